What follows belongs to an exercise in optimizing a design on an open flow for small area; a production flow would make more cautious choices.
Where RTL was checked, it was by simulation tests only, not by an equivalence proof against the original.
Runs are listed by start time; runs that overlapped did not see each other's results, and the first one shown may already differ from the original design.
The series may have gaps, and a smaller design here may also do less where the tests do not look.
No functional check of the RTL was part of run 3.

==> flow/config.mk <==
export PLATFORM = sky130hd
export DESIGN_NAME = AluTop
export DESIGN_NICKNAME = AluTop
export VERILOG_FILES = /design/flow/design.v
export SDC_FILE = /design/flow/constraint.sdc
export NUM_CORES = 4
export LEC_CHECK = 0
export CAP_MARGIN = 20
export CORE_MARGIN = 2
export CORE_UTILIZATION = 40
export SLEW_MARGIN = 20
==> flow/constraint.sdc <==
create_clock -name core_clock -period 34.0 [get_ports {Clock}]
set_input_delay 6.8000 -clock core_clock [delete_from_list [all_inputs] [get_ports {Clock}]]
set_output_delay 6.8000 -clock core_clock [all_outputs]
set_load 0.01 [all_outputs]
==> flow/design.v <==
package InstructionSetPkg;
	parameter DataWidth          = 16;
	parameter ImmediateWidth     = 6;
	parameter ImmediateHighStart = 11;
	typedef enum logic [3:0] {
		NAND = 4'd0,
		ROL  = 4'd1,
		MOVE = 4'd2,
		NOR  = 4'd3,
		ROR  = 4'd4,
		LIL  = 4'd5,
		LIU  = 4'd6,
		ADC  = 4'd7,
		SUB  = 4'd8,
		DIV  = 4'd9,
		MOD  = 4'd10,
		MUL  = 4'd11,
		MUH  = 4'd12,
		NOP13 = 4'd13,
		NOP14 = 4'd14,
		NOP15 = 4'd15
	} eOperation;
	typedef struct packed {
		logic Overflow;
		logic Parity;
		logic Negative;
		logic Zero;
		logic Carry;
	} sFlags;
endpackage
module CondNeg (input logic [15:0] X, input logic Neg, output logic [15:0] Y);
	logic [16:0] t;
	assign t[0] = 1'b0;
	genvar k;
	generate for (k = 0; k < 16; k++) begin : g
		assign Y[k]   = X[k] ^ t[k];
		assign t[k+1] = t[k] | (Neg & X[k]);
	end endgenerate
endmodule
module UMul16 (input logic [15:0] A, input logic [15:0] B, output logic [31:0] P);
	logic [15:0] acc [0:15];
	logic        top [0:15];
	genvar i, k;
	generate
		assign acc[0] = A & {16{B[0]}};
		assign top[0] = 1'b0;
		assign P[0] = acc[0][0];
		for (i = 1; i < 16; i++) begin : row
			logic [15:0] in, pp;
			logic [16:0] cy;
			assign in = {top[i-1], acc[i-1][15:1]};
			assign pp = A & {16{B[i]}};
			assign cy[0] = 1'b0;
			for (k = 0; k < 16; k++) begin : b
				assign acc[i][k] = in[k] ^ pp[k] ^ cy[k];
				assign cy[k+1]   = (in[k] & pp[k]) | (in[k] & cy[k]) | (pp[k] & cy[k]);
			end
			assign top[i] = cy[16];
			assign P[i] = acc[i][0];
		end
		assign P[31:16] = {top[15], acc[15][15:1]};
	endgenerate
endmodule
module DivSteps #(parameter int JHI = 15, parameter int JLO = 0)
(
	input  logic [15:0]      WordIn,
	input  logic [15:0]      D,
	input  logic             En,
	output logic [15:0]      WordOut,
	output logic [JHI:JLO]   Q
);
	logic [15:0] nD;
	logic [16:0] dHigh;    
	logic [15:0] word [JLO:JHI+1];
	assign nD = ~D;
	assign dHigh[16] = 1'b0;
	assign word[JHI+1] = WordIn;
	genvar j, k;
	generate
		for (k = 15; k >= 0; k--) begin : dh
			assign dHigh[k] = dHigh[k+1] | D[k];
		end
		for (j = JHI; j >= JLO; j--) begin : step
			localparam int W = 16 - j;
			logic [W-1:0] rp, diff;
			logic [W:0]   cy;
			assign rp = word[j+1][15:j];
			assign cy[0] = 1'b1;
			for (k = 0; k < W; k++) begin : b
				assign diff[k] = rp[k] ^ nD[k] ^ cy[k];
				assign cy[k+1] = (rp[k] & nD[k]) | (rp[k] & cy[k]) | (nD[k] & cy[k]);
			end
			assign Q[j] = En & cy[W] & ~dHigh[W];
			if (j == 0) begin : last
				assign word[j] = Q[j] ? diff : rp;
			end else begin : mid
				assign word[j] = {Q[j] ? diff : rp, word[j+1][j-1:0]};
			end
		end
	endgenerate
	assign WordOut = word[JLO];
endmodule
module AluTop
(
	input  logic        Clock,
	input  logic [3:0]  Operation,
	input  logic [4:0]  InFlags,
	input  logic [5:0]  InImm,
	input  logic [15:0] InSrc,
	input  logic [15:0] InDest,
	output logic [15:0] OutDest,
	output logic [4:0]  OutFlags
);
	localparam logic [1:0] CL_WORD = 2'd0, CL_QUO = 2'd1, CL_REM = 2'd2, CL_ZERO = 2'd3;
	logic        sN, sS;
	logic [15:0] aN, aS;
	assign sN = InDest[15];
	assign sS = InSrc[15];
	CondNeg absN (.X(InDest), .Neg(sN), .Y(aN));
	CondNeg absS (.X(InSrc),  .Neg(sS), .Y(aS));
	logic [31:0] prod;
	UMul16 mul (.A(aN), .B(aS), .P(prod));
	logic        isDivMod;
	logic [15:0] wordA;
	logic [15:8] qA;
	assign isDivMod = (Operation == 4'd9) || (Operation == 4'd10);
	DivSteps #(.JHI(15), .JLO(8)) divA (.WordIn(aN), .D(aS), .En(isDivMod), .WordOut(wordA), .Q(qA));
	logic        isSub, c;
	logic [15:0] addB, sum;
	logic [16:0] cy;
	assign c     = InFlags[0];
	assign isSub = (Operation == 4'd8);
	assign addB  = InSrc ^ {16{isSub}};
	assign cy[0] = c ^ isSub;
	genvar k;
	generate for (k = 0; k < 16; k++) begin : g_add
		assign sum[k]  = InDest[k] ^ addB[k] ^ cy[k];
		assign cy[k+1] = (InDest[k] & addB[k]) | (InDest[k] & cy[k]) | (addB[k] & cy[k]);
	end endgenerate
	logic [15:0] valA;
	logic [4:0]  flagsA;
	logic [1:0]  clsA;
	logic        negA, updA;
	always_comb begin
		flagsA = InFlags;
		clsA   = CL_WORD;
		negA   = 1'b0;
		updA   = 1'b0;
		case (Operation)
			4'd0:  valA = ~(InSrc & InDest);
			4'd1:  valA = {InSrc[14:0], c};
			4'd2:  valA = InSrc;
			4'd3:  valA = ~(InSrc | InDest);
			4'd4:  valA = {c, InSrc[15:1]};
			4'd5:  valA = {{10{InImm[5]}}, InImm};
			4'd6:  valA = InImm[5] ? {InImm[4:0], InDest[10:0]} : {{4{InImm[5]}}, InImm, InDest[5:0]};
			4'd7, 4'd8: valA = sum;
			4'd11: valA = prod[15:0];
			4'd12: valA = prod[31:16];
			4'd9, 4'd10: valA = wordA;
			default: valA = 16'd0;
		endcase
		if (Operation == 4'd1) flagsA[0] = InSrc[15];
		if (Operation == 4'd4) flagsA[0] = InSrc[0];
		if (Operation == 4'd7 || Operation == 4'd8) begin
			flagsA[0] = cy[16] ^ isSub;
			flagsA[4] = (InDest[15] ^ sum[15]) & ~(InDest[15] ^ addB[15]);
		end
		if (Operation >= 4'd7 && Operation <= 4'd12) updA = 1'b1;
		if (Operation == 4'd11 || Operation == 4'd12 || Operation == 4'd9) negA = sN ^ sS;
		if (Operation == 4'd10) negA = sN;
		if (Operation == 4'd9)  clsA = (InSrc == 16'd0) ? CL_ZERO : CL_QUO;
		if (Operation == 4'd10) clsA = (InSrc == 16'd0) ? CL_ZERO : CL_REM;
	end
	logic [15:0] valB, dB;
	logic [15:8] qB;
	logic [4:0]  flagsB;
	logic [1:0]  clsB;
	logic        negB, updB;
	always_ff @(posedge Clock) begin
		valB   <= valA;
		dB     <= aS;
		qB     <= qA;
		flagsB <= flagsA;
		clsB   <= clsA;
		negB   <= negA;
		updB   <= updA;
	end
	logic [15:0] wordB;
	logic [7:2]  qBn;
	DivSteps #(.JHI(7), .JLO(2)) divB (.WordIn(valB), .D(dB), .En(clsB == CL_QUO || clsB == CL_REM), .WordOut(wordB), .Q(qBn));
	logic [15:0] valC, dC;
	logic [15:2] qC;
	logic [4:0]  flagsC;
	logic [1:0]  clsC;
	logic        negC, updC;
	always_ff @(posedge Clock) begin
		valC   <= wordB;
		dC     <= dB;
		qC     <= {qB, qBn};
		flagsC <= flagsB;
		clsC   <= clsB;
		negC   <= negB;
		updC   <= updB;
	end
	logic [15:0] wordC, mag;
	logic [1:0]  qCn;
	DivSteps #(.JHI(1), .JLO(0)) divC (.WordIn(valC), .D(dC), .En(clsC == CL_QUO || clsC == CL_REM), .WordOut(wordC), .Q(qCn));
	always_comb begin
		case (clsC)
			CL_QUO:  mag = {qC, qCn};
			CL_ZERO: mag = 16'd0;
			default: mag = wordC;
		endcase
	end
	CondNeg negR (.X(mag), .Neg(negC), .Y(OutDest));
	always_comb begin
		OutFlags = flagsC;
		if (updC) begin
			OutFlags[1] = ~|OutDest;
			OutFlags[2] = OutDest[15];
			OutFlags[3] = ~^OutDest;
		end
	end
endmodule
==> flow/run.sh <==
#!/bin/bash
# synth_recipe.tcl (not shown) runs the flow's synth.tcl, then flattens the netlist and writes it again
# the make line also repeats each setting of config.mk as NAME=value (left out here)
make -C /OpenROAD-flow-scripts/flow DESIGN_CONFIG=/design/flow/config.mk WORK_HOME=/design/flow/orfs CLKGATE_MAP_FILE= SYNTH_SCRIPT=/design/flow/synth_recipe.tcl finish
==> summary.txt, run 1 <==
Clock tree
  – CTS tree: done
  – CTS root buf: clkbuf_16
  – Postcts setup bufs: 0
  – CTS Buffer Depth: 2
  – Hold_buf cts: 0
  – Clock Sinks: 104
  – Post-CTS Resized: 0
  – Inserted Clock Buffers: 9
  – Clock slew at reported path FFs: around 0.07 ns
  – Htree depth: 3
  – Worst skew pair latency: around 0.34 ns

Route
  – Routed via count: between 10000 and 15000
  – Via-to-Cell Ratio: approximately 5.6
  – TritonRoute pass-1 iters: 5
  – 1st-iter DRT viols: ~960
  – Drt drc: 0
  – Routed len/inst: 20.3 um
  – DRT Wirelength: 47800 um
  – DRT antenna net count: 0

Floorplan
  – Full die area: 44100 sq um
  – Site Rows: 75
  – IO Pins: ~70
  – Initial Util: 0.405
  – Die X: about 210 um
  – Die Span Y: around 210 um
  – Area of the core: approximately 42000 sq um

Layout
  – Nets: approximately 2300
  – Fillers: a little over 4000
  – Multi-input logic area: approximately 14000 sq um
  – Register area: between 2000 and 2500 sq um
  – P&R area growth vs syn: 9.72%
  – Non-filler cells, final: between 2000 and 2500
  – Share of layout cells above drive strength 1: 0.0794

Setup path
  – Critical Path Source Type: register
  – Crit end category: register
  – Worst reg-to-reg setup slack: about 2.3 ns
  – Slowest-stage cell, CP: nand3_1
  – WP data required: 34.22 ns
  – Worst EP arrival: 31.93 ns
  – Worst path most repeated cell: fa_1
  – Largest stage delay on the critical path: 0.48 ns
  – Crit Path Class: reg2reg
  – Critical Path Fanout Max: 15

Yosys
  – Dominant cells by area after synthesis: fa_1 42%, dfxtp_1 12%, nor2_1 6.2%
  – Area of the mapped netlist: around 17000 sq um
  – Syn nets: about 2200
  – Netlist cell types: 85
  – Post-synthesis xor/xnor area fraction: 0.0401
  – Flop and latch count out of synthesis: 104
  – Post-Synthesis Cells: ~1800
  – Multiplexer share of the synthesized area: 0.0555
  – Yosys warnings: 10
  – Largest family of logic cells by synthesized area: adder cells
  – Post-synth EDFFs: 0
  – Top_reg_cell synth: dfxtp_1
  – Post-synthesis sequential area ratio: 0.123
  – Syn_area_per_cell: ~9.5 sq um
  – Async SR Flop Fraction: 0
  – Simple-Gate Fraction of Synth Area: 0.149
  – Yosys top cell area share: 0.422
  – Synth Area in Compound Gates: 0.111
  – Adder-Cell Fraction of Synth Area: 0.456
  – Synth area leader: fa_1

STA
  – Final hold vios: 0
  – Skew final: ~0.0075 ns
  – Maximum clock rate: approximately 0.032 GHz
  – Slew @ Worst Pin: between 1 and 1.5 ns
  – Period utilization: 0.933
  – Endpoints failing setup: 0
  – Rel. slew slack: 0.281
  – RSZ-0062 raised after global routing: no
  – Slew Limit Fails: 0
  – Post-layout min period: roughly 32 ns
  – Setup TNS: 0 ns
  – Final hold slack: ~0.33 ns

GRT
  – Vias in the first global route: roughly 14000
  – Initial antenna violation count: 6
  – First-pass GRT wire length: ~80000 um
  – GRT overflow: 0
  – Largest net degree at the start of global routing: 35
  – Total global-route track usage: 0.229

Place
  – DP Cell Count: 2339
  – Hpwl dp: around 40000 um
  – RePlAce Congestion: 0.921
  – # port buffers: 68

Worst hold path
  – HP Class: reg2reg

Run
  – Max-Cap Viols: 0

Status
  – Status: timing/DRC/antenna clean
-- flip-flops by register name (all words and copies together), names as in the netlist --
signal,flops
dB,16
valB,16
dC,16
negB,1
flagsB,5
updB,1
qC,14
updC,1
valC,16
qB,8
negC,1
clsC,2
clsB,2
flagsC,5
-- path summary, 6_finish.rpt --
path | end | cells after the start | start
worst max register to register | valC[12]$_DFF_P_ | 85 | dB[0]$_DFF_P_
worst max-delay path | valC[12]$_DFF_P_ | 85 | dB[0]$_DFF_P_
worst min register to register | flagsC[1]$_DFF_P_ | 0 | flagsB[1]$_DFF_P_
worst min-delay path | flagsC[1]$_DFF_P_ | 0 | flagsB[1]$_DFF_P_
-- cells in the final DEF (no fill, tap or decap), types with 9 or more instances in the layout --
master           instances
buf_4                   49
xnor2_1                 32
a211oi_1                17
nor4bb_1                10
nand2_1                110
and3_1                  11
inv_1                  179
a21o_1                  10
nor2_1                 279
a222oi_1                 9
mux2_2                  50
o31ai_1                 13
nor4_1                  12
mux2i_1                 38
nand4_1                 13
a21oi_1                 71
fa_1                   358
or3_1                   10
nand3_1                 26
a22oi_1                 11
ha_1                    47
clkbuf_16                9
xor2_1                  35
o21a_1                   9
clkdlybuf4s50_1         68
nand2b_1                14
o21ai_0                 56
nor3_1                  19
dfxtp_1                104
-- critical path: cells and delay by family, from the launching register on --
family          cells  cell delay, ns
flops               1            0.47
mux                 2            0.79
simple gates        8            2.08
buf+inv             7            1.10
fa+ha+maj          64           26.37
compound gates      4            0.72
-- metrics by stage --
step           area, sq um   util  setup slack, ns
2_1_floorplan        17000      -             1.96
3_3_place_gp         18400  0.438             2.75
3_5_place_dp         18400  0.438             2.13
4_1_cts              18600  0.444             2.06
5_1_grt              18600  0.444            0.564
6_report             18600  0.444             2.29
-- synthesized netlist by cell type (all sizes together), types with 38 or more instances --
master  count
fa        358
nor2      280
inv       179
nand2     110
dfxtp     104
clkbuf     90
a21oi      71
o21ai      64
mux2       50
ha         47
xor2       39
mux2i      38
-- cells by family (layout without fill, tap and decap cells) --
kind of cell / Yosys count / count (layout)
xor gates and xnor gates: 74 / 74
adders and majority gates: 405 / 405
other: 0 / 1
buffers and inverters: 289 / 310
muxes: 88 / 88
and+or+nand+nor: 555 / 555
DFF: 104 / 104
AOI/OAI and AO/OA: 277 / 277
-- per-layer routing --
layer | track usage | part of all wire | up-vias
li1 | - | - | 5908
met1 | 0.293 | 0.40 | 6651
met2 | 0.380 | 0.48 | 420
met3 | 0.0331 | 0.062 | 92
met4 | 0.118 | 0.056 | 4
met5 | 0 | 0.00048 | -
-- area by class of cell --
cell class	instances	share of cell area
Multi-Input combinational cell	1399	0.744
Tap cell	539	0.0362
Timing Repair Buffer	117	0.0562
Inverter	180	0.0362
Antenna cell	1	0.000134
Sequential cell	104	0.112
Clock buffer	10	0.0128
Clock inverter	3	0.00235
Power of run 1 is not shown: default switching activity piles up to over one toggle a cycle in this logic, so the estimate is an artifact.
==> run 2: changes to the inputs <==
--- a/flow/config.mk
+++ b/flow/config.mk
@@ -6,4 +6,5 @@
 export NUM_CORES = 4
 export LEC_CHECK = 0
+export ABC_AREA = 1
 export CAP_MARGIN = 20
 export CORE_MARGIN = 2
==> summary.txt, run 2 <==
STA
  – RSZ-0062 raised after global routing: no
  – Period utilization: 0.954
  – Post-layout min period: approximately 32 ns
  – Endpoints failing setup: 0
  – Final hold slack: 0.330 ns
  – Final hold vios: 0
  – Slew Limit Fails: 0
  – Maximum clock rate: between 0.03 and 0.04 GHz
  – Rel. slew slack: 0.327
  – Skew final: 0.00621 ns
  – Setup TNS: 0 ns
  – Slew @ Worst Pin: just under 1 ns

Yosys
  – Top_reg_cell synth: dfxtp_1
  – Area of the mapped netlist: around 17000 sq um
  – Commonest cells post-synth: 358 x fa_1, 346 x nand2_1, 298 x nor2_1
  – Dominant cells by area after synthesis: fa_1 43%, dfxtp_1 13%, nand2_1 7.8%
  – Most common cell in the netlist: fa_1
  – Flop and latch count out of synthesis: 104
  – Yosys top cell area share: 0.433
  – Async SR Flop Fraction: 0
  – Syn_area_per_cell: 8.52 sq um
  – Syn nets: ~2400
  – Netlist cell types: 63
  – Post-synthesis sequential area ratio: 0.126
  – Post-synth EDFFs: 0
  – Post-Synthesis Cells: 1941
  – Synth area leader: fa_1
  – Yosys warnings: 10

Setup path
  – Worst reg-to-reg setup slack: between 1.5 and 2 ns
  – Worst setup endpoint: valC[4]$_DFF_P_
  – Critical R2R Launch: dB[0]$_DFF_P_
  – Crit Path Class: reg2reg
  – Cell count along the critical path: 92
  – WP data required: roughly 34 ns
  – Slowest-stage cell, CP: dfxtp_1
  – Buf+Inv Stages, Crit Path: 9
  – CP startpoint: dB[0]$_DFF_P_
  – Crit end category: register
  – CP delay by family, top: adder cells
  – Worst r2r path cells: between 90 and 100
  – Largest stage delay on the critical path: about 0.5 ns
  – Worst EP arrival: roughly 33 ns
  – Worst path most repeated cell: fa_1
  – Reg2reg end: valC[4]$_DFF_P_
  – Critical Path Fanout Max: 16
  – Critical Path Source Type: register

Route
  – DR WL met2: about 24000 um
  – DRT antenna net count: 0
  – Met3 WL: about 2500 um
  – Met1 wire length: roughly 21000 um
  – 1st-iter DRT viols: 1065
  – Via-to-Cell Ratio: 5.30
  – TritonRoute pass-1 iters: 5
  – DRT Wirelength: 49600 um
  – Routed via count: roughly 13000
  – Routed len/inst: 19.7 um
  – Drt drc: 0
  – Top layer used by detailed routing: met5

GRT
  – GRT overflow: 0
  – Initial antenna violation count: 4
  – First-pass GRT wire length: ~79000 um
  – Largest net degree at the start of global routing: 31
  – Vias in the first global route: between 10000 and 15000
  – Total global-route track usage: 0.238

Clock tree
  – CTS root buf: clkbuf_16
  – CTS tree: done
  – Inserted Clock Buffers: 9
  – Worst skew pair latency: approximately 0.35 ns
  – Clock Sinks: approximately 100
  – Clock slew at reported path FFs: approximately 0.08 ns
  – CTS Buffer Depth: 2
  – Htree depth: 3

Floorplan
  – Die Span Y: 207 um
  – Area of the core: around 41000 sq um
  – Site Rows: 74
  – Initial Util: 0.405
  – Die X: about 210 um
  – IO Pins: 69
  – Full die area: 43000 sq um

Status
  – Status: timing/DRC/antenna clean

Run
  – Max-Cap Viols: 0

Layout
  – Share of layout cells above drive strength 1: 0.0550
  – Nets: between 2000 and 2500
  – Most frequent cells in the layout: 358 x fa_1, 345 x nand2_1, 296 x nor2_1
  – P&R area growth vs syn: 9.60%
  – Design Area, Final: approximately 18000 sq um
  – Final Util: 0.444
  – Commonest non-fill, non-tap cell in the layout: fa_1

Worst hold path
  – HP Class: reg2reg

Place
  – Hpwl dp: about 41000 um
  – RePlAce Congestion: slightly below 1
  – # port buffers: 68
  – Placed Area: between 15000 and 20000 sq um
run 2: cell count changes in the layout (fill, tap and decap cells not counted), moves of 14 or more:
cell | previous run | this run
nand2_1 | 110 | 345
inv_1 | 179 | 286
mux2_2 | 50 | 0
a21oi_1 | 71 | 24
nand3_1 | 26 | 69
xnor2_1 | 32 | 10
buf_4 | 49 | 28
mux2i_1 | 38 | 20
nor2_1 | 279 | 296
nand2b_1 | 14 | 0
run 2: repair_timing:
item                                    4_1_cts  5_1_grt
endpoints found under the setup margin        0       15
resized for setup                             0        8
hold buffers                                  0        0
setup buffers                                 0        1
endpoints found under the hold margin         0        0
run 2: logic make-up after synthesis:
logic type | synth area share
compound gates | 0.0724
xor+xnor | 0.0253
fa+ha+maj | 0.469
buf+inv | 0.0874
flops | 0.126
mux | 0.0121
simple gates | 0.208
run 2: how the worst min path moves through the flow:
stage | startpoint | end | slack [ns] | depth (start not counted)
2_1_floorplan | flagsB[0]$_DFF_P_ | flagsC[0]$_DFF_P_ | 0.31 | 0
3_3_place_gp | flagsB[4]$_DFF_P_ | flagsC[4]$_DFF_P_ | 0.31 | 0
3_5_place_dp | flagsB[2]$_DFF_P_ | flagsC[2]$_DFF_P_ | 0.31 | 0
4_1_cts | flagsB[2]$_DFF_P_ | flagsC[2]$_DFF_P_ | 0.33 | 0
5_1_grt | negB$_DFF_P_ | negC$_DFF_P_ | 0.34 | 0
6_report | flagsB[2]$_DFF_P_ | flagsC[2]$_DFF_P_ | 0.33 | 0
run 2: routing by layer:
metal  global-route usage  vias to the layer above
met5                    0                        -
met4               0.0874                        4
met3               0.0242                       99
met2                0.406                      401
met1                0.315                     6747
li1                     -                     6068
run 2: worst reg2reg max path: cells and delay by family (launching register included):
family	cells	cell delay, ns
buffers and inverters	9	1.53
AOI/OAI and AO/OA	8	1.23
and+or+nand+nor	11	2.23
adders and majority gates	64	26.82
DFF	1	0.51
run 2: layout make-up:
| type | instances | area [sq um] |
|---|---|---|
| sequential | 104 | 2080 |
| tap | 532 | 666 |
| timing repair inverter | 1 | 5.00 |
| fill | 4060 | 22700 |
| timing repair buffer | 96 | 891 |
| multi-input combinational | 1464 | 13100 |
| antenna | 1 | 2.50 |
| inverter | 301 | 1140 |
| clock inverter | 7 | 62.6 |
| clock buffer | 9 | 225 |
run 2: metrics by stage:
step           setup slack, ns  instances
2_1_floorplan             3.65       1941
3_3_place_gp             0.733       2496
3_5_place_dp             0.152       2496
4_1_cts                  0.109       2512
5_1_grt                 0.0954       2514
6_report                  1.56       2515
Power of run 2 is left out for the same reason.
==> run 3: changes to the inputs <==
--- a/flow/design.v
+++ b/flow/design.v
@@ -39,25 +39,25 @@
 endmodule
 module UMul16 (input logic [15:0] A, input logic [15:0] B, output logic [31:0] P);
-	logic [15:0] acc [0:15];
-	logic        top [0:15];
+	logic [15:0] accn [0:15];
+	logic        topn [0:15];
 	genvar i, k;
 	generate
-		assign acc[0] = A & {16{B[0]}};
-		assign top[0] = 1'b0;
-		assign P[0] = acc[0][0];
+		assign accn[0] = ~(A & {16{B[0]}});
+		assign topn[0] = 1'b1;
+		assign P[0] = ~accn[0][0];
 		for (i = 1; i < 16; i++) begin : row
-			logic [15:0] in, pp;
-			logic [16:0] cy;
-			assign in = {top[i-1], acc[i-1][15:1]};
-			assign pp = A & {16{B[i]}};
-			assign cy[0] = 1'b0;
+			logic [15:0] inn, ppn;
+			logic [16:0] cyn;
+			assign inn = {topn[i-1], accn[i-1][15:1]};
+			assign ppn = ~(A & {16{B[i]}});
+			assign cyn[0] = 1'b1;
 			for (k = 0; k < 16; k++) begin : b
-				assign acc[i][k] = in[k] ^ pp[k] ^ cy[k];
-				assign cy[k+1]   = (in[k] & pp[k]) | (in[k] & cy[k]) | (pp[k] & cy[k]);
+				assign accn[i][k] = inn[k] ^ ppn[k] ^ cyn[k];
+				assign cyn[k+1]   = (inn[k] & ppn[k]) | (inn[k] & cyn[k]) | (ppn[k] & cyn[k]);
 			end
-			assign top[i] = cy[16];
-			assign P[i] = acc[i][0];
-		end
-		assign P[31:16] = {top[15], acc[15][15:1]};
+			assign topn[i] = cyn[16];
+			assign P[i] = ~accn[i][0];
+		end
+		assign P[31:16] = ~{topn[15], accn[15][15:1]};
 	endgenerate
 endmodule
@@ -175,12 +175,12 @@
 	logic [15:0] valB, dB;
 	logic [15:8] qB;
-	logic [4:0]  flagsB;
+	logic [1:0]  flagsB;    
 	logic [1:0]  clsB;
 	logic        negB, updB;
 	always_ff @(posedge Clock) begin
 		valB   <= valA;
-		dB     <= aS;
+		dB     <= updA ? aS : {aS[15:3], flagsA[3:1]};
 		qB     <= qA;
-		flagsB <= flagsA;
+		flagsB <= {flagsA[4], flagsA[0]};
 		clsB   <= clsA;
 		negB   <= negA;
@@ -188,9 +188,9 @@
 	end
 	logic [15:0] wordB;
-	logic [7:2]  qBn;
-	DivSteps #(.JHI(7), .JLO(2)) divB (.WordIn(valB), .D(dB), .En(clsB == CL_QUO || clsB == CL_REM), .WordOut(wordB), .Q(qBn));
+	logic [7:3]  qBn;
+	DivSteps #(.JHI(7), .JLO(3)) divB (.WordIn(valB), .D(dB), .En(clsB == CL_QUO || clsB == CL_REM), .WordOut(wordB), .Q(qBn));
 	logic [15:0] valC, dC;
-	logic [15:2] qC;
-	logic [4:0]  flagsC;
+	logic [15:3] qC;
+	logic [1:0]  flagsC;
 	logic [1:0]  clsC;
 	logic        negC, updC;
@@ -205,6 +205,6 @@
 	end
 	logic [15:0] wordC, mag;
-	logic [1:0]  qCn;
-	DivSteps #(.JHI(1), .JLO(0)) divC (.WordIn(valC), .D(dC), .En(clsC == CL_QUO || clsC == CL_REM), .WordOut(wordC), .Q(qCn));
+	logic [2:0]  qCn;
+	DivSteps #(.JHI(2), .JLO(0)) divC (.WordIn(valC), .D(dC), .En(clsC == CL_QUO || clsC == CL_REM), .WordOut(wordC), .Q(qCn));
 	always_comb begin
 		case (clsC)
@@ -216,5 +216,5 @@
 	CondNeg negR (.X(mag), .Neg(negC), .Y(OutDest));
 	always_comb begin
-		OutFlags = flagsC;
+		OutFlags = {flagsC[1], dC[2:0], flagsC[0]};
 		if (updC) begin
 			OutFlags[1] = ~|OutDest;
==> flow/flow/run.sh (new file) <==
#!/bin/bash
# Layout flow: the standard layout (standard.sh) with an area-oriented
# synthesis in front of it.
#  2. the same ORFS synthesis run with flow/my_synth.tcl: Yosys's synth
#     without its quick ABC pass, so that the full adders written in the RTL
#     are extracted as written, and the final ABC mapping with
#     flow/abc_area.script (area-oriented standard-cell mapping).
#  3. flow/regnames.py gives that netlist's flip-flops the standard names
#     (paired by the net on their Q pin); if anything does not pair one to
#     one, the standard netlist is kept.
#  4. standard.sh finish on the chosen netlist.
# Each tool's output goes to a log file of its own in the work folder.
set -uo pipefail
W=$(pwd)
F=$W/flow
R=$W/orfs/results/$FLOW_PLATFORM/AluTop/base
A=$W/area/results/$FLOW_PLATFORM/AluTop/base

bash standard.sh synth > "$W/log_1_standard_synth.txt" 2>&1 || exit 1
cp "$R/1_2_yosys.v" "$W/standard_1_2_yosys.v"

MY_ABC_SCRIPT=$F/abc_area.script bash standard.sh SYNTH_SCRIPT=$F/my_synth.tcl WORK_HOME=$W/area synth \
	> "$W/log_2_area_synth.txt" 2>&1
if [[ -f $A/1_2_yosys.v ]] && python3 "$F/regnames.py" "$W/standard_1_2_yosys.v" "$A/1_2_yosys.v" \
	"$W/area_1_2_yosys.v" > "$W/log_3_regnames.txt" 2>&1; then
	cp "$W/area_1_2_yosys.v" "$R/1_2_yosys.v"
	touch "$R/1_2_yosys.v"
	echo "using the area synthesis" >> "$W/log_3_regnames.txt"
else
	echo "using the standard synthesis" >> "$W/log_3_regnames.txt"
fi

bash standard.sh > "$W/log_4_layout.txt" 2>&1
==> flow/flow/abc_area.script (new file) <==
strash
dch
amap
topo
stime -c
==> flow/flow/my_synth.tcl (new file) <==
# The standard flow's synthesis script with three changes: Yosys's synth runs without its
# quick ABC pass (so that full adders are found in the logic as written), the
# flip-flops are frozen once they carry their register names, and the final
# ABC mapping uses the script named by MY_ABC_SCRIPT.
proc synth {args} { yosys synth -nofsm -noshare -noabc {*}$args }
proc renames {args} {
  yosys rename {*}$args
  yosys setattr -set keep 1 t:*DFF* t:*dff*
}
proc abc {args} {
  set i [lsearch -exact $args -script]
  if { $i >= 0 && [info exists ::env(MY_ABC_SCRIPT)] } {
    set args [lreplace $args [expr {$i + 1}] [expr {$i + 1}] $::env(MY_ABC_SCRIPT)]
  }
  yosys abc {*}$args
}
source $::env(SCRIPTS_DIR)/synth.tcl
# left out here: clear keep_hierarchy
setattr -unset keep
# left out here: flatten, clean up, hide names made inside functions, write 1_2_yosys.v
==> flow/flow/regnames.py (new file) <==
#!/usr/bin/env python3
"""Give the flip-flops of a netlist the names the standard synthesis gave them.

usage: regnames.py STANDARD.v CUSTOM.v OUT.v
Flip-flops are paired by the net on their Q pin. Exits non-zero, writing
nothing, unless every flip-flop pairs one to one with the same cell type."""
import re
import sys

INST = re.compile(r'^(\s*)(sky130_fd_sc_hd__\w+)\s+(\\\S+|\S+)\s*\(', re.M)


def flops(text):
    out = {}
    for m in INST.finditer(text):
        cell, name = m.group(2), m.group(3)
        if not re.match(r'sky130_fd_sc_hd__(df|sdf|edf|dl)', cell):
            continue
        body = text[m.end():text.index(');', m.end())]
        q = re.search(r'\.Q\(\s*(\\\S+|[^\s)]+)\s*\)', body)
        if not q:
            sys.exit('flop without Q: ' + name)
        out[name] = (cell, q.group(1), m)
    return out


std = open(sys.argv[1]).read()
cus = open(sys.argv[2]).read()
fs, fc = flops(std), flops(cus)
by_q = {}
for name, (cell, q, _) in fs.items():
    if q in by_q:
        sys.exit('two standard flops on one net ' + q)
    by_q[q] = (name, cell)
if len(fs) != len(fc):
    sys.exit('flop counts differ: %d standard, %d custom' % (len(fs), len(fc)))
ren = {}
for name, (cell, q, m) in fc.items():
    if q not in by_q:
        sys.exit('no standard flop drives ' + q)
    sname, scell = by_q.pop(q)
    if re.sub(r'_\d+$', '', scell) != re.sub(r'_\d+$', '', cell):
        sys.exit('cell types differ on ' + q)
    ren[name] = sname
names_in_use = set(m.group(3) for m in INST.finditer(cus))
for name, sname in ren.items():
    if sname != name and sname in names_in_use and sname not in ren:
        sys.exit('name clash ' + sname)
# rewrite instance names (positions from the end so offsets stay valid)
edits = sorted(((m.start(3), m.end(3), ren[n]) for n, (c, q, m) in fc.items()), reverse=True)
for a, b, new in edits:
    if new.startswith('\\') and not new.endswith(' '):
        new = new + ' '
    cus = cus[:a] + new + cus[b:]
open(sys.argv[3], 'w').write(cus)
print('renamed %d of %d flops' % (sum(1 for n in ren if ren[n] != n), len(ren)))
==> flow/standard.sh (new file) <==
#!/bin/bash
# synth_recipe.tcl (not shown) runs the flow's synth.tcl, then flattens the netlist and writes it again
# the make line also repeats each setting of config.mk as NAME=value (left out here)
make -C /OpenROAD-flow-scripts/flow DESIGN_CONFIG=/design/flow/config.mk WORK_HOME=/design/flow/orfs CLKGATE_MAP_FILE= SYNTH_SCRIPT=/design/flow/synth_recipe.tcl "${@:-finish}"
--- a/flow/config.mk
+++ b/flow/config.mk
@@ -6,5 +6,4 @@
 export NUM_CORES = 4
 export LEC_CHECK = 0
-export ABC_AREA = 1
 export CAP_MARGIN = 20
 export CORE_MARGIN = 2
removed: flow/run.sh
==> summary.txt, run 3 <==
Route
  – Via-to-Cell Ratio: ~5.5
  – Routed len/inst: between 20 and 25 um
  – DRT antenna net count: 0
  – Routed via count: ~12000
  – TritonRoute pass-1 iters: 7
  – 1st-iter DRT viols: between 700 and 800
  – Drt drc: 0
  – DRT Wirelength: between 40000 and 50000 um

Setup path
  – Worst path most repeated cell: fa_1
  – Slowest-stage cell, CP: or4b_1
  – Critical Path Source Type: register
  – Buf+Inv Stages, Crit Path: 6
  – WP data required: between 20 and 30 ns
  – Crit end category: output pin
  – CP delay by family, top: adder cells
  – Crit Path Class: reg2out
  – Worst EP arrival: around 26 ns
  – Critical Path Fanout Max: 29
  – Largest stage delay on the critical path: roughly 0.54 ns

Layout
  – Multi-input logic area: between 10000 and 15000 sq um
  – Design Area, Final: 17200 sq um
  – Nets: ~2200
  – P&R area growth vs syn: 13.0%
  – Commonest non-fill, non-tap cell in the layout: nor2_1
  – Most frequent cells in the layout: 363 x nor2_1, 360 x fa_1, 176 x clkinv_1
  – Fillers: 3707
  – Share of layout cells above drive strength 1: 0.0375
  – Register area: about 1900 sq um
  – # diodes: 0

STA
  – Endpoints failing setup: 0
  – Final hold vios: 0
  – Post-layout min period: about 32 ns
  – Skew final: about 0.0079 ns
  – Rel. slew slack: 0.262
  – RSZ-0062 raised after global routing: no
  – Period utilization: 0.951
  – Slew @ Worst Pin: between 1 and 1.5 ns
  – Slew Limit Fails: 0
  – Maximum clock rate: 0.0309 GHz
  – Final hold slack: about 0.32 ns
  – Setup TNS: 0 ns
  – Final Worst Setup Slack: between 1.5 and 2 ns

GRT
  – Largest net degree at the start of global routing: 30
  – Initial antenna violation count: 2
  – Total global-route track usage: 0.243
  – GRT overflow: 0
  – Vias in the first global route: about 13000
  – First-pass GRT wire length: around 73000 um

Floorplan
  – Die Span Y: approximately 200 um
  – Die X: 199 um
  – Site Rows: slightly above 70
  – Full die area: between 30000 and 40000 sq um
  – Initial Util: 0.405
  – IO Pins: between 60 and 70
  – Area of the core: approximately 37000 sq um

Place
  – Hpwl dp: around 37000 um
  – # port buffers: a little under 70
  – Placed Area: between 15000 and 20000 sq um
  – Pre-CTS setup slack: between 1.5 and 2 ns
  – RePlAce Congestion: 0.969

Yosys
  – Yosys warnings: 10
  – Post-Synthesis Cells: around 1600
  – Syn_area_per_cell: 9.78 sq um
  – Syn nets: roughly 2000
  – Area of the mapped netlist: ~15000 sq um

Clock tree
  – CTS tree: done
  – Htree depth: 3
  – Worst skew pair latency: 0.35 ns
  – Clock Sinks: 97
  – CTS Buffer Depth: 2
  – Postcts setup bufs: 0
  – CTS root buf: clkbuf_16
  – Clock slew at reported path FFs: about 0.07 ns
  – Inserted Clock Buffers: 9

Worst hold path
  – HP Class: reg2reg

Status
  – Status: timing/DRC/antenna clean

Run
  – Max-Cap Viols: 0
==> run 3: final timing paths <==
kind,startpoint,end,slack (ns),depth (start not counted)
worst max-delay path,valC[2]$_DFF_P_,OutFlags[3],1.65,77
worst min-delay path,qB[10]$_DFF_P_,qC[10]$_DFF_P_,0.32,0
worst max register to register,dB[0]$_DFF_P_,valC[3]$_DFF_P_,7.06,74
worst min register to register,qB[10]$_DFF_P_,qC[10]$_DFF_P_,0.32,0
==> run 3: layer usage <==
layer	global-route usage	vias to the layer above	part of all wire
met2	0.429	309	0.51
met5	0	-	0
met1	0.318	6185	0.41
met3	0.0254	76	0.051
met4	0.0683	0	0.028
li1	-	5486	-
==> run 3: stage by stage <==
step,utilization,std cells
6_report,0.458,2189
3_3_place_gp,0.449,2173
3_5_place_dp,0.449,2173
2_1_floorplan,-,1553
4_1_cts,0.458,2189
5_1_grt,0.458,2189
==> run 3: worst register-to-register path: cells and delay by family, from the launching register on <==
kind,cells,cell delay (ns)
adders and majority gates,51,21.41
AOI/OAI and AO/OA,5,0.60
and+or+nand+nor,9,1.79
DFF,1,0.45
buffers and inverters,9,2.61
==> run 3: repair_timing <==
action,in CTS,in global routing
hold buffers,0,0
gates resized for setup,0,1
hold endpoints to repair,0,0
setup endpoints to repair,0,2
==> run 3: area by class of cell <==
cell class	instances	share of cell area
repair buffers	110	0.0580
clock inverters	6	0.00532
well taps	511	0.0372
multi-input cells	1279	0.734
flip-flops and latches	97	0.113
clock buffers	10	0.0133
inverters	176	0.0385
Power of run 3 is left out for the same reason.
==> run 4: changes to the inputs <==
--- a/flow/design.v
+++ b/flow/design.v
@@ -39,25 +39,32 @@
 endmodule
 module UMul16 (input logic [15:0] A, input logic [15:0] B, output logic [31:0] P);
-	logic [15:0] accn [0:15];
-	logic        topn [0:15];
+	logic [29:0] p15;
+	UMul15 core (.A(A[14:0]), .B(B[14:0]), .P(p15));
+	assign P[14:0]  = p15[14:0];
+	assign P[30:15] = {1'b0, p15[29:15]} | (B & {16{A[15]}}) | (A & {16{B[15]}});
+	assign P[31]    = 1'b0;
+endmodule
+module UMul15 (input logic [14:0] A, input logic [14:0] B, output logic [29:0] P);
+	logic [14:0] accn [0:14];
+	logic        topn [0:14];
 	genvar i, k;
 	generate
-		assign accn[0] = ~(A & {16{B[0]}});
+		assign accn[0] = ~(A & {15{B[0]}});
 		assign topn[0] = 1'b1;
 		assign P[0] = ~accn[0][0];
-		for (i = 1; i < 16; i++) begin : row
-			logic [15:0] inn, ppn;
-			logic [16:0] cyn;
-			assign inn = {topn[i-1], accn[i-1][15:1]};
-			assign ppn = ~(A & {16{B[i]}});
+		for (i = 1; i < 15; i++) begin : row
+			logic [14:0] inn, ppn;
+			logic [15:0] cyn;
+			assign inn = {topn[i-1], accn[i-1][14:1]};
+			assign ppn = ~(A & {15{B[i]}});
 			assign cyn[0] = 1'b1;
-			for (k = 0; k < 16; k++) begin : b
+			for (k = 0; k < 15; k++) begin : b
 				assign accn[i][k] = inn[k] ^ ppn[k] ^ cyn[k];
 				assign cyn[k+1]   = (inn[k] & ppn[k]) | (inn[k] & cyn[k]) | (ppn[k] & cyn[k]);
 			end
-			assign topn[i] = cyn[16];
+			assign topn[i] = cyn[15];
 			assign P[i] = ~accn[i][0];
 		end
-		assign P[31:16] = ~{topn[15], accn[15][15:1]};
+		assign P[29:15] = ~{topn[14], accn[14][14:1]};
 	endgenerate
 endmodule
@@ -65,5 +72,5 @@
 (
 	input  logic [15:0]      WordIn,
-	input  logic [15:0]      D,
+	input  logic [15:0]      ND,
 	input  logic             En,
 	output logic [15:0]      WordOut,
@@ -73,5 +80,5 @@
 	logic [16:0] dHigh;    
 	logic [15:0] word [JLO:JHI+1];
-	assign nD = ~D;
+	assign nD = ND;
 	assign dHigh[16] = 1'b0;
 	assign word[JHI+1] = WordIn;
@@ -79,5 +86,5 @@
 	generate
 		for (k = 15; k >= 0; k--) begin : dh
-			assign dHigh[k] = dHigh[k+1] | D[k];
+			assign dHigh[k] = dHigh[k+1] | ~nD[k];
 		end
 		for (j = JHI; j >= JLO; j--) begin : step
@@ -112,5 +119,4 @@
 	output logic [4:0]  OutFlags
 );
-	localparam logic [1:0] CL_WORD = 2'd0, CL_QUO = 2'd1, CL_REM = 2'd2, CL_ZERO = 2'd3;
 	logic        sN, sS;
 	logic [15:0] aN, aS;
@@ -121,9 +127,12 @@
 	logic [31:0] prod;
 	UMul16 mul (.A(aN), .B(aS), .P(prod));
-	logic        isDivMod;
+	logic        isDiv, isMod, srcZero, enA;
 	logic [15:0] wordA;
 	logic [15:8] qA;
-	assign isDivMod = (Operation == 4'd9) || (Operation == 4'd10);
-	DivSteps #(.JHI(15), .JLO(8)) divA (.WordIn(aN), .D(aS), .En(isDivMod), .WordOut(wordA), .Q(qA));
+	assign isDiv   = (Operation == 4'd9);
+	assign isMod   = (Operation == 4'd10);
+	assign srcZero = (InSrc == 16'd0);
+	assign enA     = (isDiv | isMod) & ~srcZero;
+	DivSteps #(.JHI(15), .JLO(8)) divA (.WordIn(aN), .ND(~aS), .En(enA), .WordOut(wordA), .Q(qA));
 	logic        isSub, c;
 	logic [15:0] addB, sum;
@@ -140,11 +149,7 @@
 	logic [15:0] valA;
 	logic [4:0]  flagsA;
-	logic [1:0]  clsA;
-	logic        negA, updA;
+	logic        selA, negA, updA;
 	always_comb begin
 		flagsA = InFlags;
-		clsA   = CL_WORD;
-		negA   = 1'b0;
-		updA   = 1'b0;
 		case (Operation)
 			4'd0:  valA = ~(InSrc & InDest);
@@ -158,5 +163,5 @@
 			4'd11: valA = prod[15:0];
 			4'd12: valA = prod[31:16];
-			4'd9, 4'd10: valA = wordA;
+			4'd9, 4'd10: valA = srcZero ? 16'd0 : wordA;
 			default: valA = 16'd0;
 		endcase
@@ -167,55 +172,47 @@
 			flagsA[4] = (InDest[15] ^ sum[15]) & ~(InDest[15] ^ addB[15]);
 		end
-		if (Operation >= 4'd7 && Operation <= 4'd12) updA = 1'b1;
-		if (Operation == 4'd11 || Operation == 4'd12 || Operation == 4'd9) negA = sN ^ sS;
-		if (Operation == 4'd10) negA = sN;
-		if (Operation == 4'd9)  clsA = (InSrc == 16'd0) ? CL_ZERO : CL_QUO;
-		if (Operation == 4'd10) clsA = (InSrc == 16'd0) ? CL_ZERO : CL_REM;
-	end
-	logic [15:0] valB, dB;
+		updA = (Operation >= 4'd7 && Operation <= 4'd12);
+		selA = enA ? isDiv : updA;
+		negA = 1'b0;
+		if (Operation == 4'd11 || Operation == 4'd12) negA = sN ^ sS;
+		if (enA) negA = isDiv ? (sN ^ sS) : sN;
+	end
+	logic [15:0] valB, ndB;
 	logic [15:8] qB;
 	logic [1:0]  flagsB;    
-	logic [1:0]  clsB;
-	logic        negB, updB;
+	logic        enB, selB, negB;
 	always_ff @(posedge Clock) begin
 		valB   <= valA;
-		dB     <= updA ? aS : {aS[15:3], flagsA[3:1]};
+		ndB    <= updA ? ~aS : {~aS[15:3], flagsA[3:1]};
 		qB     <= qA;
 		flagsB <= {flagsA[4], flagsA[0]};
-		clsB   <= clsA;
+		enB    <= enA;
+		selB   <= selA;
 		negB   <= negA;
-		updB   <= updA;
 	end
 	logic [15:0] wordB;
 	logic [7:3]  qBn;
-	DivSteps #(.JHI(7), .JLO(3)) divB (.WordIn(valB), .D(dB), .En(clsB == CL_QUO || clsB == CL_REM), .WordOut(wordB), .Q(qBn));
-	logic [15:0] valC, dC;
+	DivSteps #(.JHI(7), .JLO(3)) divB (.WordIn(valB), .ND(ndB), .En(enB), .WordOut(wordB), .Q(qBn));
+	logic [15:0] valC, ndC;
 	logic [15:3] qC;
 	logic [1:0]  flagsC;
-	logic [1:0]  clsC;
-	logic        negC, updC;
+	logic        enC, selC, negC;
 	always_ff @(posedge Clock) begin
 		valC   <= wordB;
-		dC     <= dB;
+		ndC    <= ndB;
 		qC     <= {qB, qBn};
 		flagsC <= flagsB;
-		clsC   <= clsB;
+		enC    <= enB;
+		selC   <= selB;
 		negC   <= negB;
-		updC   <= updB;
 	end
 	logic [15:0] wordC, mag;
 	logic [2:0]  qCn;
-	DivSteps #(.JHI(2), .JLO(0)) divC (.WordIn(valC), .D(dC), .En(clsC == CL_QUO || clsC == CL_REM), .WordOut(wordC), .Q(qCn));
-	always_comb begin
-		case (clsC)
-			CL_QUO:  mag = {qC, qCn};
-			CL_ZERO: mag = 16'd0;
-			default: mag = wordC;
-		endcase
-	end
+	DivSteps #(.JHI(2), .JLO(0)) divC (.WordIn(valC), .ND(ndC), .En(enC), .WordOut(wordC), .Q(qCn));
+	assign mag = (enC & selC) ? {qC, qCn} : wordC;
 	CondNeg negR (.X(mag), .Neg(negC), .Y(OutDest));
 	always_comb begin
-		OutFlags = {flagsC[1], dC[2:0], flagsC[0]};
-		if (updC) begin
+		OutFlags = {flagsC[1], ndC[2:0], flagsC[0]};
+		if (enC | selC) begin
 			OutFlags[1] = ~|OutDest;
 			OutFlags[2] = OutDest[15];
--- a/flow/flow/my_synth.tcl
+++ b/flow/flow/my_synth.tcl
@@ -8,4 +8,6 @@
   yosys setattr -set keep 1 t:*DFF* t:*dff*
 }
+# Only full adders: a half adder cell is no smaller than its XOR and AND.
+proc extract_fa {args} { yosys extract_fa -fa }
 proc abc {args} {
   set i [lsearch -exact $args -script]
==> summary.txt, run 4 <==
Status
  – Status: timing/DRC/antenna clean

Worst hold path
  – HP Start: selB$_DFF_P_
  – HP Class: reg2reg

Setup path
  – Critical Path Fanout Max: 16
  – Worst EP arrival: 25.94 ns
  – Critical Path Source Type: register
  – CP startpoint: ndC[0]$_DFF_P_
  – Slowest-stage cell, CP: or4b_1
  – Largest stage delay on the critical path: 0.56 ns
  – WP data required: about 27 ns
  – Crit Path Class: reg2out
  – Worst path most repeated cell: fa_1
  – Critical R2R Launch: ndB[0]$_DFF_P_
  – Crit end category: output pin

Yosys
  – Area of the mapped netlist: 13800 sq um
  – Syn_area_per_cell: about 9.6 sq um
  – Syn nets: roughly 1800
  – Post-Synthesis Cells: 1443
  – Yosys warnings: 10

Clock tree
  – Inserted Clock Buffers: 9
  – Clock Sinks: 95
  – Hold_buf cts: 0
  – Clock slew at reported path FFs: 0.08 ns
  – CTS Buffer Depth: 2
  – CTS root buf: clkbuf_16
  – Htree depth: 3
  – CTS tree: done
  – Worst skew pair latency: between 0.3 and 0.4 ns

Floorplan
  – Initial Util: 0.403
  – Area of the core: between 30000 and 40000 sq um
  – Site Rows: slightly below 70
  – Die Span Y: 190 um
  – Die X: roughly 190 um
  – IO Pins: 69
  – Full die area: ~36000 sq um

Layout
  – Nets: around 2000
  – # diodes: 0
  – Commonest non-fill, non-tap cell in the layout: fa_1
  – P&R area growth vs syn: 14.6%
  – Share of layout cells above drive strength 1: 0.0519
  – Most frequent cells in the layout: 329 x fa_1, 318 x nor2_1, 137 x clkinv_1
  – Non-filler cells, final: approximately 2000

Route
  – TritonRoute pass-1 iters: 8
  – Routed len/inst: about 21 um
  – 1st-iter DRT viols: around 820
  – DRT antenna net count: 0
  – Via-to-Cell Ratio: 5.89
  – DRT Wirelength: between 40000 and 50000 um
  – Routed via count: 11989
  – Drt drc: 0

GRT
  – Initial antenna violation count: 1
  – Vias in the first global route: approximately 13000
  – Largest net degree at the start of global routing: 27
  – First-pass GRT wire length: about 70000 um
  – GRT overflow: 0
  – Total global-route track usage: 0.251

Place
  – RePlAce Congestion: ~1
  – Hpwl dp: 34600 um
  – # port buffers: a little under 70
  – DP Cell Count: approximately 2000

STA
  – Final hold slack: around 0.33 ns
  – Post-layout min period: ~33 ns
  – Period utilization: 0.963
  – Slew @ Worst Pin: between 1 and 1.5 ns
  – Setup TNS: 0 ns
  – Endpoints failing setup: 0
  – RSZ-0062 raised after global routing: no
  – Maximum clock rate: around 0.031 GHz
  – Slew Limit Fails: 0
  – Rel. slew slack: 0.183
  – Final hold vios: 0
  – Skew final: around 0.012 ns

Run
  – Max-Cap Viols: 0
## run 4: what timing repair did
action	4_1_cts	5_1_grt
buffers inserted	0	11
endpoints found under the setup margin	0	5
gates resized for setup	0	13
## run 4: layer usage
metal | vias up | track usage | share of wire
li1 | 5350 | - | -
met4 | 2 | 0.0772 | 0.031
met1 | 6098 | 0.329 | 0.41
met2 | 453 | 0.431 | 0.50
met5 | - | 0 | 0.00031
met3 | 86 | 0.0343 | 0.066
## run 4: worst max-delay path, delay by kind of cell, from the launching register on
family / cells / cell delay [ns]
fa+ha+maj: 42 / 19.25
simple gates: 17 / 3.86
compound gates: 8 / 0.98
buf+inv: 4 / 0.94
flops: 1 / 0.36
xor+xnor: 1 / 0.20
## run 4: final timing paths
path / to / slack [ns] / depth (start not counted)
max: OutFlags[3] / 1.26 / 72
min: selC$_DFF_P_ / 0.33 / 0
max reg2reg: valC[3]$_DFF_P_ / 6.87 / 71
min reg2reg: selC$_DFF_P_ / 0.33 / 0
## run 4: layout make-up
cell class | instances | area [sq um]
Clock buffer | 9 | 225
Clock inverter | 7 | 88.8
Fill cell | 3304 | 18400
Inverter | 138 | 522
Multi-Input combinational cell | 1209 | 11500
Sequential cell | 95 | 1900
Tap cell | 455 | 569
Timing Repair Buffer | 121 | 1080
Timing Repair inverter | 1 | 5.00
## run 4: per-stage QoR
step	worst slack (ns)	utilization	instance area (sq um)
detailed placement	0.460	0.449	15400
CTS	0.0637	0.458	15700
global placement	1.00	0.449	15400
finish	1.26	0.462	15800
floorplan	1.71	-	13800
global route	0.0273	0.462	15800
Power of run 4 is left out for the same reason.
==> run 5: changes to the inputs <==
--- a/flow/flow/run.sh
+++ b/flow/flow/run.sh
@@ -9,5 +9,6 @@
 #     (paired by the net on their Q pin); if anything does not pair one to
 #     one, the standard netlist is kept.
-#  4. standard.sh finish on the chosen netlist.
+#  4. standard.sh finish on the chosen netlist, with a buf_1 as the buffer
+#     that every input and output port gets.
 # Each tool's output goes to a log file of its own in the work folder.
 set -uo pipefail
@@ -31,3 +32,3 @@
 fi
 
-bash standard.sh > "$W/log_4_layout.txt" 2>&1
+bash standard.sh "BUFFER_PORTS_ARGS=-buffer_cell sky130_fd_sc_hd__buf_1" finish > "$W/log_4_layout.txt" 2>&1
==> flow/flow/my_synth.tcl (replaced) <==
# The standard flow's synthesis script with three changes: Yosys's synth runs without its
# quick ABC pass (so that full adders are found in the logic as written),
# only full adders are extracted, and the final ABC mapping uses the script
# named by MY_ABC_SCRIPT.
proc synth {args} { yosys synth -nofsm -noshare -noabc {*}$args }
# Only full adders: a half adder cell is no smaller than its XOR and AND.
proc extract_fa {args} { yosys extract_fa -fa }
proc abc {args} {
  set i [lsearch -exact $args -script]
  if { $i >= 0 && [info exists ::env(MY_ABC_SCRIPT)] } {
    set args [lreplace $args [expr {$i + 1}] [expr {$i + 1}] $::env(MY_ABC_SCRIPT)]
  }
  yosys abc {*}$args
}
source $::env(SCRIPTS_DIR)/synth.tcl
# left out here: clear keep_hierarchy, flatten, clean up, hide names made inside functions, write 1_2_yosys.v
--- a/flow/config.mk
+++ b/flow/config.mk
@@ -8,4 +8,6 @@
 export CAP_MARGIN = 20
 export CORE_MARGIN = 2
-export CORE_UTILIZATION = 40
+export CORE_UTILIZATION = 55
+export CTS_BUF_LIST = sky130_fd_sc_hd__clkbuf_8
+export CTS_CLUSTER_SIZE = 20
 export SLEW_MARGIN = 20
==> summary.txt, run 5 <==
GRT
  – Total global-route track usage: 0.332
  – Vias in the first global route: 12359
  – Largest net degree at the start of global routing: 33
  – Initial antenna violation count: 2
  – First-pass GRT wire length: about 67000 um
  – GRT overflow: 0

STA
  – Period utilization: 0.965
  – Maximum clock rate: a little over 0.03 GHz
  – Skew final: 0.0124 ns
  – Final hold slack: between 0.3 and 0.4 ns
  – Final hold vios: 0
  – Post-layout min period: approximately 33 ns
  – Slew @ Worst Pin: 1.01 ns
  – Rel. slew slack: 0.318
  – Slew Limit Fails: 0
  – Endpoints failing setup: 0

Setup path
  – Crit end category: output pin
  – Crit Path Class: reg2out
  – Worst EP arrival: 26.00 ns
  – Worst path most repeated cell: fa_1
  – Critical Path Source Type: register
  – WP data required: around 27 ns
  – Worst reg-to-reg setup slack: a little under 7 ns
  – Slowest-stage cell, CP: or4b_1
  – Largest stage delay on the critical path: roughly 0.58 ns
  – Critical Path Fanout Max: 18

Route
  – Routed len/inst: about 22 um
  – Routed via count: between 10000 and 15000
  – Via-to-Cell Ratio: 6.28
  – Drt drc: 0
  – 1st-iter DRT viols: approximately 930
  – TritonRoute pass-1 iters: 5
  – DRT Wirelength: roughly 42000 um
  – DRT antenna net count: 0

Clock tree
  – Hold_buf cts: 0
  – CTS tree: done
  – Htree depth: 3
  – Clock slew at reported path FFs: ~0.1 ns
  – Clock Sinks: between 90 and 100
  – CTS Buffer Depth: 2
  – CTS root buf: clkbuf_8
  – Inserted Clock Buffers: 9
  – Worst skew pair latency: 0.37 ns

Floorplan
  – Initial Util: 0.555
  – Die Span Y: 163 um
  – Area of the core: ~25000 sq um
  – Full die area: 26400 sq um
  – Site Rows: 58
  – Die X: 163 um
  – IO Pins: between 60 and 70

Layout
  – Design Area, Final: around 15000 sq um
  – Share of layout cells above drive strength 1: 0.0518
  – Commonest non-fill, non-tap cell in the layout: fa_1
  – Most frequent cells in the layout: 331 x fa_1, 318 x nor2_1, 136 x clkinv_1
  – P&R area growth vs syn: 9.83%
  – Nets: between 1500 and 2000

Status
  – Status: timing/DRC/antenna clean

Place
  – Hpwl dp: roughly 33000 um
  – RePlAce Congestion: roughly 0.98
  – Placed Area: 14800 sq um
  – # port buffers: around 70

Yosys
  – Syn_area_per_cell: approximately 9.6 sq um
  – Area of the mapped netlist: between 10000 and 15000 sq um
  – Post-Synthesis Cells: between 1000 and 1500
  – Syn nets: approximately 1800
  – Yosys warnings: 10

Run
  – Max-Cap Viols: 0

Worst hold path
  – HP Class: reg2reg
-- run 5: critical path: cells and delay by family, from the launching register on --
kind,cells,cell delay [ns]
adders and majority gates,42,19.35
and+or+nand+nor,17,3.90
AOI/OAI and AO/OA,8,1.01
buffers and inverters,5,0.82
DFF,1,0.38
xor gates and xnor gates,1,0.21
-- run 5: final timing paths --
check                 start         endpoint  depth (start not counted)
max          ndC[0]$_DFF_P_      OutFlags[3]                         73
min reg2reg    negB$_DFF_P_     negC$_DFF_P_                          0
max reg2reg  ndB[0]$_DFF_P_  valC[3]$_DFF_P_                         70
min            negB$_DFF_P_     negC$_DFF_P_                          0
-- run 5: what timing repair did --
action                     4_1_cts  5_1_grt
gates resized for setup          0        7
hold endpoints to repair         0        0
setup endpoints to repair        0        6
setup buffers                    0       12
-- run 5: stage by stage --
step,utilization,setup WS (ns),TNS (ns),cells
floorplan,-,1.71,0,1443
global placement,0.596,1.10,0,1884
detailed placement,0.596,0.530,0,1884
CTS,0.605,0.0538,0,1900
global route,0.610,-0.0152,-0.0152,1913
finish,0.610,1.20,0,1914
-- run 5: final cells by class --
type / count / area (sq um)
diodes: 1 / 2.50
well taps: 330 / 413
clock inverters: 6 / 85.1
repair buffers: 124 / 676
fillers: 2207 / 9710
flip-flops and latches: 95 / 1900
clock buffers: 10 / 138
inverters: 138 / 526
repair inverters: 1 / 5.00
multi-input cells: 1209 / 11400
-- run 5: layer usage --
layer / GRT usage / up-vias / wire length [um]
met5: 0 / - / 13
met4: 0.131 / 2 / 1920
met3: 0.0540 / 126 / 2530
met2: 0.595 / 417 / 21300
met1: 0.400 / 6114 / 16000
li1: - / 5356 / -
Power of run 5 is left out for the same reason.
==> run 6: changes to the inputs <==
--- a/flow/config.mk
+++ b/flow/config.mk
@@ -6,8 +6,8 @@
 export NUM_CORES = 4
 export LEC_CHECK = 0
-export CAP_MARGIN = 20
+export CAP_MARGIN = 0
 export CORE_MARGIN = 2
-export CORE_UTILIZATION = 55
+export CORE_UTILIZATION = 65
 export CTS_BUF_LIST = sky130_fd_sc_hd__clkbuf_8
 export CTS_CLUSTER_SIZE = 20
-export SLEW_MARGIN = 20
+export SLEW_MARGIN = 0
==> summary.txt, run 6 <==
Route
  – DRT Wirelength: between 30000 and 40000 um
  – DRT antenna net count: 0
  – Drt drc: 0
  – TritonRoute pass-1 iters: 5
  – Top layer used by detailed routing: met4
  – Via-to-Cell Ratio: 6.59
  – DR WL met2: around 20000 um
  – Met3 WL: 2740 um
  – Routed len/inst: between 20 and 25 um
  – Routed via count: ~12000
  – Met1 wire length: 14900 um
  – 1st-iter DRT viols: ~900

Setup path
  – CP delay by family, top: adder cells
  – WP data required: 27.20 ns
  – Largest stage delay on the critical path: 0.59 ns
  – Critical Path Source Type: register
  – Slowest-stage cell, CP: or4b_1
  – Worst path most repeated cell: fa_1
  – Worst EP arrival: 26.08 ns
  – Crit Path Class: reg2out
  – Crit end category: output pin
  – Critical Path Fanout Max: 18
  – Buf+Inv Stages, Crit Path: 4

Layout
  – Share of layout cells above drive strength 1: 0.0421
  – P&R area growth vs syn: 8.37%
  – Design Area, Final: 15000 sq um
  – Most frequent cells in the layout: 331 x fa_1, 319 x nor2_1, 135 x clkinv_1
  – Nets: ~1900
  – # diodes: 0
  – Register area: 1900 sq um
  – Multi-input logic area: 11400 sq um
  – Fillers: ~1600
  – Commonest non-fill, non-tap cell in the layout: fa_1

GRT
  – Largest net degree at the start of global routing: 36
  – GRT overflow: 0
  – First-pass GRT wire length: between 60000 and 70000 um
  – Vias in the first global route: 12232
  – Initial antenna violation count: 1
  – Total global-route track usage: 0.375

Clock tree
  – Worst skew pair latency: 0.37 ns
  – CTS root buf: clkbuf_8
  – Clock Sinks: 95
  – Htree depth: 3
  – CTS Buffer Depth: 2
  – CTS tree: done
  – Inserted Clock Buffers: 9
  – Hold_buf cts: 0
  – Clock slew at reported path FFs: approximately 0.10 ns

Floorplan
  – Area of the core: roughly 21000 sq um
  – Initial Util: 0.660
  – Full die area: between 20000 and 25000 sq um
  – Site Rows: 53
  – Die X: about 150 um
  – Die Span Y: roughly 150 um
  – IO Pins: 69

Yosys
  – Syn nets: ~1800
  – Yosys warnings: 10
  – Post-Synthesis Cells: 1443
  – Syn_area_per_cell: between 9 and 10 sq um
  – Area of the mapped netlist: 13800 sq um

Place
  – RePlAce Congestion: about 0.98
  – # port buffers: slightly below 70
  – Placed Area: 14700 sq um
  – Hpwl dp: around 32000 um
  – Pre-CTS setup slack: about 0.38 ns

Worst hold path
  – HP Class: reg2reg

STA
  – Period utilization: 0.967
  – Final hold vios: 0
  – Slew Limit Fails: 0
  – Skew final: approximately 0.0094 ns
  – Maximum clock rate: between 0.03 and 0.04 GHz
  – Rel. slew slack: 0.324
  – Final Worst Setup Slack: around 1.1 ns
  – Endpoints failing setup: 0
  – Final hold slack: 0.333 ns
  – Slew @ Worst Pin: between 1 and 1.5 ns
  – Post-layout min period: approximately 33 ns

Run
  – Max-Cap Viols: 0

Status
  – Status: timing/DRC/antenna clean
-- run 6: path summary, 6_finish.rpt --
path                           from                end  slack (ns)  cells past startpoint
setup / recovery     ndC[0]$_DFF_P_        OutFlags[3]        1.12                     72
hold / removal    flagsB[1]$_DFF_P_  flagsC[1]$_DFF_P_        0.33                      0
setup reg to reg     ndB[0]$_DFF_P_    valC[3]$_DFF_P_        6.62                     69
hold reg to reg   flagsB[1]$_DFF_P_  flagsC[1]$_DFF_P_        0.33                      0
-- run 6: per-stage QoR --
stage	util	TNS [ns]	std cells
final	0.715	0	1844
after global routing	0.715	-0.0395	1844
after CTS	0.712	0	1840
after detailed placement	0.702	0	1822
after global placement	0.702	0	1822
after floorplan	-	0	1443
-- run 6: what timing repair did --
action,in CTS,in global routing
setup buffers,2,4
resized for setup,1,9
setup endpoints to repair,1,9
-- run 6: area by class of cell --
| type | count | area share |
|---|---|---|
| multi-input combinational | 1209 | 0.763 |
| clock inverter | 6 | 0.00409 |
| timing repair buffer | 111 | 0.0388 |
| inverter | 138 | 0.0352 |
| sequential | 95 | 0.127 |
| clock buffer | 10 | 0.00919 |
| tap | 275 | 0.0230 |
-- run 6: per-layer routing --
layer	global-route usage	up-vias
met4	0.174	0
met2	0.649	544
met3	0.0418	126
met1	0.478	6144
li1	-	5333
met5	0	-
Power of run 6 is left out for the same reason.
==> run 7: changes to the inputs <==
--- a/flow/design.v
+++ b/flow/design.v
@@ -90,17 +90,35 @@
 		for (j = JHI; j >= JLO; j--) begin : step
 			localparam int W = 16 - j;
-			logic [W-1:0] rp, diff;
-			logic [W:0]   cy;
+			logic [W-1:0] rp;
 			assign rp = word[j+1][15:j];
-			assign cy[0] = 1'b1;
-			for (k = 0; k < W; k++) begin : b
-				assign diff[k] = rp[k] ^ nD[k] ^ cy[k];
-				assign cy[k+1] = (rp[k] & nD[k]) | (rp[k] & cy[k]) | (nD[k] & cy[k]);
-			end
-			assign Q[j] = En & cy[W] & ~dHigh[W];
-			if (j == 0) begin : last
-				assign word[j] = Q[j] ? diff : rp;
-			end else begin : mid
-				assign word[j] = {Q[j] ? diff : rp, word[j+1][j-1:0]};
+			if (((JHI - j) % 2) == 0) begin : pos
+				logic [W-1:0] diff;
+				logic [W:0]   cy;
+				assign cy[0] = 1'b1;
+				for (k = 0; k < W; k++) begin : b
+					assign diff[k] = rp[k] ^ nD[k] ^ cy[k];
+					assign cy[k+1] = (rp[k] & nD[k]) | (rp[k] & cy[k]) | (nD[k] & cy[k]);
+				end
+				assign Q[j] = En & cy[W] & ~dHigh[W];
+				if (j == 0) begin : last
+					assign word[j] = Q[j] ? diff : rp;
+				end else begin : mid
+					assign word[j] = {Q[j] ? diff : rp, word[j+1][j-1:0]};
+				end
+			end else begin : neg
+				logic [W-1:0] rpn, diffn;
+				logic [W:0]   cyn;
+				assign rpn = ~rp;
+				assign cyn[0] = 1'b0;
+				for (k = 0; k < W; k++) begin : b
+					assign diffn[k] = rpn[k] ^ ~nD[k] ^ cyn[k];
+					assign cyn[k+1] = (rpn[k] & ~nD[k]) | (rpn[k] & cyn[k]) | (~nD[k] & cyn[k]);
+				end
+				assign Q[j] = En & ~cyn[W] & ~dHigh[W];
+				if (j == 0) begin : last
+					assign word[j] = Q[j] ? ~diffn : rp;
+				end else begin : mid
+					assign word[j] = {Q[j] ? ~diffn : rp, word[j+1][j-1:0]};
+				end
 			end
 		end
==> summary.txt, run 7 <==
Clock tree
  – Worst skew pair latency: roughly 0.37 ns
  – CTS Buffer Depth: 2
  – Clock slew at reported path FFs: 0.11 ns
  – Inserted Clock Buffers: 9
  – Clock Sinks: 95
  – CTS root buf: clkbuf_8
  – Htree depth: 3
  – Postcts setup bufs: 0
  – CTS tree: done
  – Hold_buf cts: 0
  – Post-CTS Resized: 0

STA
  – Endpoints failing setup: 0
  – Skew final: 0.0213 ns
  – Slew Limit Fails: 0
  – Final hold vios: 0
  – RSZ-0062 raised after global routing: no
  – Slew @ Worst Pin: around 1.4 ns
  – Setup TNS: 0 ns
  – Post-layout min period: between 30 and 40 ns
  – Period utilization: 0.963
  – Maximum clock rate: just over 0.03 GHz
  – Rel. slew slack: 0.0671

Layout
  – Multi-input logic area: approximately 11000 sq um
  – Register area: roughly 1900 sq um
  – Share of layout cells above drive strength 1: 0.0405
  – Most frequent cells in the layout: 331 x fa_1, 306 x nor2_1, 125 x clkinv_1
  – # diodes: 0
  – P&R area growth vs syn: 8.55%
  – Nets: approximately 1900
  – Commonest non-fill, non-tap cell in the layout: fa_1
  – Fillers: 1621

GRT
  – Vias in the first global route: around 12000
  – Total global-route track usage: 0.373
  – First-pass GRT wire length: about 64000 um
  – Initial antenna violation count: 2
  – Largest net degree at the start of global routing: 36
  – GRT overflow: 0

Route
  – Via-to-Cell Ratio: around 6.5
  – 1st-iter DRT viols: about 780
  – DRT Wirelength: between 30000 and 40000 um
  – DRT antenna net count: 0
  – Routed via count: 11944
  – Drt drc: 0
  – TritonRoute pass-1 iters: 5
  – Routed len/inst: 21.3 um

Floorplan
  – Initial Util: 0.658
  – Site Rows: between 50 and 60
  – Full die area: around 22000 sq um
  – Die X: 149 um
  – Area of the core: 20900 sq um
  – IO Pins: between 60 and 70
  – Die Span Y: ~150 um

Status
  – Status: timing/DRC/antenna clean

Setup path
  – CP delay by family, top: adder cells
  – Largest stage delay on the critical path: between 0.6 and 0.7 ns
  – Crit Path Class: reg2out
  – Critical Path Fanout Max: 17
  – WP data required: ~27 ns
  – Critical Path Source Type: register
  – Slowest-stage cell, CP: or4b_1
  – Worst path most repeated cell: fa_1
  – Worst EP arrival: approximately 26 ns
  – Crit end category: output pin
  – Buf+Inv Stages, Crit Path: 4

Yosys
  – Post-Synthesis Cells: 1433
  – Syn_area_per_cell: between 9 and 10 sq um
  – Syn nets: 1812
  – Area of the mapped netlist: roughly 14000 sq um
  – Yosys warnings: 10

Place
  – # port buffers: around 70
  – RePlAce Congestion: ~1.0
  – Hpwl dp: about 31000 um

Worst hold path
  – HP Class: reg2reg

Run
  – Max-Cap Viols: 0
==> run 7: area by class of cell <==
cell class                      count  share of cell area
Clock buffer                       10             0.00922
Clock inverter                      6             0.00771
Inverter                          127              0.0324
Multi-Input combinational cell   1210               0.763
Sequential cell                    95               0.127
Tap cell                          275              0.0230
Timing Repair Buffer              107              0.0367
==> run 7: worst paths after layout <==
check                 start              end  slack, ns  depth (start not counted)
max          ndC[0]$_DFF_P_      OutFlags[3]       1.26                         69
min          qB[13]$_DFF_P_   qC[13]$_DFF_P_       0.32                          0
max reg2reg  ndB[0]$_DFF_P_  valC[3]$_DFF_P_       7.65                         74
min reg2reg  qB[13]$_DFF_P_   qC[13]$_DFF_P_       0.32                          0
==> run 7: through the flow <==
stage	cells	hold WS, ns	utilization	instance area [sq um]	setup WS [ns]
6_report	1830	0.317	0.715	14900	1.26
5_1_grt	1830	0.321	0.715	14900	0.0997
4_1_cts	1830	0.320	0.714	14900	0.656
3_5_place_dp	1814	0.313	0.702	14700	1.13
3_3_place_gp	1814	0.310	0.702	14700	1.95
2_1_floorplan	1433	0.310	-	13800	2.31
==> run 7: per-layer routing <==
layer	up-vias	global-route usage	wire [um]
li1	5269	-	-
met1	6014	0.457	14000
met2	524	0.633	19600
met3	137	0.0686	3060
met4	0	0.196	2280
met5	-	0	0
Power of run 7 is left out for the same reason.
==> run 8: changes to the inputs <==
--- a/flow/config.mk
+++ b/flow/config.mk
@@ -11,3 +11,4 @@
 export CTS_BUF_LIST = sky130_fd_sc_hd__clkbuf_8
 export CTS_CLUSTER_SIZE = 20
+export GPL_TIMING_DRIVEN = 0
 export SLEW_MARGIN = 0
==> summary.txt, run 8 <==
Setup path
  – Worst EP arrival: between 20 and 30 ns
  – WP data required: roughly 27 ns
  – Worst r2r path cells: 70
  – Reg2reg end: valC[3]$_DFF_P_
  – Critical Path Source Type: register
  – Slowest-stage cell, CP: or4b_1
  – Largest stage delay on the critical path: roughly 0.62 ns
  – CP delay by family, top: adder cells
  – Crit Path Class: reg2out
  – Buf+Inv Stages, Crit Path: 4
  – Worst path most repeated cell: fa_1
  – Crit end category: output pin
  – Critical Path Fanout Max: 17
  – Worst reg-to-reg setup slack: 7.28 ns
  – Critical R2R Launch: ndB[0]$_DFF_P_

Run
  – Max-Cap Viols: 1

Place
  – Hpwl dp: roughly 32000 um
  – DP Cell Count: 1789
  – RePlAce Congestion: ~0.99
  – # port buffers: about 70

Layout
  – Commonest non-fill, non-tap cell in the layout: fa_1
  – Share of layout cells above drive strength 1: 0.0352
  – Fillers: 1668
  – Most frequent cells in the layout: 331 x fa_1, 306 x nor2_1, 124 x clkinv_1
  – Non-filler cells, final: about 1800
  – P&R area growth vs syn: 8.06%
  – Nets: ~1900

GRT
  – Vias in the first global route: between 10000 and 15000
  – Initial antenna violation count: 2
  – First-pass GRT wire length: 61900 um
  – Total global-route track usage: 0.364
  – Largest net degree at the start of global routing: 36
  – GRT overflow: 0

Clock tree
  – CTS root buf: clkbuf_8
  – Htree depth: 3
  – Hold_buf cts: 0
  – Worst skew pair latency: ~0.37 ns
  – Clock Sinks: 95
  – CTS Buffer Depth: 2
  – Inserted Clock Buffers: 9
  – Clock slew at reported path FFs: approximately 0.090 ns
  – CTS tree: done

Route
  – 1st-iter DRT viols: 934
  – TritonRoute pass-1 iters: 5
  – DRT antenna net count: 0
  – Drt drc: 0
  – Via-to-Cell Ratio: 6.48
  – Routed len/inst: between 20 and 25 um
  – Routed via count: around 12000
  – DRT Wirelength: a little under 40000 um

STA
  – Rel. slew slack: -0.0126
  – RSZ-0062 raised after global routing: no
  – Final hold vios: 0
  – Maximum clock rate: ~0.031 GHz
  – Post-layout min period: roughly 33 ns
  – Slew Limit Fails: 1
  – Setup TNS: 0 ns
  – Endpoints failing setup: 0
  – Skew final: between 0.01 and 0.015 ns
  – Period utilization: 0.959
  – Slew @ Worst Pin: 1.48 ns

Worst hold path
  – Hold path depth: 0
  – Hold Crit Endpoint: negC$_DFF_P_
  – HP Class: reg2reg
  – HP Start: negB$_DFF_P_

Yosys
  – Yosys warnings: 10
  – Syn_area_per_cell: about 9.6 sq um
  – Post-Synthesis Cells: approximately 1400
  – Syn nets: ~1800
  – Area of the mapped netlist: between 10000 and 15000 sq um

Floorplan
  – Die X: ~150 um
  – Site Rows: between 50 and 60
  – Full die area: between 20000 and 25000 sq um
  – Area of the core: ~21000 sq um
  – Die Span Y: 149 um
  – Initial Util: 0.658
  – IO Pins: slightly below 70

Status
  – Status: finished with violations
  – Violated checks: max-capacitance violations, max-slew violations
run 8: layout make-up:
| type | count | area [sq um] | area share |
|---|---|---|---|
| diodes | 1 | 2.50 | 0.000168 |
| plain buffers | 1 | 7.51 | 0.000505 |
| flip-flops and latches | 95 | 1900 | 0.128 |
| repair buffers | 86 | 447 | 0.0301 |
| well taps | 275 | 344 | 0.0232 |
| inverters | 127 | 485 | 0.0327 |
| clock inverters | 7 | 96.3 | 0.00648 |
| clock buffers | 9 | 124 | 0.00834 |
| multi-input cells | 1210 | 11500 | 0.771 |
run 8: per-stage QoR:
step                      setup slack, ns  utilization  hold WS (ns)  cell area, sq um
after floorplan                      2.31            -         0.310             13800
after global placement              0.854        0.687         0.310             14400
after detailed placement            0.413        0.698         0.313             14600
after CTS                          0.0531        0.708         0.335             14800
after global routing                0.154        0.711         0.341             14900
final                                1.39        0.711         0.332             14900
run 8: how the worst max path moves through the flow:
stage | startpoint | end | slack (ns) | cells after the start
2_1_floorplan | ndC[0]$_DFF_P_ | OutFlags[3] | 2.31 | 67
3_3_place_gp | ndC[0]$_DFF_P_ | OutFlags[3] | 0.85 | 66
3_5_place_dp | ndC[0]$_DFF_P_ | OutFlags[3] | 0.41 | 66
4_1_cts | ndC[0]$_DFF_P_ | OutFlags[3] | 0.05 | 68
5_1_grt | ndC[0]$_DFF_P_ | OutFlags[3] | 0.15 | 70
6_report | ndC[0]$_DFF_P_ | OutFlags[3] | 1.39 | 70
run 8: per-layer routing:
metal	vias to the layer above	GRT usage	wire [um]
met5	-	0	0
met4	0	0.173	1940
met3	112	0.0543	2730
met2	497	0.628	19600
met1	5904	0.453	14200
li1	5229	-	-
run 8: what timing repair did:
| item | in CTS | in global routing |
|---|---|---|
| buffers inserted | 0 | 5 |
| gates resized for setup | 1 | 4 |
| setup endpoints to repair | 1 | 6 |
run 8: worst register-to-register path: cells and delay by family, from the launching register on:
kind                       cells  cell delay [ns]
adders and majority gates     50            22.29
and+or+nand+nor                9             1.75
buffers and inverters          5             1.29
AOI/OAI and AO/OA              6             0.81
DFF                            1             0.50
Power of run 8 is left out for the same reason.
==> run 9: changes to the inputs <==
--- a/flow/config.mk
+++ b/flow/config.mk
@@ -10,5 +10,4 @@
 export CORE_UTILIZATION = 65
 export CTS_BUF_LIST = sky130_fd_sc_hd__clkbuf_8
-export CTS_CLUSTER_SIZE = 20
-export GPL_TIMING_DRIVEN = 0
+export CTS_CLUSTER_SIZE = 40
 export SLEW_MARGIN = 0
==> summary.txt, run 9 <==
Clock tree
  – Inserted Clock Buffers: 9
  – Post-CTS Resized: 0
  – Htree depth: 3
  – Clock slew at reported path FFs: between 0.1 and 0.15 ns
  – CTS tree: done
  – Worst skew pair latency: around 0.37 ns
  – Clock Sinks: 95
  – Hold_buf cts: 0
  – CTS Buffer Depth: 2
  – CTS root buf: clkbuf_8
  – Postcts setup bufs: 0

STA
  – Period utilization: 0.963
  – Setup TNS: 0 ns
  – RSZ-0062 raised after global routing: no
  – Post-layout min period: roughly 33 ns
  – Slew @ Worst Pin: approximately 1.4 ns
  – Final hold vios: 0
  – Skew final: between 0.02 and 0.025 ns
  – Maximum clock rate: about 0.031 GHz
  – Rel. slew slack: 0.0671
  – Endpoints failing setup: 0
  – Slew Limit Fails: 0

Yosys
  – Yosys warnings: 10
  – Syn_area_per_cell: about 9.6 sq um
  – Post-Synthesis Cells: 1433
  – Syn nets: about 1800
  – Area of the mapped netlist: 13800 sq um

Floorplan
  – Full die area: 22300 sq um
  – Die Span Y: between 100 and 150 um
  – IO Pins: 69
  – Site Rows: 53
  – Die X: roughly 150 um
  – Initial Util: 0.658
  – Area of the core: ~21000 sq um

Route
  – DRT antenna net count: 0
  – TritonRoute pass-1 iters: 5
  – Via-to-Cell Ratio: around 6.5
  – DRT Wirelength: slightly below 40000 um
  – 1st-iter DRT viols: 779
  – Routed len/inst: between 20 and 25 um
  – Routed via count: between 10000 and 15000
  – Drt drc: 0

Setup path
  – WP data required: approximately 27 ns
  – Slowest-stage cell, CP: or4b_1
  – Worst path most repeated cell: fa_1
  – Worst r2r path cells: 74
  – Critical R2R Launch: ndB[0]$_DFF_P_
  – Worst reg-to-reg setup slack: 7.65 ns
  – Reg2reg end: valC[3]$_DFF_P_
  – Critical Path Source Type: register
  – Largest stage delay on the critical path: a little over 0.6 ns
  – Worst EP arrival: 25.94 ns
  – Crit Path Class: reg2out
  – Crit end category: output pin
  – Critical Path Fanout Max: 17

Place
  – Placed Area: roughly 15000 sq um
  – Hpwl dp: roughly 31000 um
  – # port buffers: between 60 and 70
  – RePlAce Congestion: 0.996

Layout
  – Design Area, Final: about 15000 sq um
  – # diodes: 0
  – Commonest non-fill, non-tap cell in the layout: fa_1
  – Share of layout cells above drive strength 1: 0.0405
  – Fillers: approximately 1600
  – P&R area growth vs syn: 8.55%
  – Most frequent cells in the layout: 331 x fa_1, 306 x nor2_1, 125 x clkinv_1
  – Final Util: 0.715
  – Nets: around 1900

Worst hold path
  – Hold Crit Endpoint: qC[13]$_DFF_P_
  – HP Start: qB[13]$_DFF_P_
  – Hold path depth: 0
  – HP Class: reg2reg

GRT
  – GRT overflow: 0
  – Initial antenna violation count: 2
  – Vias in the first global route: 12130
  – First-pass GRT wire length: 63700 um
  – Total global-route track usage: 0.373
  – Largest net degree at the start of global routing: 36

Run
  – Max-Cap Viols: 0

Status
  – Status: timing/DRC/antenna clean
==> run 9: worst max-delay path: cells and delay by family, from the launching register on <==
family	cells	cell delay, ns
compound gates	7	1.42
fa+ha+maj	41	18.41
buf+inv	4	1.05
flops	1	0.36
simple gates	17	4.30
==> run 9: layout make-up <==
cell class,count,area (sq um),area share
multi-input cells,1210,11400,0.763
flip-flops and latches,95,1900,0.127
repair buffers,107,548,0.0367
inverters,127,484,0.0324
well taps,275,344,0.0230
clock buffers,10,138,0.00922
clock inverters,6,115,0.00771
==> run 9: metal layers <==
metal | track usage | vias to the layer above | share of wire
li1 | - | 5269 | -
met1 | 0.457 | 6014 | 0.36
met2 | 0.633 | 524 | 0.50
met3 | 0.0686 | 137 | 0.079
met4 | 0.196 | 0 | 0.058
met5 | 0 | - | 0
==> run 9: stage by stage <==
stage | hold slack [ns] | setup WS, ns | instances
2_1_floorplan | 0.310 | 2.31 | 1433
3_3_place_gp | 0.310 | 1.95 | 1814
3_5_place_dp | 0.313 | 1.13 | 1814
4_1_cts | 0.320 | 0.656 | 1830
5_1_grt | 0.321 | 0.0997 | 1830
6_report | 0.317 | 1.26 | 1830
==> run 9: worst max path at each step <==
stage | start | to | depth (start not counted)
global placement | ndC[0]$_DFF_P_ | OutFlags[3] | 67
finish | ndC[0]$_DFF_P_ | OutFlags[3] | 69
global route | ndC[0]$_DFF_P_ | OutFlags[3] | 69
detailed placement | ndC[0]$_DFF_P_ | OutFlags[3] | 67
CTS | ndC[0]$_DFF_P_ | OutFlags[3] | 67
floorplan | ndC[0]$_DFF_P_ | OutFlags[3] | 67
Power of run 9 is left out for the same reason.
==> run 10: changes to the inputs <==
--- a/flow/config.mk
+++ b/flow/config.mk
@@ -6,8 +6,9 @@
 export NUM_CORES = 4
 export LEC_CHECK = 0
-export CAP_MARGIN = 0
+export CAP_MARGIN = 20
 export CORE_MARGIN = 2
 export CORE_UTILIZATION = 65
 export CTS_BUF_LIST = sky130_fd_sc_hd__clkbuf_8
-export CTS_CLUSTER_SIZE = 40
-export SLEW_MARGIN = 0
+export CTS_CLUSTER_SIZE = 20
+export GPL_TIMING_DRIVEN = 0
+export SLEW_MARGIN = 20
==> summary.txt, run 10 <==
GRT
  – Vias in the first global route: ~12000
  – GRT overflow: 0
  – Largest net degree at the start of global routing: 36
  – First-pass GRT wire length: just over 60000 um
  – Total global-route track usage: 0.362
  – Initial antenna violation count: 4

Setup path
  – Crit end category: output pin
  – Worst r2r path cells: 70
  – Critical R2R Launch: ndB[0]$_DFF_P_
  – Worst reg-to-reg setup slack: roughly 7.4 ns
  – Buf+Inv Stages, Crit Path: 4
  – WP data required: 27.20 ns
  – CP delay by family, top: adder cells
  – Crit Path Class: reg2out
  – Critical Path Fanout Max: 17
  – Slowest-stage cell, CP: or4b_1
  – Reg2reg end: valC[3]$_DFF_P_
  – Worst path most repeated cell: fa_1
  – Largest stage delay on the critical path: slightly above 0.6 ns
  – Critical Path Source Type: register
  – Worst EP arrival: about 26 ns

Route
  – DRT Wirelength: around 39000 um
  – DRT antenna net count: 0
  – 1st-iter DRT viols: between 700 and 800
  – Routed len/inst: 21.3 um
  – Routed via count: around 12000
  – Via-to-Cell Ratio: approximately 6.5
  – Drt drc: 0
  – TritonRoute pass-1 iters: 5

Clock tree
  – Worst skew pair latency: roughly 0.36 ns
  – Hold_buf cts: 0
  – CTS tree: done
  – CTS root buf: clkbuf_8
  – Clock slew at reported path FFs: ~0.090 ns
  – Clock Sinks: 95
  – Inserted Clock Buffers: 9
  – Htree depth: 3
  – CTS Buffer Depth: 2

Layout
  – P&R area growth vs syn: 8.83%
  – Commonest non-fill, non-tap cell in the layout: fa_1
  – Share of layout cells above drive strength 1: 0.0449
  – Nets: around 1900
  – Final Util: 0.717
  – Fillers: 1656
  – Most frequent cells in the layout: 331 x fa_1, 304 x nor2_1, 124 x clkinv_1

Run
  – Max-Cap Viols: 0

Yosys
  – Yosys warnings: 10
  – Syn nets: roughly 1800
  – Syn_area_per_cell: roughly 9.6 sq um
  – Area of the mapped netlist: between 10000 and 15000 sq um
  – Post-Synthesis Cells: about 1400

Place
  – Hpwl dp: 31600 um
  – RePlAce Congestion: 0.995
  – # port buffers: between 60 and 70

STA
  – RSZ-0062 raised after global routing: no
  – Skew final: about 0.013 ns
  – Setup TNS: 0 ns
  – Rel. slew slack: 0.270
  – Period utilization: 0.963
  – Final hold vios: 0
  – Endpoints failing setup: 0
  – Post-layout min period: approximately 33 ns
  – Slew @ Worst Pin: about 1.1 ns
  – Slew Limit Fails: 0
  – Maximum clock rate: between 0.03 and 0.04 GHz

Worst hold path
  – Hold Crit Endpoint: selC$_DFF_P_
  – HP Start: selB$_DFF_P_
  – HP Class: reg2reg
  – Hold path depth: 0

Status
  – Status: timing/DRC/antenna clean

Floorplan
  – Die Span Y: between 100 and 150 um
  – IO Pins: 69
  – Die X: roughly 150 um
  – Site Rows: between 50 and 60
  – Initial Util: 0.658
  – Area of the core: 20900 sq um
  – Full die area: around 22000 sq um
## run 10: cell types whose count changed in the layout (fill, tap and decap cells not counted), moves of 2 or more
cell / previous run / this run
o22ai_2: 3 / 14
buf_4: 39 / 7
o21ai_2: 0 / 7
buf_6: 0 / 10
o21ai_1: 6 / 0
nor2_1: 306 / 304
diode_2: 0 / 2
o22ai_1: 74 / 63
nor2_2: 0 / 2
buf_8: 0 / 3
clkinv_2: 0 / 2
## run 10: cell type report
| type | instances | area [sq um] | share of cell area |
|---|---|---|---|
| Antenna cell | 2 | 5.00 | 0.000334 |
| Buffer | 1 | 7.51 | 0.000502 |
| Clock buffer | 9 | 124 | 0.00828 |
| Clock inverter | 7 | 93.8 | 0.00627 |
| Inverter | 127 | 485 | 0.0324 |
| Multi-Input combinational cell | 1210 | 11500 | 0.770 |
| Sequential cell | 95 | 1900 | 0.127 |
| Tap cell | 275 | 344 | 0.0230 |
| Timing Repair Buffer | 88 | 485 | 0.0324 |
## run 10: worst register-to-register path, delay by kind of cell (launching register included)
kind                       cells  cell delay [ns]
adders and majority gates     50            22.28
and+or+nand+nor                9             1.68
buffers and inverters          5             1.23
AOI/OAI and AO/OA              6             0.79
DFF                            1             0.49
## run 10: routing by layer
metal | share of wire | vias to the layer above | routed length [um] | global-route usage
met2 | 0.51 | 523 | 19700 | 0.617
met3 | 0.068 | 95 | 2650 | 0.0396
met1 | 0.38 | 5982 | 14500 | 0.470
li1 | - | 5227 | - | -
met5 | 0 | - | 0 | 0
met4 | 0.048 | 0 | 1850 | 0.164
## run 10: what timing repair did
item | 4_1_cts | 5_1_grt
buffers inserted | 0 | 5
endpoints found under the setup margin | 1 | 6
resized for setup | 1 | 4
## run 10: worst max path at each step
stage | startpoint | to | slack [ns] | depth (start not counted)
CTS | ndC[0]$_DFF_P_ | OutFlags[3] | 0.13 | 66
global route | ndC[0]$_DFF_P_ | OutFlags[3] | 0.03 | 70
floorplan | ndC[0]$_DFF_P_ | OutFlags[3] | 2.31 | 67
finish | ndC[0]$_DFF_P_ | OutFlags[3] | 1.25 | 70
global placement | ndC[0]$_DFF_P_ | OutFlags[3] | 0.85 | 66
detailed placement | ndC[0]$_DFF_P_ | OutFlags[3] | 0.41 | 66
## run 10: metrics by stage
stage | hold WS, ns | area (sq um) | cells | worst slack, ns
finish | 0.333 | 15000 | 1814 | 1.25
global route | 0.344 | 15000 | 1812 | 0.0265
CTS | 0.335 | 14900 | 1806 | 0.135
detailed placement | 0.312 | 14700 | 1790 | 0.408
global placement | 0.310 | 14400 | 1776 | 0.854
floorplan | 0.310 | 13800 | 1433 | 2.31
Power of run 10 is left out for the same reason.
==> run 11: changes to the inputs <==
--- a/flow/design.v
+++ b/flow/design.v
@@ -74,6 +74,9 @@
 	input  logic [15:0]      ND,
 	input  logic             En,
+	input  logic             Cin,
+	input  logic             Force,
 	output logic [15:0]      WordOut,
-	output logic [JHI:JLO]   Q
+	output logic [JHI:JLO]   Q,
+	output logic             Cout
 );
 	logic [15:0] nD;
@@ -95,5 +98,5 @@
 				logic [W-1:0] diff;
 				logic [W:0]   cy;
-				assign cy[0] = 1'b1;
+				assign cy[0] = (j == JLO) ? Cin : 1'b1;
 				for (k = 0; k < W; k++) begin : b
 					assign diff[k] = rp[k] ^ nD[k] ^ cy[k];
@@ -101,8 +104,11 @@
 				end
 				assign Q[j] = En & cy[W] & ~dHigh[W];
+				if (j == JLO) begin : co
+					assign Cout = cy[W];
+				end
 				if (j == 0) begin : last
-					assign word[j] = Q[j] ? diff : rp;
+					assign word[j] = (Q[j] | ((j == JLO) & Force)) ? diff : rp;
 				end else begin : mid
-					assign word[j] = {Q[j] ? diff : rp, word[j+1][j-1:0]};
+					assign word[j] = {(Q[j] | ((j == JLO) & Force)) ? diff : rp, word[j+1][j-1:0]};
 				end
 			end else begin : neg
@@ -110,5 +116,5 @@
 				logic [W:0]   cyn;
 				assign rpn = ~rp;
-				assign cyn[0] = 1'b0;
+				assign cyn[0] = (j == JLO) ? ~Cin : 1'b0;
 				for (k = 0; k < W; k++) begin : b
 					assign diffn[k] = rpn[k] ^ ~nD[k] ^ cyn[k];
@@ -116,8 +122,11 @@
 				end
 				assign Q[j] = En & ~cyn[W] & ~dHigh[W];
+				if (j == JLO) begin : co
+					assign Cout = ~cyn[W];
+				end
 				if (j == 0) begin : last
-					assign word[j] = Q[j] ? ~diffn : rp;
+					assign word[j] = (Q[j] | ((j == JLO) & Force)) ? ~diffn : rp;
 				end else begin : mid
-					assign word[j] = {Q[j] ? ~diffn : rp, word[j+1][j-1:0]};
+					assign word[j] = {(Q[j] | ((j == JLO) & Force)) ? ~diffn : rp, word[j+1][j-1:0]};
 				end
 			end
@@ -152,17 +161,13 @@
 	assign srcZero = (InSrc == 16'd0);
 	assign enA     = (isDiv | isMod) & ~srcZero;
-	DivSteps #(.JHI(15), .JLO(8)) divA (.WordIn(aN), .ND(~aS), .En(enA), .WordOut(wordA), .Q(qA));
-	logic        isSub, c;
-	logic [15:0] addB, sum;
-	logic [16:0] cy;
-	assign c     = InFlags[0];
-	assign isSub = (Operation == 4'd8);
-	assign addB  = InSrc ^ {16{isSub}};
-	assign cy[0] = c ^ isSub;
-	genvar k;
-	generate for (k = 0; k < 16; k++) begin : g_add
-		assign sum[k]  = InDest[k] ^ addB[k] ^ cy[k];
-		assign cy[k+1] = (InDest[k] & addB[k]) | (InDest[k] & cy[k]) | (addB[k] & cy[k]);
-	end endgenerate
+	logic        coA;
+	DivSteps #(.JHI(15), .JLO(8)) divA (.WordIn(aN), .ND(~aS), .En(enA), .Cin(1'b1), .Force(1'b0),
+		.WordOut(wordA), .Q(qA), .Cout(coA));
+	logic        isSub, isAddSub, c;
+	logic [15:0] addB;
+	assign c        = InFlags[0];
+	assign isSub    = (Operation == 4'd8);
+	assign isAddSub = (Operation == 4'd7) || isSub;
+	assign addB     = InSrc ^ {16{isSub}};
 	logic [15:0] valA;
 	logic [4:0]  flagsA;
@@ -178,5 +183,5 @@
 			4'd5:  valA = {{10{InImm[5]}}, InImm};
 			4'd6:  valA = InImm[5] ? {InImm[4:0], InDest[10:0]} : {{4{InImm[5]}}, InImm, InDest[5:0]};
-			4'd7, 4'd8: valA = sum;
+			4'd7, 4'd8: valA = InDest;
 			4'd11: valA = prod[15:0];
 			4'd12: valA = prod[31:16];
@@ -186,7 +191,7 @@
 		if (Operation == 4'd1) flagsA[0] = InSrc[15];
 		if (Operation == 4'd4) flagsA[0] = InSrc[0];
-		if (Operation == 4'd7 || Operation == 4'd8) begin
-			flagsA[0] = cy[16] ^ isSub;
-			flagsA[4] = (InDest[15] ^ sum[15]) & ~(InDest[15] ^ addB[15]);
+		if (isAddSub) begin
+			flagsA[0] = c ^ isSub;    
+			flagsA[4] = isSub;
 		end
 		updA = (Operation >= 4'd7 && Operation <= 4'd12);
@@ -202,6 +207,6 @@
 	always_ff @(posedge Clock) begin
 		valB   <= valA;
-		ndB    <= updA ? ~aS : {~aS[15:3], flagsA[3:1]};
-		qB     <= qA;
+		ndB    <= isAddSub ? addB : updA ? ~aS : {~aS[15:3], flagsA[3:1]};
+		qB     <= {qA[15] | isAddSub, qA[14:8]};
 		flagsB <= {flagsA[4], flagsA[0]};
 		enB    <= enA;
@@ -211,5 +216,7 @@
 	logic [15:0] wordB;
 	logic [7:3]  qBn;
-	DivSteps #(.JHI(7), .JLO(3)) divB (.WordIn(valB), .ND(ndB), .En(enB), .WordOut(wordB), .Q(qBn));
+	logic        coB;
+	DivSteps #(.JHI(7), .JLO(3)) divB (.WordIn(valB), .ND(ndB), .En(enB), .Cin(1'b1), .Force(1'b0),
+		.WordOut(wordB), .Q(qBn), .Cout(coB));
 	logic [15:0] valC, ndC;
 	logic [15:3] qC;
@@ -227,9 +234,16 @@
 	logic [15:0] wordC, mag;
 	logic [2:0]  qCn;
-	DivSteps #(.JHI(2), .JLO(0)) divC (.WordIn(valC), .ND(ndC), .En(enC), .WordOut(wordC), .Q(qCn));
+	logic        addC, coC;
+	assign addC = ~enC & qC[15];
+	DivSteps #(.JHI(2), .JLO(0)) divC (.WordIn(valC), .ND(ndC), .En(enC), .Cin(~addC | flagsC[0]),
+		.Force(addC), .WordOut(wordC), .Q(qCn), .Cout(coC));
 	assign mag = (enC & selC) ? {qC, qCn} : wordC;
 	CondNeg negR (.X(mag), .Neg(negC), .Y(OutDest));
 	always_comb begin
 		OutFlags = {flagsC[1], ndC[2:0], flagsC[0]};
+		if (addC) begin
+			OutFlags[0] = coC ^ flagsC[1];
+			OutFlags[4] = (valC[15] ^ OutDest[15]) & ~(valC[15] ^ ndC[15]);
+		end
 		if (enC | selC) begin
 			OutFlags[1] = ~|OutDest;
--- a/flow/config.mk
+++ b/flow/config.mk
@@ -6,9 +6,8 @@
 export NUM_CORES = 4
 export LEC_CHECK = 0
-export CAP_MARGIN = 20
+export CAP_MARGIN = 0
 export CORE_MARGIN = 2
 export CORE_UTILIZATION = 65
 export CTS_BUF_LIST = sky130_fd_sc_hd__clkbuf_8
 export CTS_CLUSTER_SIZE = 20
-export GPL_TIMING_DRIVEN = 0
-export SLEW_MARGIN = 20
+export SLEW_MARGIN = 0
==> summary.txt, run 11 <==
Floorplan
  – Site Rows: between 50 and 60
  – Initial Util: 0.669
  – IO Pins: 69
  – Area of the core: about 20000 sq um
  – Full die area: around 22000 sq um
  – Die Span Y: ~150 um
  – Die X: around 150 um

Setup path
  – Critical R2R Launch: ndB[0]$_DFF_P_
  – Crit end category: output pin
  – Worst setup endpoint: OutFlags[3]
  – Buf+Inv Stages, Crit Path: 6
  – CP delay by family, top: adder cells
  – WP data required: roughly 27 ns
  – Cell count along the critical path: roughly 70
  – Worst reg-to-reg setup slack: ~7.4 ns
  – Critical Path Source Type: register
  – Slowest-stage cell, CP: or4b_1
  – Reg2reg end: valC[3]$_DFF_P_
  – Largest stage delay on the critical path: between 0.5 and 0.6 ns
  – Worst r2r path cells: 76
  – Worst path most repeated cell: fa_1
  – Critical Path Fanout Max: 17
  – CP startpoint: ndC[0]$_DFF_P_
  – Worst EP arrival: between 20 and 30 ns
  – Crit Path Class: reg2out

Yosys
  – Syn nets: about 1800
  – Area of the mapped netlist: about 14000 sq um
  – Post-Synthesis Cells: 1473
  – Yosys warnings: 10
  – Syn_area_per_cell: roughly 9.2 sq um

STA
  – Period utilization: 0.960
  – Setup TNS: 0 ns
  – Slew @ Worst Pin: between 0.9 and 1 ns
  – Slew Limit Fails: 0
  – Final hold vios: 0
  – Endpoints failing setup: 0
  – Final Worst Setup Slack: approximately 1.4 ns
  – Skew final: roughly 0.023 ns
  – Maximum clock rate: 0.0306 GHz
  – Post-layout min period: approximately 33 ns
  – Rel. slew slack: 0.339

Route
  – DRT Wirelength: 39900 um
  – DRT antenna net count: 0
  – Via-to-Cell Ratio: between 6 and 7
  – 1st-iter DRT viols: about 880
  – Drt drc: 0
  – Routed via count: 11948
  – Routed len/inst: around 21 um
  – TritonRoute pass-1 iters: 7

Place
  – Pre-CTS setup slack: between 1 and 1.5 ns
  – RePlAce Congestion: 1.06
  – Placed Area: ~14000 sq um
  – Hpwl dp: 32700 um
  – # port buffers: 68

Status
  – Status: timing/DRC/antenna clean

Worst hold path
  – HP Start: selB$_DFF_P_
  – HP Class: reg2reg
  – Hold path depth: 0

Clock tree
  – Htree depth: 3
  – CTS tree: done
  – Clock slew at reported path FFs: ~0.12 ns
  – CTS root buf: clkbuf_8
  – CTS Buffer Depth: 2
  – Postcts setup bufs: 0
  – Worst skew pair latency: between 0.3 and 0.4 ns
  – Hold_buf cts: 0
  – Clock Sinks: 95
  – Inserted Clock Buffers: 9

GRT
  – Vias in the first global route: ~13000
  – Total global-route track usage: 0.384
  – First-pass GRT wire length: 65300 um
  – GRT overflow: 0
  – Largest net degree at the start of global routing: 35
  – Initial antenna violation count: 2

Layout
  – Most frequent cells in the layout: 323 x nor2_1, 316 x fa_1, 146 x clkinv_1
  – P&R area growth vs syn: 8.21%
  – Design Area, Final: approximately 15000 sq um
  – Final Util: 0.724
  – # diodes: 0
  – Commonest non-fill, non-tap cell in the layout: nor2_1
  – Share of layout cells above drive strength 1: 0.0370
  – Fillers: about 1600
  – Nets: 1954

Run
  – Max-Cap Viols: 0
==> run 11: layer usage <==
layer	up-vias	global-route usage	share of wire	wire length, um
li1	5347	-	-	-
met1	5895	0.453	0.36	14300
met2	527	0.680	0.51	20500
met3	175	0.0489	0.062	2470
met4	4	0.220	0.066	2620
met5	-	0	0.00058	23
==> run 11: how the worst min path moves through the flow <==
| stage | to | slack (ns) |
|---|---|---|
| after global routing | valC[1]$_DFF_P_ | 0.34 |
| after floorplan | flagsC[0]$_DFF_P_ | 0.31 |
| after global placement | flagsC[1]$_DFF_P_ | 0.31 |
| after detailed placement | selC$_DFF_P_ | 0.31 |
| final | selC$_DFF_P_ | 0.34 |
| after CTS | selC$_DFF_P_ | 0.34 |
==> run 11: repair_timing <==
action,CTS,global route
hold endpoints to repair,0,0
gates resized for setup,0,6
endpoints found under the setup margin,0,2
==> run 11: worst register-to-register path: cells and delay by family, from the launching register on <==
kind	cells	cell delay [ns]
fa+ha+maj	50	22.25
buf+inv	8	1.56
simple gates	12	1.50
compound gates	6	0.72
flops	1	0.48
==> run 11: metrics by stage <==
step                      hold WS, ns  cells
final                           0.339   1865
after global routing            0.342   1865
after CTS                       0.338   1865
after detailed placement        0.312   1849
after global placement          0.311   1849
after floorplan                 0.310   1473
==> run 11: cell type report <==
type,count,area (sq um),share of cell area
Clock buffer,9,124,0.00841
Clock inverter,7,88.8,0.00603
Inverter,148,563,0.0382
Multi-Input combinational cell,1229,11200,0.758
Sequential cell,95,1900,0.129
Tap cell,270,338,0.0229
Timing Repair Buffer,107,548,0.0372
Power of run 11 is left out for the same reason.
==> run 12: changes to the inputs <==
==> flow/flow/abc_area.script (replaced) <==
strash
dch -f
amap -m -A 8 -F 2
topo
stime -c
==> summary.txt, run 12 <==
GRT
  – Vias in the first global route: 12730
  – GRT overflow: 0
  – Total global-route track usage: 0.396
  – Initial antenna violation count: 2
  – Largest net degree at the start of global routing: 30
  – First-pass GRT wire length: roughly 66000 um

Clock tree
  – Clock Sinks: 95
  – Inserted Clock Buffers: 9
  – CTS root buf: clkbuf_8
  – Worst skew pair latency: between 0.3 and 0.4 ns
  – CTS tree: done
  – CTS Buffer Depth: 2
  – Htree depth: 3
  – Clock slew at reported path FFs: roughly 0.090 ns

Setup path
  – Worst path most repeated cell: fa_1
  – Slowest-stage cell, CP: fa_1
  – Crit end category: output pin
  – Largest stage delay on the critical path: about 0.47 ns
  – Worst r2r path cells: 70
  – Crit Path Class: reg2out
  – Critical Path Fanout Max: 17
  – WP data required: ~27 ns
  – Worst EP arrival: between 20 and 30 ns
  – Critical Path Source Type: register

Floorplan
  – Initial Util: 0.666
  – Site Rows: between 50 and 60
  – Area of the core: 20300 sq um
  – Die X: around 150 um
  – IO Pins: 69
  – Die Span Y: between 100 and 150 um
  – Full die area: 22000 sq um

Route
  – Via-to-Cell Ratio: between 6 and 7
  – 1st-iter DRT viols: ~1100
  – Routed len/inst: around 22 um
  – TritonRoute pass-1 iters: 8
  – DRT antenna net count: 0
  – DRT Wirelength: roughly 41000 um
  – Drt drc: 0
  – Routed via count: roughly 12000

STA
  – Setup TNS: 0 ns
  – Period utilization: 0.955
  – Final hold vios: 0
  – Slew @ Worst Pin: approximately 1.3 ns
  – Endpoints failing setup: 0
  – Skew final: 0.00865 ns
  – Rel. slew slack: 0.109
  – Slew Limit Fails: 0
  – Post-layout min period: 32.48 ns
  – Maximum clock rate: around 0.031 GHz
  – RSZ-0062 raised after global routing: no

Layout
  – Multi-input logic area: 11100 sq um
  – Nets: 1934
  – P&R area growth vs syn: 7.95%
  – Share of layout cells above drive strength 1: 0.0343
  – Register area: between 1500 and 2000 sq um
  – # diodes: 0
  – Fillers: 1578
  – Most frequent cells in the layout: 333 x nor2_1, 316 x fa_1, 154 x clkinv_1
  – Commonest non-fill, non-tap cell in the layout: nor2_1

Yosys
  – Syn nets: 1823
  – Syn_area_per_cell: a little over 9 sq um
  – Post-Synthesis Cells: ~1500
  – Area of the mapped netlist: roughly 14000 sq um
  – Yosys warnings: 10

Place
  – # port buffers: a little under 70
  – Hpwl dp: about 34000 um
  – RePlAce Congestion: ~1.0

Worst hold path
  – Hold path depth: 0
  – HP Class: reg2reg

Run
  – Max-Cap Viols: 0

Status
  – Status: timing/DRC/antenna clean
==> run 12: metal layers <==
metal | GRT usage | share of wire
met1 | 0.466 | 0.35
met2 | 0.682 | 0.50
met3 | 0.0564 | 0.077
met4 | 0.265 | 0.077
met5 | 0 | 0.00041
==> run 12: worst max-delay path, delay by kind of cell, from the launching register on <==
family          cells  cell delay [ns]
fa+ha+maj          42            18.85
compound gates     17             2.77
simple gates       13             2.31
buf+inv             5             0.85
flops               1             0.39
xor+xnor            1             0.16
==> run 12: worst paths after layout <==
| check | from | end | slack [ns] |
|---|---|---|---|
| setup / recovery | ndC[0]$_DFF_P_ | OutFlags[3] | 1.52 |
| hold / removal | qB[10]$_DFF_P_ | qC[10]$_DFF_P_ | 0.33 |
| setup reg to reg | ndB[0]$_DFF_P_ | valC[3]$_DFF_P_ | 7.46 |
| hold reg to reg | qB[10]$_DFF_P_ | qC[10]$_DFF_P_ | 0.33 |
==> run 12: cell type report <==
class | instances | area share
repair buffers | 101 | 0.0345
well taps | 270 | 0.0232
clock inverters | 6 | 0.00420
inverters | 156 | 0.0406
multi-input cells | 1207 | 0.758
clock buffers | 10 | 0.00943
flip-flops and latches | 95 | 0.130
==> run 12: what timing repair did <==
item / in CTS / in global routing
endpoints found under the setup margin: 0 / 4
hold buffers: 0 / 0
resized for setup: 0 / 5
setup buffers: 0 / 3
==> run 12: stage by stage <==
stage                     instance area (sq um)  worst slack [ns]   util  cells  hold slack [ns]
after global placement                    14400              1.92  0.707   1826            0.310
after global routing                      14600           0.00531  0.719   1845            0.327
final                                     14600              1.52  0.719   1845            0.327
after floorplan                           13500              2.54      -   1459            0.310
after CTS                                 14600             0.672  0.717   1842            0.326
after detailed placement                  14400              1.14  0.707   1826            0.314
Power of run 12 is left out for the same reason.
==> run 13: changes to the inputs <==
--- a/flow/config.mk
+++ b/flow/config.mk
@@ -6,8 +6,9 @@
 export NUM_CORES = 4
 export LEC_CHECK = 0
-export CAP_MARGIN = 0
+export CAP_MARGIN = 10
 export CORE_MARGIN = 2
 export CORE_UTILIZATION = 65
 export CTS_BUF_LIST = sky130_fd_sc_hd__clkbuf_8
 export CTS_CLUSTER_SIZE = 20
-export SLEW_MARGIN = 0
+export GPL_TIMING_DRIVEN = 0
+export SLEW_MARGIN = 10
==> summary.txt, run 13 <==
Status
  – Status: timing/DRC/antenna clean

Layout
  – Final Util: 0.720
  – P&R area growth vs syn: 8.10%
  – Most frequent cells in the layout: 332 x nor2_1, 316 x fa_1, 154 x clkinv_1
  – Share of layout cells above drive strength 1: 0.0340
  – Non-filler cells, final: roughly 1800
  – Commonest non-fill, non-tap cell in the layout: nor2_1
  – Design Area, Final: approximately 15000 sq um
  – Nets: around 1900
  – Fillers: around 1500

STA
  – Period utilization: 0.963
  – Slew Limit Fails: 0
  – Maximum clock rate: about 0.031 GHz
  – Final hold vios: 0
  – Endpoints failing setup: 0
  – Skew final: approximately 0.013 ns
  – Setup TNS: 0 ns
  – RSZ-0062 raised after global routing: no
  – Rel. slew slack: 0.149
  – Slew @ Worst Pin: approximately 1.2 ns
  – Post-layout min period: around 33 ns

Clock tree
  – CTS tree: done
  – CTS Buffer Depth: 2
  – CTS root buf: clkbuf_8
  – Clock slew at reported path FFs: approximately 0.1 ns
  – Htree depth: 3
  – Worst skew pair latency: 0.37 ns
  – Clock Sinks: between 90 and 100
  – Inserted Clock Buffers: 9

GRT
  – Total global-route track usage: 0.396
  – First-pass GRT wire length: 66200 um
  – Vias in the first global route: 12864
  – Largest net degree at the start of global routing: 30
  – Initial antenna violation count: 1
  – GRT overflow: 0

Route
  – TritonRoute pass-1 iters: 5
  – 1st-iter DRT viols: ~1000
  – Routed via count: 12206
  – DRT antenna net count: 0
  – Drt drc: 0
  – Via-to-Cell Ratio: between 6 and 7
  – DRT Wirelength: approximately 42000 um
  – Routed len/inst: 22.8 um

Floorplan
  – Die Span Y: 148 um
  – Site Rows: 52
  – Initial Util: 0.666
  – Full die area: ~22000 sq um
  – IO Pins: 69
  – Die X: 148 um
  – Area of the core: about 20000 sq um

Setup path
  – Worst path most repeated cell: fa_1
  – Crit end category: output pin
  – Critical Path Fanout Max: 7
  – Critical Path Source Type: register
  – Crit Path Class: reg2out
  – Worst EP arrival: between 20 and 30 ns
  – Slowest-stage cell, CP: fa_1
  – WP data required: 27.20 ns
  – Largest stage delay on the critical path: around 0.5 ns
  – Worst r2r path cells: 70

Worst hold path
  – Hold path depth: 0
  – HP Class: reg2reg

Place
  – DP Cell Count: around 1800
  – Placed Area: about 14000 sq um
  – Hpwl dp: 34000 um
  – # port buffers: about 70
  – RePlAce Congestion: around 1

Yosys
  – Yosys warnings: 10
  – Post-Synthesis Cells: 1459
  – Syn nets: around 1800
  – Syn_area_per_cell: between 9 and 10 sq um
  – Area of the mapped netlist: 13500 sq um

Run
  – Max-Cap Viols: 0
## run 13: critical path: cells and delay by family, from the launching register on
family | cells | cell delay [ns]
XOR/XNOR | 1 | 0.16
flip-flops | 1 | 0.42
AO/OA/AOI/OAI | 17 | 2.84
adder cells (fa/ha/maj) | 42 | 19.23
AND/OR/NAND/NOR | 13 | 2.13
buffers and inverters | 5 | 0.78
## run 13: timing repair
item / in CTS / in global routing
setup endpoints to repair: 0 / 4
endpoints found under the hold margin: 0 / 0
gates resized for setup: 0 / 5
hold buffers: 0 / 0
buffers inserted: 0 / 7
## run 13: per-layer routing
metal | part of all wire | vias up | track usage
met5 | 0.00079 | - | 0
met4 | 0.071 | 2 | 0.241
met3 | 0.067 | 195 | 0.0466
met2 | 0.51 | 604 | 0.703
met1 | 0.35 | 6124 | 0.464
li1 | - | 5281 | -
## run 13: layout make-up
| class | instances | area [sq um] | share of cell area |
|---|---|---|---|
| diodes | 1 | 2.50 | 0.000171 |
| repair buffers | 84 | 433 | 0.0296 |
| inverters | 156 | 593 | 0.0406 |
| well taps | 270 | 338 | 0.0231 |
| flip-flops and latches | 95 | 1900 | 0.130 |
| clock inverters | 7 | 63.8 | 0.00437 |
| plain buffers | 1 | 7.51 | 0.000514 |
| clock buffers | 9 | 124 | 0.00848 |
| multi-input cells | 1207 | 11100 | 0.763 |
## run 13: worst paths after layout
| kind | start | end | slack [ns] |
|---|---|---|---|
| hold reg to reg | qB[10]$_DFF_P_ | qC[10]$_DFF_P_ | 0.33 |
| setup / recovery | ndC[0]$_DFF_P_ | OutFlags[3] | 1.25 |
| hold / removal | qB[10]$_DFF_P_ | qC[10]$_DFF_P_ | 0.33 |
| setup reg to reg | ndB[0]$_DFF_P_ | valC[3]$_DFF_P_ | 6.80 |
## run 13: stage by stage
stage          worst slack (ns)  hold WS (ns)
2_1_floorplan              2.54         0.310
3_3_place_gp              0.703         0.312
3_5_place_dp              0.661         0.312
4_1_cts                   0.198         0.329
5_1_grt                  0.0611         0.334
6_report                   1.25         0.326
Power of run 13 is left out for the same reason.

## static timing again, ports no longer ideal
How much do the figures lean on ideal ports? The routed layouts below were timed once more, with nothing changed but the port constraints.
Step 1 (the two cells are an assumption about what drives the block):
set clk [get_ports {Clock}]
set_driving_cell -lib_cell sky130_fd_sc_hd__clkbuf_16 $clk
set_driving_cell -lib_cell sky130_fd_sc_hd__buf_2 [delete_from_list [all_inputs] $clk]
Step 2 adds t to the input delays and takes it off the output delays; t is the mean of the earliest and latest rising clock arrival at the registers after step 1. Input paths then give back, and output paths get back, about the clock's delay inside the block.
a / b / c = no drivers / after step 1 / after step 2; a / b = the first two.
run	shift t [ns]	setup slack, ns	hold slack, ns	worst setup path at the end	latest minus earliest clock arrival (ns)
run 1	0.387	2.291 / 2.291 / 2.291	0.328 / 0.328 / 0.328	register to register	0.009 / 0.009
run 2	0.394	1.559 / 1.559 / 1.559	0.330 / 0.330 / 0.330	register to register	0.010 / 0.010
run 3	0.388	1.654 / 1.611 / 1.999	0.325 / 0.325 / 0.325	register to output	0.008 / 0.008
run 4	0.376	1.259 / 1.225 / 1.600	0.329 / 0.329 / 0.329	register to output	0.013 / 0.013
run 5	0.397	1.197 / 1.163 / 1.560	0.320 / 0.320 / 0.320	register to output	0.014 / 0.014
run 6	0.393	1.120 / 1.088 / 1.480	0.333 / 0.333 / 0.333	register to output	0.015 / 0.015
run 7	0.397	1.265 / 1.228 / 1.625	0.317 / 0.317 / 0.317	register to output	0.022 / 0.022
run 8	0.400	1.389 / 1.354 / 1.754	0.332 / 0.332 / 0.332	register to output	0.014 / 0.014
run 9	0.397	1.265 / 1.228 / 1.625	0.317 / 0.317 / 0.317	register to output	0.022 / 0.022
run 10	0.397	1.253 / 1.212 / 1.609	0.333 / 0.333 / 0.333	register to output	0.013 / 0.013
run 11	0.399	1.368 / 1.328 / 1.727	0.339 / 0.339 / 0.339	register to output	0.026 / 0.025
run 12	0.393	1.515 / 1.478 / 1.870	0.327 / 0.327 / 0.327	register to output	0.009 / 0.009
run 13	0.398	1.253 / 1.216 / 1.614	0.326 / 0.326 / 0.326	register to output	0.014 / 0.014
